Source: an optimization exercise on an open RTL-to-GDS flow (aim: small area). Production flows keep margins and buffers that such runs may drop. The RTL was checked by simulation tests, not by an equivalence proof against the original design. Runs are listed by start time; runs that overlapped did not see each other's results, and the first one shown may already differ from the original design. Some runs may be left out. An edit can pass the tests and still lose a function that they never use. Power is estimated from default activity; no workload was simulated.

## constraint.sdc

```tcl
create_clock -name core_clock -period 8.0 [get_ports {CLK}]
set_input_delay 1.6000 -clock core_clock [delete_from_list [all_inputs] [get_ports {CLK}]]
set_output_delay 1.6000 -clock core_clock [all_outputs]
set_load 0.01 [all_outputs]
```

## config.mk

```make
export PLATFORM = sky130hd
export DESIGN_NAME = Xbar
export DESIGN_NICKNAME = Xbar
export VERILOG_FILES = /design/flow/design.v
export SDC_FILE = /design/flow/constraint.sdc
export NUM_CORES = 4
export LEC_CHECK = 0
export CAP_MARGIN = 20
export CELL_PAD_IN_SITES_DETAIL_PLACEMENT = 1
export CELL_PAD_IN_SITES_GLOBAL_PLACEMENT = 2
export CORE_MARGIN = 2
export CORE_UTILIZATION = 30
export PLACE_DENSITY = 0.45
export SLEW_MARGIN = 20
```

## design.v

```verilog
module SizedFIFO(CLK, RST_N, D_IN, ENQ, FULL_N, D_OUT, DEQ, EMPTY_N, CLR);
   parameter               p1width = 1;  
   parameter               p2depth = 3;
   parameter               p3cntr_width = 1;  
   parameter               guarded = 1;
   localparam              p2depth2 = p2depth -2 ;
   input                   CLK;
   input                   RST_N;
   input                   CLR;
   input [p1width - 1 : 0] D_IN;
   input                   ENQ;
   input                   DEQ;
   output                  FULL_N;
   output                  EMPTY_N;
   output [p1width - 1 : 0] D_OUT;
   reg                      not_ring_full;
   reg                      ring_empty;
   reg [p3cntr_width-1 : 0] head;
   wire [p3cntr_width-1 : 0] next_head;
   reg [p3cntr_width-1 : 0]  tail;
   wire [p3cntr_width-1 : 0] next_tail;
   reg [p1width - 1 : 0]     arr[0: ((p2depth >= 2) ? (p2depth2) : 0)];
   reg [p1width - 1 : 0]     D_OUT;
   reg                       hasodata;
   wire [p3cntr_width-1:0]   depthLess2 = p2depth2[p3cntr_width-1:0] ;
   wire [p3cntr_width-1 : 0] incr_tail;
   wire [p3cntr_width-1 : 0] incr_head;
   assign                    incr_tail = tail + 1'b1 ;
   assign                    incr_head = head + 1'b1 ;
   assign    next_head = (head == depthLess2 ) ? {p3cntr_width{1'b0}} : incr_head ;
   assign    next_tail = (tail == depthLess2 ) ? {p3cntr_width{1'b0}} : incr_tail ;
   assign    EMPTY_N = hasodata;
   assign    FULL_N  = not_ring_full;
   always @(posedge CLK   )
     begin
        if (!RST_N)
          begin
             head <=  {p3cntr_width {1'b0}} ;
             tail <=  {p3cntr_width {1'b0}} ;
             ring_empty <=  1'b1;
             not_ring_full <=  1'b1;
             hasodata <=  1'b0;
          end  
        else
         begin
            if (!CLR && ENQ && ((DEQ && !ring_empty) || (!DEQ && hasodata && not_ring_full)))
              begin
                 arr[tail] <=  D_IN;
              end
            if (CLR)
              begin
                 head <=  {p3cntr_width {1'b0}} ;
                 tail <=  {p3cntr_width {1'b0}} ;
                 ring_empty <=  1'b1;
                 not_ring_full <=  1'b1;
                 hasodata <=  1'b0;
              end  
            else if (DEQ && ENQ )
              begin
                 if (ring_empty)
                   begin
                      D_OUT <=  D_IN;
                   end
                 else
                   begin
                      tail <=  next_tail;
                      D_OUT <=  arr[head];
                      head <=  next_head;
                   end
              end  
            else if ( DEQ )
              begin
                 if (ring_empty)
                   begin
                      hasodata <=  1'b0;
                   end
                 else
                   begin
                      D_OUT <=  arr[head];
                      head <=  next_head;
                      not_ring_full <=  1'b1;
                      ring_empty <=  next_head == tail ;
                   end
              end  
            else if (ENQ)
              begin
                 if (! hasodata)
                   begin
                      D_OUT <=  D_IN;
                      hasodata <=  1'b1;
                   end
                 else if ( not_ring_full )  
                   begin
                      tail <=  next_tail;
                      ring_empty <=  1'b0;
                      not_ring_full <=  ! (next_tail == head) ;
                   end
              end  
         end  
     end  
endmodule
module XbarArbiter(CLK, RST_N, raises, grant, valid);
    parameter N=4;
    input CLK;
    input RST_N;
    input [N-1:0] raises;
    output reg [N-1:0] grant;
    output reg valid;
    function [1:0] gen_grant_carry;
	input c, r, p;
	begin
	    gen_grant_carry[1] = ~r & (c | p);
	    gen_grant_carry[0] = r & (c | p);
	end
    endfunction
    reg [N-1:0] token;
    reg [N-1:0] granted_A;
    reg [N-1:0] granted_B;
    reg carry;
    reg [1:0] gc;
    integer i;
    always@(*) begin
	valid = 1'b0;
	grant = 0;
	carry = 0;
	granted_A = 0;
	granted_B = 0;
	for(i=0; i < N; i=i+1) begin
	    gc = gen_grant_carry(carry, raises[i], token[i]);
	    granted_A[i] = gc[0];
	    carry = gc[1];
	end
	for(i=0; i < N; i=i+1) begin
	    gc = gen_grant_carry(carry, raises[i], token[i]);
	    granted_B[i] = gc[0];
	    carry = gc[1];
	end
	for(i=0; i < N; i=i+1) begin
	    if(granted_A[i] | granted_B[i]) begin
		grant = 0;
		grant[i] = 1'b1;
		valid = 1'b1;
	    end
	end
    end
    always@(posedge CLK) begin
	if(RST_N) token <= {token[N-2:0], token[N-1]};
	else token <= 1;
    end
endmodule
module Xbar(CLK, RST_N,
	    i_valid,
	    i_prio,
	    i_tail,
	    i_dst,
	    i_vc,
	    i_data, 
	    o_valid,
	    o_prio,
	    o_tail,
	    o_dst,
	    o_vc,
	    o_data, 
 	    i_cred,
	    i_cred_valid,
	    o_cred_en
	    );
    parameter N		    = 8;
    parameter NUM_VCS	    = 2;
    parameter CUT	    = 2;
    parameter DATA	    = 32;
    parameter BUFFER_DEPTH  = 8;
    parameter LOG_N	    = (
	N <= 1 ? 0: 
	N <= 2 ? 1: 
	N <= 4 ? 2: 
	N <= 8 ? 3: 
	N <= 16 ? 4: 
	N <= 32 ? 5: 
	N <= 64 ? 6: 
	N <= 128 ? 7: 
	N <= 256 ? 8 : 
	N <= 512 ? 9 : 
	N <= 1024 ? 10 : 
	N <= 2048 ? 11 : 
	N <= 4096 ? 12 : 
	N <= 8192 ? 13 : 
	N <= 16384 ? 14 : -1);
    parameter VC	    = (
	NUM_VCS <= 1 ? 0: 
	NUM_VCS <= 2 ? 1: 
	NUM_VCS <= 4 ? 2: 
	NUM_VCS <= 8 ? 3: 
	NUM_VCS <= 16 ? 4: 
	NUM_VCS <= 32 ? 5: 
	NUM_VCS <= 64 ? 6: 
	NUM_VCS <= 128 ? 7: 
	NUM_VCS <= 256 ? 8 : 
	NUM_VCS <= 512 ? 9 : 
	NUM_VCS <= 1024 ? 10 : 
	NUM_VCS <= 2048 ? 11 : 
	NUM_VCS <= 4096 ? 12 : 
	NUM_VCS <= 8192 ? 13 : 
	NUM_VCS <= 16384 ? 14 : -1); 
    parameter DST	    = (
	N <= 1 ? 0: 
	N <= 2 ? 1: 
	N <= 4 ? 2: 
	N <= 8 ? 3: 
	N <= 16 ? 4: 
	N <= 32 ? 5: 
	N <= 64 ? 6: 
	N <= 128 ? 7: 
	N <= 256 ? 8 : 
	N <= 512 ? 9 : 
	N <= 1024 ? 10 : 
	N <= 2048 ? 11 : 
	N <= 4096 ? 12 : 
	N <= 8192 ? 13 : 
	N <= 16384 ? 14 : -1);
    parameter FLIT_WIDTH    = 1+1+DST+VC+DATA;
    parameter CRED_WIDTH    = (
	BUFFER_DEPTH <= 1 ? 0: 
	BUFFER_DEPTH <= 2 ? 1: 
	BUFFER_DEPTH <= 4 ? 2: 
	BUFFER_DEPTH <= 8 ? 3: 
	BUFFER_DEPTH <= 16 ? 4: 
	BUFFER_DEPTH <= 32 ? 5: 
	BUFFER_DEPTH <= 64 ? 6: 
	BUFFER_DEPTH <= 128 ? 7: 
	BUFFER_DEPTH <= 256 ? 8 : 
	BUFFER_DEPTH <= 512 ? 9 : 
	BUFFER_DEPTH <= 1024 ? 10 : 
	BUFFER_DEPTH <= 2048 ? 11 : 
	BUFFER_DEPTH <= 4096 ? 12 : 
	BUFFER_DEPTH <= 8192 ? 13 : 
	BUFFER_DEPTH <= 16384 ? 14 : -1) + 1;
    input CLK, RST_N;
    input [N-1:0]              i_valid;
    input [N-1:0]              i_prio; 
    input [N-1:0]              i_tail;
    input [N*DST-1:0]          i_dst; 
    input [N*VC-1:0]           i_vc;
    input [N*DATA-1:0]         i_data;
    wire [VC-1:0]              i_vc_arr [N-1:0];
    wire [N-1:0]               f_prio;
    wire [N-1:0]               f_tail;
    wire [DST-1:0]             f_dst [N-1:0];
    wire [VC-1:0]              f_vc [N-1:0];
    wire [DATA-1:0]            f_data [N-1:0];
    wire [N-1:0]               f_elig;
    wire [DST*N-1:0]	       f_dst_flat;
    wire [VC*N-1:0]            f_vc_flat;
    wire [DATA*N-1:0]          f_data_flat;
    output reg [N-1:0]         o_valid;
    output reg [N-1:0]         o_prio;
    output reg [N-1:0]         o_tail;
    output [N*DST-1:0]         o_dst;
    output [N*VC-1:0]          o_vc;
    output [N*DATA-1:0]        o_data;
    reg [DST-1:0]              o_dst_arr [N-1:0];
    reg [VC-1:0]               o_vc_arr [N-1:0];
    reg [DATA-1:0]             o_data_arr [N-1:0];
    output [N*VC-1:0]          i_cred;  
    output reg [N-1:0]         i_cred_valid;  
    reg [VC-1:0]               i_cred_arr [N-1:0];
    input [N-1:0]              o_cred_en;
    wire [N-1:0]               grants [N-1:0];
    wire [N-1:0]               grant_valids;
    reg [N-1:0]                deq_en;
    reg [CRED_WIDTH-1:0]       creds_left [N-1:0];
    genvar i, o, k;
    integer in,out;
    generate
	for(o=0; o < N; o=o+1) begin: arbiters
	    wire [N-1:0] raises;
	    for(k=0; k < N; k=k+1) begin: raisewires
		assign raises[k] = (f_dst[k] == o) && f_elig[k];
	    end
	    XbarArbiter#(.N(N)) arbiter(.CLK(CLK), 
					.RST_N(RST_N),
					.raises(raises),
					.valid(grant_valids[o]),
					.grant(grants[o]));  
	end
    endgenerate
    always@(posedge CLK) begin
	if(RST_N) begin
	    for(in=0; in < N; in=in+1) begin
		if(i_valid[in])
		    i_cred_arr[in] <= i_vc_arr[in];
	    end
	end
	else begin
	    for(in=0; in < N; in=in+1) begin
		i_cred_arr[in]<='hx;
	    end
	end
    end
    for(i=0; i < N; i=i+1) begin: assign_arr
	assign i_vc_arr[i] = i_vc[(i+1)*VC-1:i*VC];
        assign i_cred[(i+1)*VC-1:i*VC] = i_cred_arr[i];
        assign o_dst[(i+1)*DST-1:i*DST] = o_dst_arr[i];
	assign o_vc[(i+1)*VC-1:i*VC] = o_vc_arr[i];
	assign o_data[(i+1)*DATA-1:i*DATA] = o_data_arr[i]; 
    end
    always@(*) begin
	for(in=0; in < N; in=in+1) begin: deqwires
	    deq_en[in] = 1'b0;
	    i_cred_valid[in] = 1'b0;
	    for(out=0; out < N; out=out+1) begin: outer
		if(grant_valids[out] && (grants[out][in] == 1'b1) && (creds_left[out] != 0)) begin
		    deq_en[in] = 1'b1;
		    i_cred_valid[in] = 1'b1;
		end
	    end
	end
    end
    for(i=0; i < N; i=i+1) begin
	assign f_dst_flat[(i+1)*DST-1:i*DST] = f_dst[i];
	assign f_vc_flat[(i+1)*VC-1:i*VC] = f_vc[i];
	assign f_data_flat[(i+1)*DATA-1:i*DATA] = f_data[i];
    end
    for(i=0; i < N; i=i+1) begin: steerwires
	always@(grant_valids[i] or grants[i] or creds_left[i] or f_prio or f_tail or f_dst_flat or f_vc_flat or f_data_flat) begin
	    o_valid[i] = 1'b0;
	    o_prio[i] = 'hx;
	    o_tail[i] = 'hx;
	    o_dst_arr[i] = 'hx;
	    o_vc_arr[i] = 'hx;
	    o_data_arr[i] = 'hx;
	    for(in=0; in < N; in=in+1) begin: innersteer
		if(grant_valids[i] && (grants[i][in] == 1'b1) && (creds_left[i] != 0)) begin
		    o_valid[i] = 1'b1;
		    o_prio[i] = f_prio[in];
		    o_tail[i] = f_tail[in];
		    o_dst_arr[i]  = f_dst[in];
		    o_vc_arr[i]   = f_vc[in];
		    o_data_arr[i] = f_data[in];
		end
	    end
	end
    end
    for(o=0; o < N; o=o+1) begin: output_credits
	always@(posedge CLK) begin
	    if(RST_N) begin
		if((o_cred_en[o] == 1'b0) && (o_valid[o] == 1'b1))
		    creds_left[o] <= creds_left[o] - 1;
		else if((o_cred_en[o] == 1'b1) && (o_valid[o] == 1'b0))
		    creds_left[o] <= creds_left[o] + 1;
	    end
	    else begin
		creds_left[o] <= BUFFER_DEPTH;
	    end
	end
    end
    generate
	for(i=0; i < N; i=i+1) begin: ififos
	    SizedFIFO#(.p1width(FLIT_WIDTH), .p2depth(BUFFER_DEPTH), .p3cntr_width((
	BUFFER_DEPTH <= 1 ? 0: 
	BUFFER_DEPTH <= 2 ? 1: 
	BUFFER_DEPTH <= 4 ? 2: 
	BUFFER_DEPTH <= 8 ? 3: 
	BUFFER_DEPTH <= 16 ? 4: 
	BUFFER_DEPTH <= 32 ? 5: 
	BUFFER_DEPTH <= 64 ? 6: 
	BUFFER_DEPTH <= 128 ? 7: 
	BUFFER_DEPTH <= 256 ? 8 : 
	BUFFER_DEPTH <= 512 ? 9 : 
	BUFFER_DEPTH <= 1024 ? 10 : 
	BUFFER_DEPTH <= 2048 ? 11 : 
	BUFFER_DEPTH <= 4096 ? 12 : 
	BUFFER_DEPTH <= 8192 ? 13 : 
	BUFFER_DEPTH <= 16384 ? 14 : -1))) inQ
		       (.CLK(CLK), 
			.RST_N(RST_N), 
			.D_IN({i_prio[i], i_tail[i], i_dst[(i+1)*DST-1:i*DST], i_vc[(i+1)*VC-1:i*VC], i_data[(i+1)*DATA-1:i*DATA]}),
			.ENQ(i_valid[i]),
			.D_OUT({f_prio[i], f_tail[i], f_dst[i], f_vc[i], f_data[i]}),
			.DEQ(deq_en[i]),
			.EMPTY_N(f_elig[i]),
			.FULL_N(),  
			.CLR(1'b0)  
		      );
	end
    endgenerate
endmodule
```

## run.sh

```bash
#!/bin/bash
# synth_recipe.tcl (not shown) runs the flow's synth.tcl, then flattens the netlist and writes it again
# the make line also repeats each setting of config.mk as NAME=value (left out here)
make -C /OpenROAD-flow-scripts/flow DESIGN_CONFIG=/design/flow/config.mk WORK_HOME=/design/flow/orfs CLKGATE_MAP_FILE= SYNTH_SCRIPT=/design/flow/synth_recipe.tcl finish
```

==> impl_metrics.json, run 1 <==
{
  "track_usage_pct": 27.6,
  "critical-path-slowest-cell": "nor4bb_2",
  "post-route-period-util_pct": 98.5,
  "cp-startpoint": "ififos[1].inQ.D_OUT[34]",
  "clkTransAtPathRegs_ps": 60,
  "synthTopCellsByCount": "edfxtp_1 (2440), nand2_1 (816), mux2i_1 (788)",
  "hold_path.class": "reg -> reg",
  "max_cap_violations": 0,
  "synthXorXnorAreaFrac_pct": 0.214,
  "synth-compound-area-share_pct": 11.7,
  "synth-seq-cells": 2632,
  "async_flop_share_pct": 0,
  "fp.dieH_microns": 644,
  "status": "timing/DRC/antenna clean",
  "cts_buffers": 321,
  "core_area_sq_um": 409000,
  "place_area_sq_um": 138000,
  "ys.flop_type": "edfxtp_1",
  "tritoncts": "yes",
  "cp.required_ps": 6400,
  "synth_top_area_share_pct": 59.5,
  "crit_family": "buffers and inverters",
  "synth_simple_gate_area_share_pct": 6.75,
  "hold_ws_ps": 445,
  "cts_root_buf": "clkbuf_16",
  "synth_area_leaders": "edfxtp_1 (60%), mux2i_1 (6.4%), mux4_2 (5.6%), dfxtp_1 (3.1%), o21ai_0 (3.0%)",
  "p_leak_nw": 48.1,
  "firstDrtPassIters": 12,
  "initial_core_util_pct": 30.1,
  "vias_per_cell": 5.61,
  "postRouteAntennaNets": 0,
  "cp_cell_sequence": "nor4bb_2, o21ai_0, a221oi_2, buf_4, o21ai_0, or3_2, buf_4, buf_4, mux2i_1, a21oi_1, mux2i_1, o221ai_1, buf_4, clkdlybuf4s50_1",
  "drc": 0,
  "nets": 10100,
  "wl_microns": 587000,
  "post-synth-top-count-cell": "edfxtp_1",
  "holdCritStartpoint": "arbiters[7].arbiter.token[7]",
  "r2r_start": "ififos[4].inQ.D_OUT[34]",
  "end_kind": "output pin",
  "tightest_slew_ps": 1240,
  "cp_data_arrival_time_ps": 6280,
  "hold_violations": 0,
  "grt-ovfl-total": 0,
  "stdcell_area_sq_um": 148000,
  "die_area_sq_um": 415000,
  "synthAdderAreaFrac_pct": 0.405,
  "crit_top_cell": "buf_4",
  "dp_hpwl_microns": 403000,
  "synth-seq-area-share_pct": 62.7,
  "fmax_ghz": 0.127,
  "p_per_area_nw_per_um2": 258,
  "clk_latency_ps": 970,
  "rows": 235,
  "grt_max_degree": 79,
  "grt_pass1_wl_microns": 788000,
  "setup_viol": 0,
  "path_buf_inv": 5,
  "synth.distinct_cells": 95,
  "yosys.area.top_type": "edfxtp_1",
  "synth_top_family_by_area": "multiplexers",
  "syn_inst": 9217,
  "drt-initial-drc-count": 8870,
  "finClkSkew_ps": 66.3,
  "slew_viol_final": 0,
  "num-fill-cells": 42100,
  "cp_slowest_stage_delay_ps": 820,
  "syn_area_sq_um": 123000,
  "die_x_microns": 644,
  "critPathMaxFanout": 29,
  "syn_avg_cell_area_sq_um": 13.4,
  "critPathKind": "reg -> out",
  "port_buffers": 649,
  "wire_per_inst_microns": 38.0,
  "start_kind": "flip-flop",
  "grt_pass1_vias": 87400,
  "vias": 86700,
  "synth-edff-count": 2440,
  "fin_crit_ps": 7880,
  "pin_count": 650,
  "area_growth_pct": 20.3,
  "globalplace.congestion": 0.932,
  "drive_gt1_share_pct": 18.0,
  "h-tree-depth": 5,
  "relSlewSlack_pct": 16.8,
  "clkSinkCount": 2632,
  "synth.mux.area_fraction_pct": 14.8,
  "ys_warn_count": 13,
  "vdd_drop_max_v": 0.000181,
  "antenna_found_initial": 85,
  "clock_path_buffers": 4
}
==> routing by layer <==
layer  part of all wire (%)  wire length, microns  track usage, %  vias up
met1                     42                248000            35.9    45700
met5                  0.053                   314               0        -
met4                    5.7                 33700            13.3       48
met2                     46                273000            44.6     3120
li1                       -                     -               -    36900
met3                    5.6                 32900            4.53      927
==> registers in the layout, summed over array words and instances, names as in the netlist, named ones only <==
| register | flops |
|---|---|
| arbiters.arbiter.token | 64 |
| creds_left | 32 |
| i_cred_arr | 8 |
| ififos.inQ.D_OUT | 304 |
| ififos.inQ.arr | 2128 |
| ififos.inQ.hasodata | 8 |
| ififos.inQ.head | 24 |
| ififos.inQ.not_ring_full | 8 |
| ififos.inQ.ring_empty | 8 |
| ififos.inQ.tail | 24 |
==> path summary, 6_finish.rpt <==
path,to,slack (ps),cells after the start
worst max-delay path,o_data[92],120,14
worst min-delay path,arbiters[7].arbiter.token[0],450,1
worst max register to register,ififos[5].inQ.arr[2][7],1180,13
worst min register to register,arbiters[7].arbiter.token[0],450,1
==> placed cells by master (no fill, tap or decap), drive strengths merged, types with 312 or more instances in the layout <==
cell type,netlist,final
nor2,521,521
edfxtp,2440,2440
a21oi,391,391
mux2i,788,788
mux2,312,312
clkdlybuf4s50,0,635
o21ai,754,754
buf,196,514
clkbuf,765,409
nand2,817,817
==> metrics by stage <==
stage	setup slack [ps]	total power, mW	TNS [ps]	std cells	util (%)
floorplan	-248	19.1	-18880	9217	-
global placement	388	24.3	0	14800	33.6
detailed placement	447	24.3	0	14800	33.7
CTS	4.33	38.6	0	15400	36.2
global route	-53.5	39.3	-147	15400	36.2
finish	122	38.2	0	15500	36.2
==> worst register-to-register path, delay by kind of cell, from the launching register on <==
family                 cells  cell delay (ps)
and+or+nand+nor            6             3180
AOI/OAI and AO/OA          4             1530
muxes                      1              610
buffers and inverters      2              590
DFF                        1              570
==> where the power goes <==
| group | leakage, nW | switching [mW] | internal (mW) |
|---|---|---|---|
| clock | 4.81 | 6.04 | 8.05 |
| sequential | 23.6 | 0.978 | 15.5 |
| combinational | 19.6 | 4.77 | 2.88 |
==> final cells by class <==
cell class | count | area (sq um) | area share, %
flip-flops and latches | 2632 | 77200 | 52.1
multi-input cells | 5490 | 42800 | 28.9
clock inverters | 160 | 1350 | 0.911
inverters | 134 | 508 | 0.343
clock buffers | 409 | 8540 | 5.77
repair buffers | 1149 | 10800 | 7.32
diodes | 26 | 65.1 | 0.0439
well taps | 5451 | 6820 | 4.61
==> kinds of logic (layout without fill, tap and decap cells) <==
kind of cell | count (synthesis) | after routing
flip-flops | 2632 | 2632
buffers and inverters | 1095 | 1852
adder cells (fa/ha/maj) | 35 | 35
XOR/XNOR | 30 | 30
multiplexers | 1404 | 1404
AND/OR/NAND/NOR | 1814 | 1814
other | 0 | 26
AO/OA/AOI/OAI | 2207 | 2207
==> what timing repair did <==
item,4_1_cts,5_1_grt
resized for setup,21,18
setup endpoints to repair,237,106
setup buffers,28,1
hold endpoints to repair,0,0
hold buffers,0,0
pin swaps,5,3
==> run 2: changes to the inputs <==
==> design.v (replaced) <==
module SizedFIFO(CLK, RST_N, D_IN, ENQ, D_OUT, DEQ, EMPTY_N);
   parameter p1width = 37;
   input                   CLK;
   input                   RST_N;
   input [p1width-1:0]     D_IN;
   input                   ENQ;
   input                   DEQ;
   output [p1width-1:0]    D_OUT;
   output                  EMPTY_N;
   reg [p1width-1:0]       head;      
   reg                     hv;        
   reg [p1width-1:0]       arr [0:6];
   reg [2:0]               wp;        
   reg [2:0]               rp;        
   reg                     re;        
   wire [2:0] wp_inc = (wp == 3'd6) ? 3'd0 : wp + 3'd1;
   wire [2:0] rp_inc = (rp == 3'd6) ? 3'd0 : rp + 3'd1;
   wire to_head   = ENQ && (!hv || (DEQ && re));
   wire to_ring   = ENQ && !to_head;
   wire from_ring = DEQ && !re;
   integer j;
   always @(posedge CLK) begin
      for (j = 0; j < 7; j = j + 1)
        if (to_ring && wp == j)
          arr[j] <= D_IN;
   end
   reg [p1width-1:0] nxt;
   always @(*) begin
      nxt = {p1width{1'b0}};
      for (j = 0; j < 7; j = j + 1)
        nxt = nxt | ({p1width{rp == j}} & arr[j]);
   end
   always @(posedge CLK) begin
      if (to_head)
        head <= D_IN;
      else if (from_ring)
        head <= nxt;
   end
   always @(posedge CLK) begin
      if (!RST_N) begin
         wp <= 3'd0;
         rp <= 3'd0;
         re <= 1'b1;
         hv <= 1'b0;
      end
      else begin
         if (to_ring)
           wp <= wp_inc;
         if (from_ring)
           rp <= rp_inc;
         if (to_ring)
           re <= 1'b0;
         else if (from_ring)
           re <= (rp_inc == wp);
         if (ENQ)
           hv <= 1'b1;
         else if (DEQ)
           hv <= !re;
      end
   end
   assign D_OUT = head;
   assign EMPTY_N = hv;
endmodule
module Xbar(CLK, RST_N,
            i_valid, i_prio, i_tail, i_dst, i_vc, i_data,
            o_valid, o_prio, o_tail, o_dst, o_vc, o_data,
            i_cred, i_cred_valid,
            o_cred_en);
    parameter N    = 8;
    parameter DST  = 3;
    parameter DATA = 32;
    localparam QW  = 1+1+DST+DATA;    
    input CLK, RST_N;
    input  [N-1:0]      i_valid;
    input  [N-1:0]      i_prio;
    input  [N-1:0]      i_tail;
    input  [N*DST-1:0]  i_dst;
    input  [N-1:0]      i_vc;
    input  [N*DATA-1:0] i_data;
    output reg [N-1:0]      o_valid;
    output reg [N-1:0]      o_prio;
    output reg [N-1:0]      o_tail;
    output     [N*DST-1:0]  o_dst;
    output reg [N-1:0]      o_vc;
    output reg [N*DATA-1:0] o_data;
    output     [N-1:0]      i_cred;
    output reg [N-1:0]      i_cred_valid;
    input  [N-1:0]      o_cred_en;
    reg [N-2:0] ge_r;
    wire [N-1:0] ge = {1'b1, ge_r};
    always @(posedge CLK)
        if (!RST_N) ge_r <= {(N-1){1'b1}};
        else        ge_r <= {ge_r[N-3:0], 1'b0} | {(N-1){~ge_r[N-2]}};
    reg [N-1:0] vc_r;
    integer in, out;
    always @(posedge CLK)
        for (in = 0; in < N; in = in + 1)
            if (i_valid[in]) vc_r[in] <= i_vc[in];
    assign i_cred = vc_r;
    reg [3:0] used [0:N-1];
    wire [N-1:0] cred_ok;
    wire [N-1:0]    f_prio, f_tail, f_elig;
    wire [DST-1:0]  f_dst  [0:N-1];
    wire [DATA-1:0] f_data [0:N-1];
    genvar i, o;
    generate
        for (i = 0; i < N; i = i + 1) begin: ififos
            SizedFIFO #(.p1width(QW)) inQ
                (.CLK(CLK), .RST_N(RST_N),
                 .D_IN({i_prio[i], i_tail[i], i_dst[i*DST +: DST], i_data[i*DATA +: DATA]}),
                 .ENQ(i_valid[i]),
                 .D_OUT({f_prio[i], f_tail[i], f_dst[i], f_data[i]}),
                 .DEQ(i_cred_valid[i]),
                 .EMPTY_N(f_elig[i]));
        end
        for (o = 0; o < N; o = o + 1) begin: odst
            assign o_dst[o*DST +: DST] = o;
            assign cred_ok[o] = (used[o] != 4'd8);
        end
    endgenerate
    reg [N-1:0] req   [0:N-1];
    reg [N-1:0] req_hi;
    reg [N-1:0] grant [0:N-1];
    reg         seen, seen_hi;
    always @(*) begin
        for (out = 0; out < N; out = out + 1) begin
            for (in = 0; in < N; in = in + 1)
                req[out][in] = f_elig[in] && (f_dst[in] == out);
            req_hi = req[out] & ge;
            seen = 1'b0;
            seen_hi = 1'b0;
            for (in = 0; in < N; in = in + 1) begin
                grant[out][in] = req_hi[in] ? !seen_hi
                                            : (req[out][in] && !seen && (req_hi == 0));
                seen = seen | req[out][in];
                seen_hi = seen_hi | req_hi[in];
            end
        end
    end
    always @(*) begin
        for (in = 0; in < N; in = in + 1) begin
            i_cred_valid[in] = 1'b0;
            for (out = 0; out < N; out = out + 1)
                if (grant[out][in] && cred_ok[out]) i_cred_valid[in] = 1'b1;
        end
        for (out = 0; out < N; out = out + 1) begin
            o_valid[out] = cred_ok[out] && (grant[out] != 0);
            o_prio[out]  = |(grant[out] & f_prio);
            o_tail[out]  = |(grant[out] & f_tail);
            o_vc[out]    = |(grant[out] & vc_r);
            o_data[out*DATA +: DATA] = 0;
            for (in = 0; in < N; in = in + 1)
                o_data[out*DATA +: DATA] = o_data[out*DATA +: DATA]
                                         | ({DATA{grant[out][in]}} & f_data[in]);
        end
    end
    always @(posedge CLK)
        for (out = 0; out < N; out = out + 1)
            if (!RST_N)
                used[out] <= 4'd0;
            else if (o_valid[out] && !o_cred_en[out])
                used[out] <= used[out] + 4'd1;
            else if (!o_valid[out] && o_cred_en[out])
                used[out] <= used[out] - 4'd1;
endmodule
--- a/config.mk
+++ b/config.mk
@@ -5,10 +5,15 @@
 export SDC_FILE = /design/flow/constraint.sdc
 export NUM_CORES = 4
 export LEC_CHECK = 0
+export ABC_AREA = 1
 export CAP_MARGIN = 20
 export CELL_PAD_IN_SITES_DETAIL_PLACEMENT = 1
 export CELL_PAD_IN_SITES_GLOBAL_PLACEMENT = 2
 export CORE_MARGIN = 2
-export CORE_UTILIZATION = 30
-export PLACE_DENSITY = 0.45
+export CORE_UTILIZATION = 40
+export CTS_BUF_LIST = sky130_fd_sc_hd__clkbuf_8
+export CTS_CLUSTER_DIAMETER = 45
+export CTS_CLUSTER_SIZE = 14
+export PLACE_DENSITY = 0.5
+export SETUP_SLACK_MARGIN = 0.05
 export SLEW_MARGIN = 20
==> run 2 against run 1 <==
Effect of this change: flip-flop and latch count down 153; non-clock buffer count is 256 lower; critical path type unchanged; critical endpoint unchanged; power increased by 2.9%; sequential share of layout area grew 5.3 points; utilization up 11 points; sequential power rose by 4%; global-route usage rose by 10 points; design area is 14% lower; combinational power is 46% higher; worst hold slack gained 36 ps.
==> impl_metrics.json, run 2 <==
{
  "hold_violations": 0,
  "clkTransAtPathRegs_ps": 70,
  "crit_top_cell": "nand2_1",
  "finClkSkew_ps": 66.4,
  "final_common_cell": "nand2_1",
  "tightest_slew_ps": 1310,
  "synth-seq-area-share_pct": 67.1,
  "critPathKind": "reg -> out",
  "h-tree-depth": 5,
  "busiest_layer": "met2",
  "crit_cells": 14,
  "cp_cell_sequence": "inv_1, nand2_1, nor2_1, nand2_1, nand2_1, nor2_4, nand2_2, o21ai_2, clkinv_1, buf_4, o21ai_0, nor2_1, o2111ai_1, clkdlybuf4s50_1",
  "largest_register": "ififos.inQ.arr",
  "yosys.area.top_type": "edfxtp_1",
  "initial_core_util_pct": 40.3,
  "postCtsSetupRepairBufs": 0,
  "drt-initial-drc-count": 10500,
  "wl_microns": 539000,
  "wire_per_inst_microns": 38.0,
  "fp.dieH_microns": 527,
  "synth.distinct_cells": 49,
  "critPathMaxFanout": 19,
  "slew_viol_final": 0,
  "relSlewSlack_pct": 12.7,
  "drive_gt1_share_pct": 10.1,
  "synthAdderAreaFrac_pct": 0.604,
  "cts_root_buf": "clkbuf_8",
  "synth.mux.area_fraction_pct": 0,
  "postRouteAntennaNets": 0,
  "setup_viol": 0,
  "grt_pass1_vias": 87100,
  "drc": 0,
  "cp_slowest_stage_delay_ps": 1160,
  "path_buf_inv": 4,
  "p_per_area_nw_per_um2": 307,
  "end_kind": "output pin",
  "track_usage_pct": 37.9,
  "synth_simple_gate_area_share_pct": 15.6,
  "r2r_start": "ififos[3].inQ.hv",
  "largest_reg_flops": 2072,
  "tritoncts": "yes",
  "synth-seq-cells": 2479,
  "post-synth-top-count-cell": "nand2_1",
  "grt_pass1_wl_microns": 731000,
  "syn_avg_cell_area_sq_um": 11.3,
  "area_growth_pct": 17.0,
  "cp_data_arrival_time_ps": 6360,
  "fin_crit_ps": 7960,
  "ys_warn_count": 6,
  "num-fill-cells": 28600,
  "antenna_found_initial": 53,
  "rsz0062_at_grt": "no",
  "cts.repair.resized": 0,
  "p_leak_nw": 45.4,
  "grt-ovfl-total": 0,
  "cts_buffers": 333,
  "syn_inst": 9642,
  "clock_path_buffers": 4,
  "vias_per_cell": 6.27,
  "pin_count": 650,
  "die_x_microns": 527,
  "firstDrtPassIters": 6,
  "grtUsageMet3_pct": 11.8,
  "power_mw": 39.3,
  "multi_input_area_sq_um": 31900,
  "worst-r2r-setup-slack_ps": 1650,
  "final_cell_mix": "nand2_1 (2664), edfxtp_1 (2376), clkdlybuf4s50_1 (617), nand3_1 (583), inv_1 (539)",
  "setup_tns_ps": 0,
  "grt_max_degree": 44,
  "synthXorXnorAreaFrac_pct": 0.328,
  "synth-edff-count": 2376,
  "clkSinkCount": 2479,
  "port_buffers": 625,
  "postCtsHoldBufs": 0,
  "synth_top_family_by_area": "simple AND/OR/NAND/NOR gates",
  "hold_path.class": "reg -> reg",
  "clk_latency_ps": 1080,
  "max_cap_violations": 0,
  "crit_family": "buffers and inverters",
  "status": "timing/DRC/antenna clean",
  "cp.required_ps": 6400,
  "nets": 10700,
  "syn_area_sq_um": 109000,
  "rows": 191,
  "vias": 88800,
  "die_area_sq_um": 278000,
  "synth-compound-area-share_pct": 12.0,
  "synthTopCellsByCount": "nand2_1 (2677), edfxtp_1 (2376), nand3_1 (584)",
  "globalplace.congestion": 1.03,
  "grtUsageMet2_pct": 55.4,
  "ys.flop_type": "edfxtp_1",
  "cp-endpoint": "o_data[92]",
  "critical-path-slowest-cell": "clkinv_1",
  "synth_top_area_share_pct": 65.3,
  "core_area_sq_um": 271000,
  "dp_hpwl_microns": 355000,
  "vdd_drop_max_v": 0.000216,
  "post-route-period-util_pct": 99.5,
  "synth_area_leaders": "edfxtp_1 (65%), nand2_1 (9.2%), a221oi_1 (2.8%), nand3_1 (2.7%), o22ai_1 (2.1%)",
  "top_regs": "ififos.inQ.arr x2072, ififos.inQ.head x296, used x32",
  "async_flop_share_pct": 0,
  "use_met1_pct": 48.7,
  "fmax_ghz": 0.126,
  "start_kind": "flip-flop",
  "r2r_cells": 17,
  "rr_endpoint": "ififos[1].inQ.head[24]",
  "cp-startpoint": "ififos[1].inQ.head[32]",
  "seq_area_sq_um": 73400
}
## run 2: cell types whose count changed after synthesis, moves of 282 or more
cell,change
a221oi_1,+347
clkbuf_1,-370
inv_1,+390
mux2_2,-312
mux2i_1,-788
mux4_2,-304
nand2_1,+1861
nand3_1,+535
o21ai_0,-635
o22ai_1,+282
## run 2: worst reg2reg max path, stage by stage, from the launching register on
cell and delay, ps:
dfxtp_1 740, nand2_1 290, nor2_1 470, nand2_1 110, nand2_1 120, nor2_1 70, nand4_1 70, nand2_1 670
buf_4 610, nand2_1 140, nand2_1 90, nor2_1 110, nand2_1 370, nand2_2 240, nand2_1 70, buf_4 290
nand2_1 650, nand2_2 760
## run 2: worst min-delay path by stage
stage,end,from,depth (start not counted)
2_1_floorplan,used[0][3],used[0][3],2
3_5_place_dp,used[6][3],used[6][3],2
6_report,used[1][3],used[1][3],2
4_1_cts,used[6][3],used[6][3],2
5_1_grt,used[4][3],used[4][3],2
3_3_place_gp,used[6][3],used[6][3],2
## run 2: layer usage
metal	up-vias	share of wire [%]
met3	1379	11
met5	-	0.032
met2	4975	43
met1	45500	39
li1	36900	-
met4	24	7.9
## run 2: per-stage QoR
| stage | hold WS, ps | setup WS (ps) | area (sq um) | utilization, % | instances |
|---|---|---|---|---|---|
| final | 482 | 40.9 | 128000 | 47.2 | 14200 |
| after global routing | 514 | 148 | 128000 | 47.1 | 14200 |
| after CTS | 483 | 565 | 128000 | 47.1 | 14200 |
| after detailed placement | 469 | 1750 | 120000 | 44.3 | 13500 |
| after global placement | 463 | 1710 | 120000 | 44.3 | 13500 |
| after floorplan | 446 | 2880 | 109000 | - | 9664 |
## run 2: cell families after synthesis
family                   count (synthesis)
buffers and inverters                 1163
adder cells (fa/ha/maj)                 48
flip-flops                            2479
other                                    2
AND/OR/NAND/NOR                       4049
XOR/XNOR                                41
AO/OA/AOI/OAI                         1860
## run 2: layout make-up
class,instances,share of cell area (%)
Sequential cell,2479,57.4
Inverter,576,1.69
Timing Repair Buffer,893,6.55
Multi-Input combinational cell,6022,24.9
Clock buffer,339,3.65
Antenna cell,21,0.0411
Clock inverter,272,2.26
Tap cell,3570,3.49
## run 2: power by group
| group | switching [mW] | internal [mW] |
|---|---|---|
| clock network | 5.60 | 5.39 |
| logic | 8.00 | 3.21 |
| registers | 1.86 | 15.2 |
==> run 3: changes to the inputs <==
--- a/design.v
+++ b/design.v
@@ -9,7 +9,7 @@
    output                  EMPTY_N;
    reg [p1width-1:0]       head;      
    reg                     hv;        
-   reg [p1width-1:0]       arr [0:6];
+   reg [7*p1width-1:0]     ring;      
    reg [2:0]               wp;        
    reg [2:0]               rp;        
    reg                     re;        
@@ -19,23 +19,34 @@
    wire to_ring   = ENQ && !to_head;
    wire from_ring = DEQ && !re;
    integer j;
+   wire [6:0] we;
+   genvar g;
+   for (g = 0; g < 7; g = g + 1) begin: wsel
+      assign we[g] = to_ring && (wp == g);
+   end
    always @(posedge CLK) begin
       for (j = 0; j < 7; j = j + 1)
-        if (to_ring && wp == j)
-          arr[j] <= D_IN;
-   end
-   reg [p1width-1:0] nxt;
-   always @(*) begin
-      nxt = {p1width{1'b0}};
-      for (j = 0; j < 7; j = j + 1)
-        nxt = nxt | ({p1width{rp == j}} & arr[j]);
-   end
-   always @(posedge CLK) begin
-      if (to_head)
-        head <= D_IN;
-      else if (from_ring)
-        head <= nxt;
-   end
+        if (we[j])
+          ring[j*p1width +: p1width] <= D_IN;
+   end
+   wire hold = !to_head && !from_ring;
+   wire [8:0] hsel;
+   for (g = 0; g < 7; g = g + 1) begin: hs
+      assign hsel[g] = from_ring && !to_head && (rp == g);
+   end
+   assign hsel[7] = to_head;
+   assign hsel[8] = hold;
+   wire [p1width-1:0] nxt;
+   genvar b;
+   for (b = 0; b < p1width; b = b + 1) begin: hmux
+      AoMux9 m(.s(hsel),
+               .d({head[b], D_IN[b], ring[6*p1width+b], ring[5*p1width+b],
+                   ring[4*p1width+b], ring[3*p1width+b], ring[2*p1width+b],
+                   ring[p1width+b], ring[b]}),
+               .y(nxt[b]));
+   end
+   always @(posedge CLK)
+      head <= nxt;
    always @(posedge CLK) begin
       if (!RST_N) begin
          wp <= 3'd0;
@@ -61,6 +72,39 @@
    assign D_OUT = head;
    assign EMPTY_N = hv;
 endmodule
+module Aoi222(a0, b0, a1, b1, a2, b2, y);
+   input  a0, b0, a1, b1, a2, b2;
+   output y;
+   assign y = ~((a0 & b0) | (a1 & b1) | (a2 & b2));
+endmodule
+module Aoi22(a0, b0, a1, b1, y);
+   input  a0, b0, a1, b1;
+   output y;
+   assign y = ~((a0 & b0) | (a1 & b1));
+endmodule
+module Nand3(a, b, c, y);
+   input  a, b, c;
+   output y;
+   assign y = ~(a & b & c);
+endmodule
+module AoMux9(s, d, y);
+   input  [8:0] s, d;
+   output       y;
+   wire n0, n1, n2;
+   Aoi222 g0(.a0(s[0]), .b0(d[0]), .a1(s[1]), .b1(d[1]), .a2(s[2]), .b2(d[2]), .y(n0));
+   Aoi222 g1(.a0(s[3]), .b0(d[3]), .a1(s[4]), .b1(d[4]), .a2(s[5]), .b2(d[5]), .y(n1));
+   Aoi222 g2(.a0(s[6]), .b0(d[6]), .a1(s[7]), .b1(d[7]), .a2(s[8]), .b2(d[8]), .y(n2));
+   Nand3  g3(.a(n0), .b(n1), .c(n2), .y(y));
+endmodule
+module AoMux8(s, d, y);
+   input  [7:0] s, d;
+   output       y;
+   wire n0, n1, n2;
+   Aoi222 g0(.a0(s[0]), .b0(d[0]), .a1(s[1]), .b1(d[1]), .a2(s[2]), .b2(d[2]), .y(n0));
+   Aoi222 g1(.a0(s[3]), .b0(d[3]), .a1(s[4]), .b1(d[4]), .a2(s[5]), .b2(d[5]), .y(n1));
+   Aoi22  g2(.a0(s[6]), .b0(d[6]), .a1(s[7]), .b1(d[7]), .y(n2));
+   Nand3  g3(.a(n0), .b(n1), .c(n2), .y(y));
+endmodule
 module Xbar(CLK, RST_N,
             i_valid, i_prio, i_tail, i_dst, i_vc, i_data,
             o_valid, o_prio, o_tail, o_dst, o_vc, o_data,
@@ -82,7 +126,7 @@
     output reg [N-1:0]      o_tail;
     output     [N*DST-1:0]  o_dst;
     output reg [N-1:0]      o_vc;
-    output reg [N*DATA-1:0] o_data;
+    output     [N*DATA-1:0] o_data;
     output     [N-1:0]      i_cred;
     output reg [N-1:0]      i_cred_valid;
     input  [N-1:0]      o_cred_en;
@@ -145,15 +189,29 @@
         end
         for (out = 0; out < N; out = out + 1) begin
             o_valid[out] = cred_ok[out] && (grant[out] != 0);
-            o_prio[out]  = |(grant[out] & f_prio);
-            o_tail[out]  = |(grant[out] & f_tail);
-            o_vc[out]    = |(grant[out] & vc_r);
-            o_data[out*DATA +: DATA] = 0;
-            for (in = 0; in < N; in = in + 1)
-                o_data[out*DATA +: DATA] = o_data[out*DATA +: DATA]
-                                         | ({DATA{grant[out][in]}} & f_data[in]);
         end
     end
+    wire [DATA+2:0] hd [0:N-1];      
+    generate
+        for (i = 0; i < N; i = i + 1) begin: hdw
+            assign hd[i] = {vc_r[i], f_prio[i], f_tail[i], f_data[i]};
+        end
+        for (o = 0; o < N; o = o + 1) begin: xo
+            wire [DATA+2:0] y;
+            for (i = 0; i < DATA+3; i = i + 1) begin: xb
+                AoMux8 m(.s(grant[o]),
+                         .d({hd[7][i], hd[6][i], hd[5][i], hd[4][i],
+                             hd[3][i], hd[2][i], hd[1][i], hd[0][i]}),
+                         .y(y[i]));
+            end
+            assign o_data[o*DATA +: DATA] = y[DATA-1:0];
+            always @(*) begin
+                o_tail[o] = y[DATA];
+                o_prio[o] = y[DATA+1];
+                o_vc[o]   = y[DATA+2];
+            end
+        end
+    endgenerate
     always @(posedge CLK)
         for (out = 0; out < N; out = out + 1)
             if (!RST_N)
==> flow/run.sh (new file) <==
#!/bin/bash
# Own layout flow: the standard ORFS flow with these changes.
#  1. Synthesis maps with an area-recovering ABC script (flow/abc_area.script,
#     selected by ABC_AREA=1 in config.mk) instead of ORFS's copy of it.
#  2. Port buffers are the smallest buffer (buf_1); repair_design upsizes
#     them where needed.
#  3. Clock tree: clkbuf_8 (clkbuf_16 at the root), sink clusters of up to
#     14 flip-flops, no dummy loads.
# Each step's full output goes to its own log in this folder; ORFS's own
# per-step logs stay under orfs/logs.
set -euo pipefail
W=$PWD
rm -rf "$W/own_scripts"
cp -r "$FLOW_HOME/scripts" "$W/own_scripts"
cp "$W/flow/abc_area.script" "$W/own_scripts/abc_area.script"
SCRIPTS_DIR="$W/own_scripts" bash standard.sh synth > "$W/own_synth.log" 2>&1
export BUFFER_PORTS_ARGS="-buffer_cell sky130_fd_sc_hd__buf_1"
export CTS_ARGS="-sink_clustering_enable -repair_clock_nets -buf_list sky130_fd_sc_hd__clkbuf_8 -root_buf sky130_fd_sc_hd__clkbuf_16 -sink_clustering_size 14 -sink_clustering_max_diameter 45 -dont_use_dummy_load"
bash standard.sh > "$W/own_layout.log" 2>&1
==> flow/abc_area.script (new file) <==
strash
&get -n
&dch -f
&nf -R 1000
&put
topo
==> standard.sh (new file) <==
#!/bin/bash
# synth_recipe.tcl (not shown) runs the flow's synth.tcl, then flattens the netlist and writes it again
# the make line also repeats each setting of config.mk as NAME=value (left out here)
make -C /OpenROAD-flow-scripts/flow DESIGN_CONFIG=/design/flow/config.mk WORK_HOME=/design/flow/orfs CLKGATE_MAP_FILE= SYNTH_SCRIPT=/design/flow/synth_recipe.tcl "${@:-finish}"
==> config.mk (replaced) <==
export PLATFORM = sky130hd
export DESIGN_NAME = Xbar
export DESIGN_NICKNAME = Xbar
export VERILOG_FILES = /design/flow/design.v
export SDC_FILE = /design/flow/constraint.sdc
export NUM_CORES = 4
export LEC_CHECK = 0
export ABC_AREA = 1
export CAP_MARGIN = 15
export CELL_PAD_IN_SITES_DETAIL_PLACEMENT = 1
export CELL_PAD_IN_SITES_GLOBAL_PLACEMENT = 2
export CORE_MARGIN = 2
export CORE_UTILIZATION = 42
export PLACE_DENSITY = 0.52
export SETUP_SLACK_MARGIN = 0.05
export SLEW_MARGIN = 15
export SYNTH_HIERARCHICAL = 1
export SYNTH_MINIMUM_KEEP_SIZE = 0
removed: run.sh
==> run 3 against run 2 <==
Effect of this change: now fails the layout checks on setup timing; routed wire length down 16%; utilization up 1.4 points; synthesized cell count down 39%; largest cell class unchanged.
==> impl_metrics.json, run 3 <==
{
  "status": "complete, but fails checks",
  "violations": "setup timing",
  "cts_root_buf": "clkbuf_16",
  "post-route-period-util_pct": 100,
  "fin_crit_ps": 8000,
  "postCtsHoldBufs": 0,
  "clkTransAtPathRegs_ps": 80,
  "post-place-cells": 9789,
  "critPathKind": "reg -> out",
  "synth.distinct_cells": 43,
  "async_flop_share_pct": 0,
  "tritoncts": "yes",
  "postCtsSetupRepairBufs": 0,
  "cp.required_ps": 6400,
  "final_cell_mix": "edfxtp_1 (2080), a222oi_1 (1463), nand3_1 (633), buf_1 (624), dfxtp_1 (399)",
  "cts_buffers": 314,
  "h-tree-depth": 5,
  "initial_core_util_pct": 42.3,
  "wire_per_inst_microns": 44.7,
  "final_common_cell": "edfxtp_1",
  "rsz0062_at_grt": "no",
  "antenna_found_initial": 67,
  "crit_family": "simple AND/OR/NAND/NOR gates",
  "critical-path-slowest-cell": "nor2b_1",
  "synth_area_leaders": "edfxtp_1 (65%), a222oi_1 (15%), dfxtp_1 (8.3%), nand3_1 (3.3%), a22oi_1 (2.2%)",
  "post-route-worst-setup-slack_ps": -1.73,
  "synth-seq-area-share_pct": 73.0,
  "syn_avg_cell_area_sq_um": 16.3,
  "slew_viol_final": 0,
  "end_kind": "output pin",
  "dp_hpwl_microns": 294000,
  "power_mw": 40.1,
  "finish.utilization_pct": 48.5,
  "grt_pass1_wl_microns": 614000,
  "start_kind": "flip-flop",
  "setup_tns_ps": -1.73,
  "grt_max_degree": 57,
  "grt_pass1_vias": 74400,
  "worst-r2r-setup-slack_ps": 490,
  "synth-seq-cells": 2479,
  "p_leak_nw": 34.4,
  "drc": 0,
  "postRouteAntennaNets": 0,
  "setup_viol": 1,
  "syn_area_sq_um": 96500,
  "synth-edff-count": 2080,
  "ys_warn_count": 14,
  "area_growth_pct": 14.5,
  "core_area_sq_um": 228000,
  "synth_top_area_share_pct": 64.7,
  "vias_per_cell": 7.45,
  "cp_slowest_stage_delay_ps": 870,
  "firstDrtPassIters": 17,
  "globalplace.congestion": 1.00,
  "clkSinkCount": 2479,
  "ys.flop_type": "edfxtp_1",
  "pin_count": 650,
  "drive_gt1_share_pct": 10.3,
  "path_buf_inv": 2,
  "hold_path.class": "reg -> reg",
  "yosys.area.top_type": "edfxtp_1",
  "relSlewSlack_pct": 11.1,
  "track_usage_pct": 37.5,
  "rows": 175,
  "finClkSkew_ps": 122,
  "syn_inst": 5917,
  "finalNonFillerCells": 10100,
  "max_cap_violations": 0,
  "cp_cell_sequence": "nor2b_1, nand4_1, nand4_1, nand2b_1, nand2b_1, nand3b_1, o22ai_4, buf_4, a222oi_1, nand3_1, buf_1",
  "wl_microns": 453000,
  "synthTopCellsByCount": "edfxtp_1 (2080), a222oi_1 (1463), nand3_1 (633)",
  "clk_latency_ps": 910,
  "drt-initial-drc-count": 17300,
  "grt-ovfl-total": 0,
  "num-fill-cells": 22000,
  "largest_reg_flops": 2072,
  "die_x_microns": 483,
  "hold_ws_ps": 431,
  "port_buffers": 625,
  "top_regs": "ififos.inQ.ring x2072, ififos.inQ.head x296, used x32",
  "fp.dieH_microns": 483,
  "tightest_slew_ps": 1320,
  "critPathMaxFanout": 23,
  "cts.repair.resized": 0,
  "clock_path_buffers": 4,
  "vias": 75400,
  "largest_register": "ififos.inQ.ring",
  "vdd_drop_max_v": 0.000190,
  "fmax_ghz": 0.125,
  "die_area_sq_um": 234000,
  "nets": 7466,
  "p_per_area_nw_per_um2": 362,
  "hold_violations": 0,
  "cp_data_arrival_time_ps": 6400,
  "post-synth-top-count-cell": "edfxtp_1"
}
run 3: changes by cell type in the layout (fill, tap and decap cells not counted), sizes merged, moves of 172 or more:
cell / change
nand2: -2574
a222oi: +1463
inv: -657
clkdlybuf4s50: -617
buf: +588
o22ai: -350
a221oi: -349
a21oi: -298
dfxtp: +296
edfxtp: -296
nand4: -255
nor2: -227
a22o: -172
run 3: per-module statistics from Yosys, one instance, submodules excluded, a selection:
module | copies in the design | cells inside | cell area (sq um) | flip-flops and latches
Aoi22 | 280 | 1 | 7.51 | 0
Aoi222 | 1448 | 1 | 10.0 | 0
Nand3 | 576 | 1 | 5.00 | 0
Xbar | 1 | 677 | 4810 | 47
run 3: path summary, 6_finish.rpt:
check,startpoint,end,cells past startpoint
setup / recovery,ififos[3].inQ.head[33],o_data[204],11
hold / removal,ififos[2].inQ.ring[168],ififos[2].inQ.head[20],2
setup reg to reg,ge_r[0],ififos[4].inQ.head[16],19
hold reg to reg,ififos[2].inQ.ring[168],ififos[2].inQ.head[20],2
run 3: cell type report:
| class | instances | area (sq um) | share of cell area, % |
|---|---|---|---|
| Timing Repair Buffer | 865 | 4250 | 3.85 |
| Inverter | 74 | 278 | 0.251 |
| Multi-Input combinational cell | 3362 | 27100 | 24.5 |
| Tap cell | 3009 | 3760 | 3.41 |
| Clock buffer | 314 | 4690 | 4.24 |
| Sequential cell | 2479 | 70400 | 63.7 |
| Antenna cell | 22 | 55.1 | 0.0498 |
run 3: logic make-up after synthesis:
kind of cell / count (synthesis) / share of synthesized area [%]
and+or+nand+nor: 1249 / 6.57
AOI/OAI and AO/OA: 2009 / 19.0
xor gates and xnor gates: 32 / 0.290
other: 2 / 0.00778
adders and majority gates: 48 / 0.684
DFF: 2479 / 73.0
buffers and inverters: 98 / 0.474
run 3: through the flow:
step	cell area, sq um	worst slack [ps]
after global placement	106000	767
final	111000	-1.73
after CTS	111000	275
after floorplan	96700	77.9
after detailed placement	106000	656
after global routing	111000	103
run 3: tightest hold or removal path: cells and delay by family, from the launching register on:
kind / cells / cell delay (ps)
flip-flops: 1 / 320
AND/OR/NAND/NOR: 1 / 70
AO/OA/AOI/OAI: 1 / 60
run 3: power by group:
part           switching [mW]  leakage, nW  internal (mW)
registers                4.53         22.1           15.3
clock network            4.32         2.43           3.86
logic                    8.78         9.87           3.28
run 3: per-layer routing:
metal  track usage (%)  routed length, microns  vias up  share of wire, %
met2              54.0                  191000     5367                42
met5            0.0612                     414        -             0.091
met4              23.1                   34200       66               7.6
met1              48.2                  170000    38800                37
met3              13.4                   58200     1263                13
li1                  -                       -    29900                 -
==> run 4: changes to the inputs <==
==> run.sh (new file) <==
#!/bin/bash
# synth_recipe.tcl (not shown) runs the flow's synth.tcl, then flattens the netlist and writes it again
# the make line also repeats each setting of config.mk as NAME=value (left out here)
make -C /OpenROAD-flow-scripts/flow DESIGN_CONFIG=/design/flow/config.mk WORK_HOME=/design/flow/orfs CLKGATE_MAP_FILE= SYNTH_SCRIPT=/design/flow/synth_recipe.tcl finish
==> config.mk (replaced) <==
export PLATFORM = sky130hd
export DESIGN_NAME = Xbar
export DESIGN_NICKNAME = Xbar
export VERILOG_FILES = /design/flow/design.v
export SDC_FILE = /design/flow/constraint.sdc
export NUM_CORES = 4
export LEC_CHECK = 0
export CAP_MARGIN = 20
export CELL_PAD_IN_SITES_DETAIL_PLACEMENT = 1
export CELL_PAD_IN_SITES_GLOBAL_PLACEMENT = 2
export CORE_MARGIN = 2
export CORE_UTILIZATION = 40
export CTS_BUF_LIST = sky130_fd_sc_hd__clkbuf_8
export CTS_CLUSTER_DIAMETER = 45
export CTS_CLUSTER_SIZE = 14
export PLACE_DENSITY = 0.5
export SETUP_SLACK_MARGIN = 0.05
export SLEW_MARGIN = 20
export SYNTH_HIERARCHICAL = 1
export SYNTH_MINIMUM_KEEP_SIZE = 0
removed: flow/run.sh
removed: flow/abc_area.script
removed: standard.sh
==> run 4 against run 3 <==
Effect of this change: now clean on timing, DRC and antenna; design area is 9.3% higher; via count is 4.4% higher; critical path depth stayed put; setup slack better by 300 ps; flip-flop and latch count stayed put; global-route usage is 1.3 points lower; synthesized area is 3.7% higher; largest power group unchanged.
==> impl_metrics.json, run 4 <==
{
  "cp_data_arrival_time_ps": 6100,
  "final_common_cell": "edfxtp_1",
  "start_kind": "flip-flop",
  "crit_family": "buffers and inverters",
  "fin_crit_ps": 7700,
  "clk_latency_ps": 1140,
  "cts_root_buf": "clkbuf_8",
  "hold_path.class": "reg -> reg",
  "cts.repair.resized": 0,
  "cp_cell_sequence": "and4b_1, nand2_1, nand4bb_1, nand3b_4, o41ai_1, nand3_1, inv_1, buf_4, a222oi_1, nand3_1, clkdlybuf4s50_1",
  "firstDrtPassIters": 17,
  "synth_area_leaders": "edfxtp_1 (62%), a222oi_1 (15%), dfxtp_1 (8.0%), a22oi_2 (3.5%), nand3_1 (3.2%)",
  "grt-ovfl-total": 0,
  "async_flop_share_pct": 0,
  "p_clk_share_pct": 26.4,
  "wire_per_inst_microns": 43.9,
  "nets": 7655,
  "rows": 183,
  "ys.flop_type": "edfxtp_1",
  "syn_avg_cell_area_sq_um": 16.3,
  "vdd_drop_max_v": 0.000250,
  "vias": 78700,
  "slew_viol_final": 0,
  "postCtsHoldBufs": 0,
  "tightest_slew_ps": 1330,
  "clkTransAtPathRegs_ps": 90,
  "grt_max_degree": 58,
  "initial_core_util_pct": 40.2,
  "power_mw": 42.0,
  "top_regs": "ififos.inQ.ring x2072, ififos.inQ.head x296, used x32",
  "max_cap_violations": 0,
  "multi_input_area_sq_um": 30000,
  "status": "timing/DRC/antenna clean",
  "synth.distinct_cells": 94,
  "syn_inst": 6157,
  "grt_pass1_vias": 76800,
  "die_x_microns": 504,
  "p_int_mw": 24.7,
  "largest_register": "ififos.inQ.ring",
  "relSlewSlack_pct": 11.4,
  "grt_pass1_wl_microns": 645000,
  "cp.required_ps": 6400,
  "pin_count": 650,
  "postRouteAntennaNets": 0,
  "finClkSkew_ps": 137,
  "track_usage_pct": 36.2,
  "seq_area_sq_um": 70500,
  "power.switching_mw": 17.3,
  "dp_hpwl_microns": 324000,
  "critPathMaxFanout": 18,
  "num-fill-cells": 24000,
  "h-tree-depth": 5,
  "vias_per_cell": 7.22,
  "power_frac_seq_pct": 48.4,
  "drive_gt1_share_pct": 17.9,
  "final_cell_mix": "edfxtp_1 (2080), a222oi_1 (1454), nand3_1 (635), clkdlybuf4s50_1 (624), dfxtp_1 (394)",
  "synthTopCellsByCount": "edfxtp_1 (2080), a222oi_1 (1454), nand3_1 (635)",
  "p_leak_nw": 38.3,
  "cts_buffers": 330,
  "die_area_sq_um": 254000,
  "drc": 0,
  "antenna_found_initial": 67,
  "comb_power_share_pct": 25.2,
  "synth-edff-count": 2080,
  "area_growth_pct": 20.7,
  "core_area_sq_um": 249000,
  "syn_area_sq_um": 100000,
  "yosys.area.top_type": "edfxtp_1",
  "post-synth-top-count-cell": "edfxtp_1",
  "wl_microns": 478000,
  "port_buffers": 625,
  "fp.dieH_microns": 504,
  "ys_warn_count": 14,
  "p_sw_share_pct": 41.1,
  "synth-seq-area-share_pct": 70.4,
  "setup_tns_ps": 0,
  "critical-path-slowest-cell": "inv_1",
  "globalplace.congestion": 1.04,
  "tritoncts": "yes",
  "drt-initial-drc-count": 16600,
  "fmax_ghz": 0.130,
  "critPathKind": "reg -> out",
  "rsz0062_at_grt": "no",
  "hold_violations": 0,
  "clock_path_buffers": 4,
  "end_kind": "output pin",
  "post-route-period-util_pct": 96.2,
  "setup_viol": 0,
  "largest_reg_flops": 2072,
  "clkSinkCount": 2479,
  "postCtsSetupRepairBufs": 0,
  "synth_top_area_share_pct": 62.4,
  "cp_slowest_stage_delay_ps": 820,
  "path_buf_inv": 3,
  "p_per_area_nw_per_um2": 348,
  "crit_top_cell": "nand3_1",
  "synth-seq-cells": 2479
}
-- run 4: changes by cell type in the layout (fill, tap and decap cells not counted), sizes merged, moves of 22 or more --
| cell | change |
|---|---|
| clkdlybuf4s50 | +624 |
| buf | -606 |
| inv | +164 |
| and3 | +41 |
| bufinv | +41 |
| clkbuf | +36 |
| clkinvlp | +34 |
| or3 | +28 |
| nand2b | -25 |
| nor4 | -25 |
| o21ai | -23 |
| and2 | +22 |
-- run 4: cell type report --
type	count	area share (%)
flip-flops and latches	2479	58.3
multi-input cells	3529	24.8
repair buffers	882	6.86
clock buffers	351	4.00
well taps	3330	3.45
clock inverters	243	2.33
inverters	63	0.196
diodes	27	0.0559
-- run 4: worst paths after layout --
path / startpoint / end / slack [ps] / depth (start not counted)
worst max-delay path: ififos[2].inQ.hv / o_data[126] / 300 / 11
worst min-delay path: ififos[5].inQ.ring[161] / ififos[5].inQ.head[13] / 410 / 2
worst max register to register: ififos[0].inQ.hv / ififos[2].inQ.ring[54] / 1410 / 14
worst min register to register: ififos[5].inQ.ring[161] / ififos[5].inQ.head[13] / 410 / 2
-- run 4: through the flow --
stage          setup slack [ps]  instances  hold WS [ps]  utilization [%]  cell area, sq um
2_1_floorplan              75.6       6179           440                -            100000
5_1_grt                     194      10900           433             48.5            121000
3_3_place_gp               1710      10300           446             45.4            113000
4_1_cts                     395      10900           400             48.5            121000
6_report                    302      10900           406             48.6            121000
3_5_place_dp               1560      10300           455             45.4            113000
-- run 4: power by group through the flow --
stage               clock, mW  sequential (mW)  combinational, mW
floorplan                   0             17.0               4.76
global placement            0             20.2               10.1
CTS                      11.3             19.9               10.3
detailed placement          0             20.2               10.2
global route             11.8             20.1               10.8
finish                   11.1             20.3               10.6
-- run 4: modules after synthesis (local to each module, per instance), a selection --
| module | cells inside | area (sq um) | flip-flops and latches | times used |
|---|---|---|---|---|
| Aoi222 | 1 | 10.0 | 0 | 1448 |
| Aoi22 | 1 | 12.5 | 0 | 280 |
| Xbar | 773 | 6050 | 47 | 1 |
| Nand3 | 1 | 5.00 | 0 | 576 |
-- run 4: per-layer routing --
metal	part of all wire (%)	up-vias	wire length [microns]	track usage (%)
li1	-	31100	-	-
met1	38	40900	184000	47.9
met2	43	5458	206000	53.4
met3	12	1250	55400	9.96
met4	6.9	44	32800	21.0
met5	0.061	-	290	0
-- run 4: cell families after synthesis --
family,Yosys count,synth area share [%]
xor gates and xnor gates,24,0.210
and+or+nand+nor,1325,7.22
buffers and inverters,171,0.877
muxes,8,0.0800
other,2,0.00750
AOI/OAI and AO/OA,2100,20.6
DFF,2479,70.4
adders and majority gates,48,0.660
-- run 4: worst register-to-register path, cell delays in order, from the launching register on --
cell and delay, ps:
dfxtp_1 820, buf_4 350, nor4b_1 730, a22oi_1 330
nand4_2 390, o41ai_1 120, and2_2 440, buf_4 380
a221oi_1 330, nand2_1 350, nand2_1 300, and3_1 320
nand3_1 260, nor2_4 790, buf_4 380
==> run 5: changes to the inputs <==
==> flow/run.sh (new file) <==
#!/bin/bash
# Own layout flow: the standard ORFS flow with these changes.
#  1. Synthesis maps with an area-recovering ABC script (flow/abc_area.script,
#     selected by ABC_AREA=1 in config.mk) instead of ORFS's copy of it.
#  2. Port buffers are the smallest buffer (buf_1); repair_design upsizes
#     them where needed.
#  3. Clock tree: clkbuf_8 (clkbuf_16 at the root), sink clusters of up to
#     18 flip-flops, no dummy loads.
# Each step's full output goes to its own log in this folder; ORFS's own
# per-step logs stay under orfs/logs.
set -euo pipefail
W=$PWD
rm -rf "$W/own_scripts"
cp -r "$FLOW_HOME/scripts" "$W/own_scripts"
cp "$W/flow/abc_area.script" "$W/own_scripts/abc_area.script"
SCRIPTS_DIR="$W/own_scripts" bash standard.sh synth > "$W/own_synth.log" 2>&1
export BUFFER_PORTS_ARGS="-buffer_cell sky130_fd_sc_hd__buf_1"
export CTS_ARGS="-sink_clustering_enable -repair_clock_nets -buf_list sky130_fd_sc_hd__clkbuf_8 -root_buf sky130_fd_sc_hd__clkbuf_16 -sink_clustering_size 18 -sink_clustering_max_diameter 60 -dont_use_dummy_load"
bash standard.sh > "$W/own_layout.log" 2>&1
==> flow/abc_area.script (new file) <==
strash
&get -n
&dch -f
&nf -R 1000
&put
topo
==> standard.sh (new file) <==
#!/bin/bash
# synth_recipe.tcl (not shown) runs the flow's synth.tcl, then flattens the netlist and writes it again
# the make line also repeats each setting of config.mk as NAME=value (left out here)
make -C /OpenROAD-flow-scripts/flow DESIGN_CONFIG=/design/flow/config.mk WORK_HOME=/design/flow/orfs CLKGATE_MAP_FILE= SYNTH_SCRIPT=/design/flow/synth_recipe.tcl "${@:-finish}"
==> config.mk (replaced) <==
export PLATFORM = sky130hd
export DESIGN_NAME = Xbar
export DESIGN_NICKNAME = Xbar
export VERILOG_FILES = /design/flow/design.v
export SDC_FILE = /design/flow/constraint.sdc
export NUM_CORES = 4
export LEC_CHECK = 0
export ABC_AREA = 1
export CAP_MARGIN = 15
export CELL_PAD_IN_SITES_DETAIL_PLACEMENT = 1
export CELL_PAD_IN_SITES_GLOBAL_PLACEMENT = 2
export CORE_MARGIN = 2
export CORE_UTILIZATION = 40
export PLACE_DENSITY = 0.5
export SETUP_SLACK_MARGIN = 0.4
export SLEW_MARGIN = 15
export SYNTH_HIERARCHICAL = 1
export SYNTH_MINIMUM_KEEP_SIZE = 0
removed: run.sh
==> run 5 against run 4 <==
Effect of this change: via count fell by 5.2%; combinational power is 14% higher; clock power fell by 47%.
==> impl_metrics.json, run 5 <==
{
  "largest_reg_flops": 2072,
  "synth-seq-area-share_pct": 73.0,
  "pin_count": 650,
  "hold_violations": 0,
  "power.switching_mw": 17.4,
  "die_x_microns": 495,
  "status": "timing/DRC/antenna clean",
  "track_usage_pct": 35.9,
  "syn_avg_cell_area_sq_um": 16.3,
  "postCtsHoldBufs": 0,
  "setup_tns_ps": 0,
  "synth.distinct_cells": 43,
  "initial_core_util_pct": 40.2,
  "synth_area_leaders": "edfxtp_1 (65%), a222oi_1 (15%), dfxtp_1 (8.3%), nand3_1 (3.3%), a22oi_1 (2.2%)",
  "fmax_ghz": 0.130,
  "top_regs": "ififos.inQ.ring x2072, ififos.inQ.head x296, used x32",
  "comb_power_share_pct": 31.9,
  "slew_viol_final": 0,
  "cts_buffers": 180,
  "crit_top_cell": "nand2b_1",
  "tritoncts": "yes",
  "wl_microns": 455000,
  "p_leak_nw": 33.2,
  "vias": 74700,
  "postRouteAntennaNets": 0,
  "finish.utilization_pct": 45.2,
  "critical-path-slowest-cell": "o32ai_4",
  "drive_gt1_share_pct": 8.58,
  "clkTransAtPathRegs_ps": 110,
  "ys.flop_type": "edfxtp_1",
  "post-synth-top-count-cell": "edfxtp_1",
  "synth-seq-cells": 2479,
  "nets": 7327,
  "clkSinkCount": 2479,
  "grt-ovfl-total": 0,
  "h-tree-depth": 4,
  "cp.required_ps": 6400,
  "async_flop_share_pct": 0,
  "finClkSkew_ps": 155,
  "synthTopCellsByCount": "edfxtp_1 (2080), a222oi_1 (1463), nand3_1 (633)",
  "p_int_mw": 20.6,
  "final_cell_mix": "edfxtp_1 (2080), a222oi_1 (1463), nand3_1 (633), buf_1 (624), dfxtp_1 (398)",
  "final_common_cell": "edfxtp_1",
  "dp_hpwl_microns": 297000,
  "antenna_found_initial": 65,
  "setup_viol": 0,
  "relSlewSlack_pct": 16.8,
  "clk_latency_ps": 870,
  "grt_pass1_vias": 71800,
  "end_kind": "output pin",
  "drt-initial-drc-count": 16800,
  "post-place-cells": 9957,
  "p_sw_share_pct": 45.9,
  "rsz0062_at_grt": "no",
  "firstDrtPassIters": 17,
  "stdcell_area_sq_um": 108000,
  "hold_path.class": "reg -> reg",
  "fp.dieH_microns": 495,
  "place_area_sq_um": 106000,
  "cp_cell_sequence": "nand2b_1, nor2_1, nand2_1, nand4_1, nand2b_1, nand2b_1, nand3b_1, o32ai_4, buf_4, a222oi_1, nand3_1, buf_1",
  "largest_register": "ififos.inQ.ring",
  "wire_per_inst_microns": 44.8,
  "fin_crit_ps": 7670,
  "post-route-period-util_pct": 95.9,
  "path_buf_inv": 2,
  "syn_inst": 5917,
  "p_per_area_nw_per_um2": 350,
  "max_cap_violations": 0,
  "p_clk_share_pct": 15.6,
  "globalplace.congestion": 0.940,
  "vias_per_cell": 7.35,
  "tightest_slew_ps": 1250,
  "crit_family": "simple AND/OR/NAND/NOR gates",
  "die_area_sq_um": 245000,
  "critPathMaxFanout": 17,
  "synth-edff-count": 2080,
  "rows": 180,
  "clock_path_buffers": 3,
  "grt_pass1_wl_microns": 611000,
  "power_mw": 38.0,
  "grt_max_degree": 56,
  "cts_root_buf": "clkbuf_16",
  "synth_top_area_share_pct": 64.7,
  "power_frac_seq_pct": 52.5,
  "area_growth_pct": 12.4,
  "critPathKind": "reg -> out",
  "port_buffers": 625,
  "vdd_drop_max_v": 0.000184,
  "num-fill-cells": 23500,
  "core_area_sq_um": 240000,
  "ys_warn_count": 14,
  "syn_area_sq_um": 96500,
  "drc": 0,
  "yosys.area.top_type": "edfxtp_1",
  "cp_data_arrival_time_ps": 6070,
  "cp_slowest_stage_delay_ps": 1070,
  "start_kind": "flip-flop",
  "finalNonFillerCells": 10200
}
## run 5: cell types whose count changed after synthesis, moves of 34 or more
cell / delta
a22oi_2: -284
a22oi_1: +278
clkinv_1: +72
and2_1: -57
inv_1: -53
and3_1: -40
and2_0: +35
o21ai_0: +34
## run 5: cell families (layout without fill, tap and decap cells)
kind of cell | count (synthesis) | in the layout | synth area share (%)
XOR/XNOR | 32 | 32 | 0.290
AO/OA/AOI/OAI | 2009 | 2009 | 19.0
AND/OR/NAND/NOR | 1249 | 1249 | 6.57
flip-flops | 2479 | 2479 | 73.0
other | 2 | 41 | 0.00778
adder cells (fa/ha/maj) | 48 | 48 | 0.684
buffers and inverters | 98 | 1114 | 0.474
## run 5: worst paths after layout
path                                              start                     to  slack (ps)  depth (start not counted)
worst max-delay path             ififos[0].inQ.head[33]            o_data[185]         330                         12
worst min-delay path            ififos[3].inQ.ring[153]  ififos[3].inQ.head[5]         370                          2
worst max register to register   ififos[0].inQ.head[33]  ififos[2].inQ.head[3]         890                         17
worst min register to register  ififos[3].inQ.ring[153]  ififos[3].inQ.head[5]         370                          2
## run 5: modules after synthesis, one instance, submodules excluded, excerpt
| module | flops+latches | copies in the design | area (sq um) |
|---|---|---|---|
| Aoi222 | 0 | 1448 | 10.0 |
| Nand3 | 0 | 576 | 5.00 |
| Xbar | 47 | 1 | 4810 |
| Aoi22 | 0 | 280 | 7.51 |
## run 5: layer usage
layer	GRT usage (%)	vias to the layer above	share of wire, %
met2	52.5	5055	43
met5	0.0391	-	0.096
met3	10.8	1134	12
met1	46.8	38800	38
li1	-	29600	-
met4	22.0	70	7.6
## run 5: repair_timing
action,4_1_cts,5_1_grt
setup endpoints to repair,0,3
buffers inserted,0,3
gates resized for setup,0,1
## run 5: worst register-to-register path, cell delays in order (launching register included)
cell,delay [ps]
dfxtp_1,710
nand2b_1,300
nor3_1,120
a21oi_1,240
nand2_1,180
a21oi_1,230
nand2_1,210
nor3_1,800
nand3_1,240
nand2_2,740
a222oi_1,270
nand3_1,420
nor2b_1,660
nand2b_1,370
nor3b_2,530
buf_4,590
a222oi_1,260
nand3_1,130
## run 5: final cells by class
cell class              count  area [sq um]  share of cell area [%]
flip-flops and latches   2479         70400                    64.9
multi-input cells        3362         27100                    24.9
repair buffers            860          4200                    3.87
well taps                3185          3990                    3.67
clock buffers             180          2490                    2.29
inverters                  74           278                   0.256
diodes                     17          42.5                  0.0392
## run 5: through the flow
step	setup WS (ps)	hold WS [ps]
after floorplan	401	413
after global placement	1420	435
after detailed placement	1150	444
after CTS	513	375
after global routing	402	408
final	331	368
## run 5: power by group through the flow
stage	combinational (mW)	clock, mW	sequential, mW
after detailed placement	11.6	0	19.9
after global routing	12.3	6.49	19.8
after CTS	11.7	6.10	19.6
after floorplan	5.45	0	17.0
after global placement	11.5	0	19.8
final	12.1	5.93	19.9
==> run 6: changes to the inputs <==
==> flow/run.sh (replaced) <==
#!/bin/bash
# Own layout flow: the standard ORFS flow with these changes.
#  1. Synthesis maps with an area-recovering ABC script (flow/abc_area.script,
#     selected by ABC_AREA=1 in config.mk) instead of ORFS's copy of it.
#  2. Port buffers are the smallest buffer (buf_1); repair_design upsizes
#     them where needed.
#  3. Clock tree: clkbuf_8 (clkbuf_16 at the root), sink clusters of up to
#     14 flip-flops, no dummy loads.
# Each step's full output goes to its own log in this folder; ORFS's own
# per-step logs stay under orfs/logs.
set -euo pipefail
W=$PWD
rm -rf "$W/own_scripts"
cp -r "$FLOW_HOME/scripts" "$W/own_scripts"
cp "$W/flow/abc_area.script" "$W/own_scripts/abc_area.script"
SCRIPTS_DIR="$W/own_scripts" bash standard.sh synth > "$W/own_synth.log" 2>&1
export BUFFER_PORTS_ARGS="-buffer_cell sky130_fd_sc_hd__buf_1"
export CTS_ARGS="-sink_clustering_enable -repair_clock_nets -buf_list sky130_fd_sc_hd__clkbuf_8 -root_buf sky130_fd_sc_hd__clkbuf_16 -sink_clustering_size 14 -sink_clustering_max_diameter 45 -dont_use_dummy_load"
bash standard.sh > "$W/own_layout.log" 2>&1
--- a/config.mk
+++ b/config.mk
@@ -10,9 +10,9 @@
 export CELL_PAD_IN_SITES_DETAIL_PLACEMENT = 1
 export CELL_PAD_IN_SITES_GLOBAL_PLACEMENT = 2
 export CORE_MARGIN = 2
-export CORE_UTILIZATION = 40
-export PLACE_DENSITY = 0.5
-export SETUP_SLACK_MARGIN = 0.4
+export CORE_UTILIZATION = 36
+export PLACE_DENSITY = 0.46
+export SETUP_SLACK_MARGIN = 0.6
 export SLEW_MARGIN = 15
 export SYNTH_HIERARCHICAL = 1
 export SYNTH_MINIMUM_KEEP_SIZE = 0
==> run 6 against run 5 <==
Effect of this change: still clean; clock-buffer cell count increased by 159; clock skew decreased by 26 ps; synthesized cell count unchanged; cell count increased by 5.7%; routed wire length increased by 4.2%; register-to-register slack improved by 340 ps; worst hold slack improved by 71 ps; synthesized area unchanged; critical endpoint is now o_data[214]; highest routed layer unchanged.
==> impl_metrics.json, run 6 <==
{
  "area_growth_pct": 16.2,
  "synthAdderAreaFrac_pct": 0.684,
  "relSlewSlack_pct": 17.4,
  "globalplace.congestion": 0.947,
  "hold_violations": 0,
  "firstDrtPassIters": 17,
  "synth_top_area_share_pct": 64.7,
  "synth_simple_gate_area_share_pct": 6.57,
  "r2r_cells": 18,
  "synth-compound-area-share_pct": 19.0,
  "syn_inst": 5917,
  "drt-initial-drc-count": 16100,
  "port_buffers": 625,
  "busiest_layer": "met2",
  "rows": 190,
  "start_kind": "flip-flop",
  "fp.dieH_microns": 522,
  "cp.required_ps": 6400,
  "dp_hpwl_microns": 315000,
  "p_per_area_nw_per_um2": 365,
  "critPathMaxFanout": 21,
  "grt-ovfl-total": 0,
  "slew_viol_final": 0,
  "vias": 75100,
  "wire_per_inst_microns": 44.2,
  "critPathKind": "reg -> out",
  "synth-edff-count": 2080,
  "h-tree-depth": 5,
  "drc": 0,
  "cp_data_arrival_time_ps": 5850,
  "synth-seq-cells": 2479,
  "grt_pass1_wl_microns": 635000,
  "synthTopCellsByCount": "edfxtp_1 (2080), a222oi_1 (1463), nand3_1 (633)",
  "clkSinkCount": 2479,
  "setup_viol": 0,
  "max_cap_violations": 0,
  "largest_register": "ififos.inQ.ring",
  "post-route-period-util_pct": 93.2,
  "tritoncts": "yes",
  "end_kind": "output pin",
  "die_x_microns": 522,
  "synth_top_family_by_area": "compound AO/OA/AOI/OAI gates",
  "p_leak_nw": 34.9,
  "synth_area_leaders": "edfxtp_1 (65%), a222oi_1 (15%), dfxtp_1 (8.3%), nand3_1 (3.3%), a22oi_1 (2.2%)",
  "top_regs": "ififos.inQ.ring x2072, ififos.inQ.head x296, used x32",
  "finClkSkew_ps": 128,
  "finish.utilization_pct": 41.9,
  "whs_path_depth": 2,
  "worst-r2r-setup-slack_ps": 1230,
  "syn_area_sq_um": 96500,
  "ys.flop_type": "edfxtp_1",
  "largest_reg_flops": 2072,
  "pin_count": 650,
  "grt_pass1_vias": 74300,
  "fin_crit_ps": 7450,
  "tightest_slew_ps": 1240,
  "rr_endpoint": "ififos[2].inQ.head[18]",
  "synth.distinct_cells": 43,
  "synth.mux.area_fraction_pct": 0,
  "hold_path.class": "reg -> reg",
  "postCtsHoldBufs": 0,
  "ys_warn_count": 14,
  "vias_per_cell": 7.00,
  "syn_avg_cell_area_sq_um": 16.3,
  "drive_gt1_share_pct": 11.4,
  "post-synth-top-count-cell": "edfxtp_1",
  "initial_core_util_pct": 36.1,
  "holdCritStartpoint": "ififos[4].inQ.ring[195]",
  "vdd_drop_max_v": 0.000210,
  "status": "timing/DRC/antenna clean",
  "grtUsageMet2_pct": 49.9,
  "grt_max_degree": 48,
  "nets": 7540,
  "use_met1_pct": 43.3,
  "cts_root_buf": "clkbuf_16",
  "die_area_sq_um": 272000,
  "clk_latency_ps": 1000,
  "async_flop_share_pct": 0,
  "antenna_found_initial": 78,
  "core_area_sq_um": 267000,
  "final_cell_mix": "edfxtp_1 (2080), a222oi_1 (1463), nand3_1 (632), buf_1 (622), dfxtp_1 (399)",
  "final_common_cell": "edfxtp_1",
  "grtUsageMet3_pct": 9.45,
  "power_mw": 40.9,
  "hold_ws_ps": 439,
  "fmax_ghz": 0.134,
  "cts_buffers": 339,
  "wl_microns": 474000,
  "clkTransAtPathRegs_ps": 70,
  "clock_path_buffers": 4,
  "r2r_start": "ififos[0].inQ.hv",
  "track_usage_pct": 33.6,
  "postRouteAntennaNets": 0,
  "synthXorXnorAreaFrac_pct": 0.290,
  "yosys.area.top_type": "edfxtp_1",
  "synth-seq-area-share_pct": 73.0,
  "hold_path_end": "ififos[4].inQ.head[10]",
  "rsz0062_at_grt": "no",
  "setup_tns_ps": 0
}
run 6: worst max-delay path by stage:
stage	start	to	slack, ps	depth (start not counted)
floorplan	ififos[0].inQ.head[33]	ififos[4].inQ.head[0]	490	15
global placement	ge_r[0]	ififos[4].inQ.head[13]	850	18
detailed placement	ge_r[0]	ififos[4].inQ.head[16]	810	18
CTS	ififos[0].inQ.hv	o_valid[7]	620	12
global route	ififos[0].inQ.hv	o_data[205]	600	12
finish	ififos[0].inQ.hv	o_data[214]	550	12
run 6: cell families (layout without fill, tap and decap cells):
group | Yosys count | in the layout
AOI/OAI and AO/OA | 2009 | 2009
adders and majority gates | 48 | 48
DFF | 2479 | 2479
xor gates and xnor gates | 32 | 32
buffers and inverters | 98 | 1327
other | 2 | 42
and+or+nand+nor | 1249 | 1249
run 6: what timing repair did:
item | in CTS | in global routing
endpoints found under the setup margin | 65 | 40
pin swaps | 1 | 4
setup buffers | 3 | 12
cloned | 0 | 0
gates resized for setup | 2 | 5
run 6: layer usage:
metal	share of wire, %	wire [microns]	vias up
met4	7.7	36700	58
met3	11	51300	1145
met5	0.075	355	-
met1	39	183000	39200
li1	-	-	30100
met2	43	203000	4682
run 6: area by class of cell:
type	instances	area, sq um
Tap cell	3552	4440
Fill cell	26600	155000
Timing Repair Buffer	914	4720
Inverter	74	278
Multi-Input combinational cell	3362	27200
Sequential cell	2479	70400
Antenna cell	18	45.0
Clock buffer	339	5040
run 6: per-module statistics from Yosys, one instance, submodules excluded, excerpt:
| module | flip-flops and latches | times used |
|---|---|---|
| Aoi22 | 0 | 280 |
| Aoi222 | 0 | 1448 |
| Nand3 | 0 | 576 |
| Xbar | 47 | 1 |
run 6: where the power goes:
group	internal (mW)	switching [mW]	leakage [nW]
sequential	15.3	4.59	22.1
combinational	3.36	9.08	10.2
clock	4.11	4.44	2.61
run 6: worst max-delay path, cell delays in order, from the launching register on:
cell      delay [ps]
dfxtp_1          400
nand2_1          470
nor2_1           270
nand2_1          200
nand4_1          180
nand2b_1         260
nand2b_1         240
nand3b_1         580
o22ai_4          890
buf_4            550
a222oi_1         170
nand3_1          390
buf_1            290
run 6: stage by stage:
step                area [sq um]  instances  setup slack (ps)
floorplan                  96700       5939               492
global placement          107000      10400               847
detailed placement        107000      10400               809
CTS                       112000      10700               621
global route              112000      10700               601
finish                    112000      10700               546
==> run 7: changes to the inputs <==
==> config.mk (replaced) <==
export PLATFORM = sky130hd
export DESIGN_NAME = Xbar
export DESIGN_NICKNAME = Xbar
export VERILOG_FILES = /design/flow/design.v
export SDC_FILE = /design/flow/constraint.sdc
export NUM_CORES = 4
export LEC_CHECK = 0
export ABC_AREA = 1
export CAP_MARGIN = 30
export CELL_PAD_IN_SITES_DETAIL_PLACEMENT = 1
export CELL_PAD_IN_SITES_GLOBAL_PLACEMENT = 2
export CORE_MARGIN = 2
export CORE_UTILIZATION = 40
export PLACE_DENSITY = 0.5
export SETUP_SLACK_MARGIN = 0.4
export SLEW_MARGIN = 40
export SYNTH_HIERARCHICAL = 1
export SYNTH_MINIMUM_KEEP_SIZE = 0
==> run 7 against run 6 <==
Effect of this change: critical endpoint is now o_data[172]; first-iteration DRC count up 0.19%; still clean on timing, DRC and antenna; routed wire length down 3.6%; global-route usage increased by 2.4 points; maximum frequency shrank 1.1%; synthesized area is the same.
==> impl_metrics.json, run 7 <==
{
  "ys.flop_type": "edfxtp_1",
  "cts.repair.resized": 0,
  "place_area_sq_um": 106000,
  "post-synth-top-count-cell": "edfxtp_1",
  "critical-path-slowest-cell": "o31ai_4",
  "syn_inst": 5917,
  "clkSinkCount": 2479,
  "final_common_cell": "edfxtp_1",
  "path_buf_inv": 2,
  "port_buffers": 625,
  "start_kind": "flip-flop",
  "wl_microns": 457000,
  "largest_reg_flops": 2072,
  "whs_path_depth": 2,
  "r2r_start": "ififos[0].inQ.head[33]",
  "hold_path_end": "ififos[4].inQ.head[19]",
  "vdd_drop_max_v": 0.000181,
  "rows": 180,
  "hold_path.class": "reg -> reg",
  "syn_area_sq_um": 96500,
  "critPathKind": "reg -> out",
  "grt_max_degree": 56,
  "synth_area_leaders": "edfxtp_1 (65%), a222oi_1 (15%), dfxtp_1 (8.3%), nand3_1 (3.3%), a22oi_1 (2.2%)",
  "stdcell_area_sq_um": 111000,
  "max_cap_violations": 0,
  "cp.required_ps": 6400,
  "clock_path_buffers": 4,
  "drive_gt1_share_pct": 11.6,
  "slew_viol_final": 0,
  "nets": 7500,
  "p_per_area_nw_per_um2": 365,
  "initial_core_util_pct": 40.2,
  "cp_cell_sequence": "nand2b_1, nor2_1, nand2_1, nand4_1, nand2b_1, nand2b_1, nand3b_1, o31ai_4, buf_4, a222oi_1, nand3_1, buf_1",
  "setup_tns_ps": 0,
  "fmax_ghz": 0.133,
  "critPathMaxFanout": 14,
  "h-tree-depth": 5,
  "wire_per_inst_microns": 44.3,
  "largest_register": "ififos.inQ.ring",
  "rr_endpoint": "ififos[2].inQ.head[23]",
  "worst-r2r-setup-slack_ps": 1130,
  "tightest_slew_ps": 989,
  "finClkSkew_ps": 126,
  "die_area_sq_um": 245000,
  "vias": 75400,
  "crit_cells": 12,
  "cts_buffers": 338,
  "cp_data_arrival_time_ps": 5930,
  "drt-initial-drc-count": 16100,
  "grt_pass1_wl_microns": 615000,
  "final_cell_mix": "edfxtp_1 (2080), a222oi_1 (1463), nand3_1 (633), buf_1 (623), dfxtp_1 (353)",
  "status": "timing/DRC/antenna clean",
  "postRouteAntennaNets": 0,
  "async_flop_share_pct": 0,
  "p_leak_nw": 34.7,
  "synthTopCellsByCount": "edfxtp_1 (2080), a222oi_1 (1463), nand3_1 (633)",
  "synth.distinct_cells": 43,
  "cp_slowest_stage_delay_ps": 970,
  "pin_count": 650,
  "syn_avg_cell_area_sq_um": 16.3,
  "cts_root_buf": "clkbuf_16",
  "ys_warn_count": 14,
  "track_usage_pct": 36.1,
  "globalplace.congestion": 0.940,
  "synth-seq-area-share_pct": 73.0,
  "top_regs": "ififos.inQ.ring x2072, ififos.inQ.head x296, used x32",
  "hold_violations": 0,
  "drc": 0,
  "grt_pass1_vias": 73600,
  "crit_top_cell": "nand2b_1",
  "r2r_cells": 18,
  "synth-edff-count": 2080,
  "crit_family": "simple AND/OR/NAND/NOR gates",
  "fp.dieH_microns": 495,
  "dp_hpwl_microns": 299000,
  "tritoncts": "yes",
  "end_kind": "output pin",
  "holdCritStartpoint": "ififos[4].inQ.ring[167]",
  "clk_latency_ps": 910,
  "area_growth_pct": 15.4,
  "firstDrtPassIters": 15,
  "synth_top_area_share_pct": 64.7,
  "fin_crit_ps": 7530,
  "relSlewSlack_pct": 34.0,
  "finish.utilization_pct": 46.3,
  "setup_viol": 0,
  "core_area_sq_um": 240000,
  "yosys.area.top_type": "edfxtp_1",
  "post-route-period-util_pct": 94.2,
  "vias_per_cell": 7.31,
  "grt-ovfl-total": 0,
  "clkTransAtPathRegs_ps": 90,
  "rsz0062_at_grt": "no",
  "antenna_found_initial": 65,
  "die_x_microns": 495,
  "synth-seq-cells": 2479
}
==> run 7: cell counts after synthesis <==
Identical to the previous run, type by type.
==> run 7: cell type report <==
cell class | instances | area [sq um]
timing repair buffer | 875 | 4440
multi-input combinational | 3362 | 27100
fill | 23500 | 129000
tap | 3185 | 3990
clock buffer | 338 | 5020
sequential | 2479 | 70500
antenna | 11 | 27.5
inverter | 74 | 279
==> run 7: routing by layer <==
metal / track usage [%] / vias to the layer above / share of wire [%]
met2: 52.4 / 5216 / 43
li1: - / 30000 / -
met5: 0.0391 / - / 0.10
met4: 23.3 / 74 / 7.7
met1: 46.0 / 39000 / 37
met3: 12.4 / 1232 / 12
==> run 7: repair_timing <==
item,in CTS,in global routing
buffers inserted,0,2
hold buffers,0,0
setup endpoints to repair,0,1
endpoints found under the hold margin,0,0
==> run 7: cell families (layout without fill, tap and decap cells) <==
logic type / count (synthesis) / count (layout) / synth area share, %
buffers and inverters: 98 / 1287 / 0.474
AOI/OAI and AO/OA: 2009 / 2009 / 19.0
adders and majority gates: 48 / 48 / 0.684
xor gates and xnor gates: 32 / 32 / 0.290
and+or+nand+nor: 1249 / 1249 / 6.57
DFF: 2479 / 2479 / 73.0
other: 2 / 35 / 0.00778
==> run 7: how the worst max path moves through the flow <==
stage,from,endpoint,slack (ps)
global route,ififos[0].inQ.head[33],o_data[172],450
floorplan,ififos[1].inQ.head[34],ififos[5].inQ.head[0],400
finish,ififos[0].inQ.head[33],o_data[172],470
detailed placement,ififos[1].inQ.head[34],ififos[2].inQ.head[23],1130
CTS,ififos[0].inQ.head[34],o_data[118],710
global placement,ififos[0].inQ.hv,o_valid[6],1420
==> run 7: tightest hold or removal path, cell delays in order, from the launching register on <==
cell and delay [ps]:
edfxtp_1 310, a222oi_1 60, nand3_1 70
==> run 7: metrics by stage <==
| step | total power [mW] | instances | hold slack, ps | setup slack, ps |
|---|---|---|---|---|
| 6_report | 40.7 | 10300 | 408 | 466 |
| 5_1_grt | 41.4 | 10300 | 431 | 449 |
| 4_1_cts | 40.1 | 10300 | 401 | 709 |
| 3_5_place_dp | 31.6 | 9973 | 444 | 1130 |
| 3_3_place_gp | 31.3 | 9957 | 435 | 1420 |
| 2_1_floorplan | 22.4 | 5939 | 413 | 401 |
==> run 7: Yosys stat by module (local to each module, per instance), a selection <==
| module | area [sq um] | flops+latches | cells inside | times used |
|---|---|---|---|---|
| Aoi222 | 10.0 | 0 | 1 | 1448 |
| Nand3 | 5.00 | 0 | 1 | 576 |
| Xbar | 4810 | 47 | 677 | 1 |
| Aoi22 | 7.51 | 0 | 1 | 280 |
==> run 7: where the power goes <==
part	total [mW]	leakage (nW)	switching, mW	internal (mW)
clock	8.50	2.60	4.38	4.12
combinational	12.2	9.97	8.91	3.31
sequential	20.0	22.1	4.64	15.3
total	40.7	34.7	17.9	22.8

[what the ideal ports hide]
The results above use ideal ports. As a check the final layouts listed here were re-extracted and re-timed, cells and wires unchanged. Step 1 assumes that a clkbuf_16 drives the clock port and a buf_2 every other input. Step 2 moves the port delays by t, midway between the first and last clock arrival at a register: inputs arrive t later, outputs are due t later. That takes back most of the time a late clock gives input paths. Slacks: ideal ports / drivers / drivers and shift; pairs: ideal ports / drivers.
| run | shift t [ns] | setup slack, ns | worst hold slack (ns) | worst setup path after step 2 | cell pins on the clock port's net |
|---|---|---|---|---|---|
| run 1 | 1.053 | 0.122 / 0.008 / 1.061 | 0.445 / 0.445 / 0.445 | register to output | 1 |
| run 2 | 1.164 | 0.041 / -0.065 / 1.099 | 0.482 / 0.482 / 0.482 | register to output | 1 |
| run 3 | 0.951 | -0.002 / -0.110 / 0.490 | 0.431 / 0.431 / 0.431 | register to register | 1 |
| run 4 | 1.174 | 0.302 / 0.194 / 1.368 | 0.406 / 0.406 / 0.406 | register to output | 1 |
| run 5 | 0.897 | 0.331 / 0.223 / 0.889 | 0.368 / 0.368 / 0.368 | register to register | 1 |
| run 6 | 1.044 | 0.546 / 0.439 / 1.234 | 0.439 / 0.439 / 0.439 | register to register | 1 |
| run 7 | 0.959 | 0.466 / 0.355 / 1.128 | 0.408 / 0.408 / 0.408 | register to register | 1 |
